Context: an optimization exercise on an open-source flow, tuned for small area. The choices shown serve that exercise and are no tape-out recipe.
Where RTL was checked, it was by simulation tests only, not by an equivalence proof against the original.
Runs are listed by start time; runs that overlapped did not see each other's results, and the first one shown may already differ from the original design.
The series may have gaps, and a smaller design here may also do less where the tests do not look.
No functional check of the RTL was part of run 1.
No driver is modelled on the clock port, so clock power and skew are understated where the tree is cut down; a real chip needs a root buffer or a tree.
No activity file was given, so power comes from the tool's default toggle rates.

$ cat design/flow/design.v
module display(
    input [3:0] digito,  
    output reg [6:0] segmentos  
);
always @(*) begin
 case(digito)
    4'b0000: segmentos = 7'b1000000;  
    4'b0001: segmentos = 7'b1111001;  
    4'b0010: segmentos = 7'b0100100;  
    4'b0011: segmentos = 7'b0110000;  
    4'b0100: segmentos = 7'b0011001;  
    4'b0101: segmentos = 7'b0010010;  
    4'b0110: segmentos = 7'b0000010;  
    4'b0111: segmentos = 7'b1111000;  
    4'b1000: segmentos = 7'b0000000;  
    4'b1001: segmentos = 7'b0010000;  
    default: segmentos = 7'b1000000;  
endcase
end
endmodule
module cronometro (
    input clock, rst, resetI, contarI, pausarI, pararI,
    output [6:0] display_mss, display_uss, display_dss, display_css
);
    parameter delay_ms = 99;
    localparam RESET = 2'd0, CONTAR = 2'd1, PAUSAR = 2'd2, PARAR = 2'd3;
    reg       apertou;
    reg       pend;         
    reg [1:0] qual;         
    reg [1:0] prox;         
    reg [1:0] estado;       
    reg       pausado;      
    wire [3:0] btn = {pararI, pausarI, contarI, resetI};    
    wire single = (btn == 4'b1110) | (btn == 4'b1101) | (btn == 4'b1011) | (btn == 4'b0111);
    wire [1:0] idx = {~pausarI | ~pararI, ~contarI | ~pararI};
    wire fire = pend & btn[qual];
    wire set = single & apertou;
    wire [3:0] ms, us, ds, cs;
    wire roll = (ms == 4'd9) & (us == 4'd9) & (ds == 4'd9) & (cs == 4'd9);
    reg [1:0] prox_cmd;
    always @(*) begin
        case (qual)
            2'd0: prox_cmd = RESET;
            2'd1: prox_cmd = CONTAR;
            2'd2: prox_cmd = (prox == PARAR) ? PARAR : PAUSAR;
            default: prox_cmd = (prox == RESET) ? RESET : PARAR;
        endcase
    end
    always @(posedge clock) begin
        if (rst) begin
            apertou <= 1'b1;
            pend <= 1'b0;
            prox <= RESET;
        end else begin
            apertou <= apertou ? ~single : ~roll;
            if (set) pend <= 1'b1;
            else if (fire) pend <= 1'b0;
            if (fire) prox <= prox_cmd;
            else if (roll & ~set) prox <= RESET;
        end
        if (set) qual <= idx;
        estado <= prox;
        pausado <= (estado == PAUSAR);
    end
    wire zera = (estado == RESET);
    wire anda = estado[0] ^ estado[1];    
    reg [6:0] count;
    wire fim = (count == delay_ms);
    always @(posedge clock) begin
        if (zera) count <= 7'd0;
        else if (anda) count <= fim ? 7'd0 : count + 7'd1;
    end
    reg w_us, w_ds, w_cs;
    wire inc_ms = anda & fim;
    wire inc_us = anda & w_us;
    wire inc_ds = anda & w_ds;
    wire inc_cs = anda & w_cs;
    digito d_ms (.clock(clock), .zera(zera), .inc(inc_ms), .q(ms));
    digito d_us (.clock(clock), .zera(zera), .inc(inc_us), .q(us));
    digito d_ds (.clock(clock), .zera(zera), .inc(inc_ds), .q(ds));
    digito d_cs (.clock(clock), .zera(zera), .inc(inc_cs), .q(cs));
    always @(posedge clock) begin
        w_us <= (ms == 4'd9) & (zera | inc_ms);
        w_ds <= (us == 4'd9) & (zera | inc_us);
        w_cs <= (ds == 4'd9) & (zera | inc_ds);
    end
    reg [3:0] e_ms, e_us, e_ds, e_cs;
    always @(posedge clock) begin
        if (!pausado) begin
            e_ms <= ms;
            e_us <= us;
            e_ds <= ds;
            e_cs <= cs;
        end
    end
    display display0 (.digito(e_ms), .segmentos(display_mss));
    display display1 (.digito(e_us), .segmentos(display_uss));
    display display2 (.digito(e_ds), .segmentos(display_dss));
    display display3 (.digito(e_cs), .segmentos(display_css));
endmodule
module digito (
    input clock, zera, inc,
    output reg [3:0] q
);
    always @(posedge clock) begin
        if (zera) q <= 4'd0;
        else if (inc) q <= (q == 4'd9) ? 4'd0 : q + 4'd1;
    end
endmodule
$ cat design/flow/config.mk
export PLATFORM = sky130hd
export DESIGN_NAME = cronometro
export DESIGN_NICKNAME = cronometro
export VERILOG_FILES = /design/flow/design.v
export SDC_FILE = /design/flow/constraint.sdc
export NUM_CORES = 4
export LEC_CHECK = 0
export CAP_MARGIN = 20
export CORE_MARGIN = 2
export CORE_UTILIZATION = 40
export SLEW_MARGIN = 20
$ cat design/flow/constraint.sdc
create_clock -name core_clock -period 5.0 [get_ports {clock}]
set_input_delay 1.0000 -clock core_clock [delete_from_list [all_inputs] [get_ports {clock}]]
set_output_delay 1.0000 -clock core_clock [all_outputs]
set_load 0.01 [all_outputs]
$ cat design/flow/run.sh
#!/bin/bash
# synth_recipe.tcl (not shown) runs the flow's synth.tcl, then flattens the netlist and writes it again
# the make line also repeats each setting of config.mk as NAME=value (left out here)
make -C /OpenROAD-flow-scripts/flow DESIGN_CONFIG=/design/flow/config.mk WORK_HOME=/design/flow/orfs CLKGATE_MAP_FILE= SYNTH_SCRIPT=/design/flow/synth_recipe.tcl finish
==> results of run 1 <==
## worst paths after layout
| check | startpoint | end | slack, ns | depth (start not counted) |
|---|---|---|---|---|
| setup reg to reg | pausado$_DFF_P_ | display_mss[6]$_DFF_P_ | 2.65 | 6 |
| setup / recovery | pausado$_DFF_P_ | display_mss[6]$_DFF_P_ | 2.65 | 6 |
| hold reg to reg | prox[0]$_SDFFE_PP0P_ | estado[0]$_DFF_P_ | 0.39 | 0 |
| hold / removal | prox[0]$_SDFFE_PP0P_ | estado[0]$_DFF_P_ | 0.39 | 0 |
## routing by layer
metal | wire, um | part of all wire | track usage
met1 | 2710 | 0.49 | 0.151
met2 | 2560 | 0.46 | 0.203
met3 | 222 | 0.040 | 0.0477
met4 | 44 | 0.0080 | 0.0433
met5 | 0 | 0 | 0
## power breakdown
group          internal (uW)  total (uW)  switching [uW]  leakage, uW
Clock                    257         480             223     0.000105
Sequential               655         659            4.24     0.000705
Combinational           11.7        23.5            11.8     0.000733
## critical path, cell delays in order (launching register included)
cell,delay (ns)
sky130_fd_sc_hd__dfxtp_1,0.99
sky130_fd_sc_hd__mux2i_1,0.53
sky130_fd_sc_hd__inv_1,0.15
sky130_fd_sc_hd__ha_1,0.21
sky130_fd_sc_hd__nand2b_1,0.14
sky130_fd_sc_hd__a21oi_1,0.13
sky130_fd_sc_hd__a31oi_1,0.05
## flip-flops by register name (all words and copies together), names as in the netlist
signal       cells
display_uss      7
estado           2
pend             1
d_ds.q           4
d_cs.q           4
display_dss      7
display_css      7
count            7
w_ds             1
d_us.q           4
apertou          1
d_ms.q           4
e_cs             4
e_ms             4
prox             2
display_mss      7
w_us             1
qual             2
pausado          1
e_us             4
e_ds             4
w_cs             1
## cells by family after synthesis
logic type      after synthesis  share of synthesized area
flops                        79                      0.511
mux                          24                     0.0776
fa+ha+maj                    23                     0.0835
compound gates               49                     0.0802
buf+inv                      20                     0.0254
xor+xnor                     17                     0.0432
simple gates                119                      0.179
## through the flow
stage,hold WS [ns],total power [uW],std cells,util,worst slack (ns)
floorplan,0.364,688,331,-,3.09
global placement,0.379,697,462,0.466,2.46
detailed placement,0.382,698,462,0.466,2.39
CTS,0.391,1180,478,0.491,2.63
global route,0.402,1210,478,0.491,2.49
finish,0.390,1160,478,0.491,2.65
## cell type report
class	instances	area, um2	area share
sequential	79	1760	0.432
multi-input combinational	232	1600	0.392
timing repair buffer	33	330	0.0810
clock buffer	11	151	0.0371
tap	105	131	0.0322
clock inverter	5	56.3	0.0138
inverter	13	48.8	0.0120
## Yosys cell counts (all sizes together), types with 4 or more instances
library cell and n:
o32ai 4, nor3 4, nor3b 4, inv 13
nand3 5, ha 23, o21ai 12, nor4bb 4
mux2 12, nor2 39, xor2 11, nand4 6
mux2i 11, nand2 22, a21oi 26, nor2b 10
dfxtp 61, edfxtp 18, clkbuf 4, nand2b 5
and2 4, xnor2 6
## cells in the final DEF (no fill, tap or decap), drive strengths merged, types with 4 or more instances in the layout
master and instances:
nor2b 10, mux2i 11, nor3b 4, nand2b 5, a21oi 26, xnor2 6
o21ai 12, clkdlybuf4s50 33, nor3 4, ha 23, nand2 22, mux2 12
nand4 6, dfxtp 61, nand3 5, and2 4, o32ai 4, clkbuf 11
nor4bb 4, inv 13, nor2 39, xor2 11, edfxtp 18
==> results list, run 1 <==
- Clock transition at path regs: ~0.080 ns
* GRT Util Overall: 0.125
- For the pin with the worst max-slew slack, the measured transition is 1.01 ns.
* Standby leakage power: around 0.0015 uW
- Entering global routing, the biggest net connects 23 pins.
- For this design the ratio of total power to cell area is 285 mW/mm2.
- The number of global-route vias before repair came to approximately 2,200.
- RSZ-0062 raised after global routing: no
* Instance count of the mapped netlist: 331
- The floorplan step set the die height to approximately 97 um.
- After clock tree synthesis, the setup repair step added 0 buffers.
* Input/output buffers: 33
- Initial DRC count: 41
- Final antenna diode count: 0
* Synth cell types: 41
- The core region is a little over 0.008 mm2.
- In this run the deepest clock path goes through 2 buffers.
- Share of async-settable or async-resettable flops after synthesis: 0
* Global-route wire length before repair: a little under 10 mm
- Number of sinks on the clock net: 79
- The initial utilization of the core area, before any placement, comes to 0.415.
- The biggest area contributor in the post-synthesis netlist is sky130_fd_sc_hd__dfxtp_1.
* Final period demand of the worst path: around 2.4 ns
- In this run, synthesis inferred 18 flip-flops with an integrated enable.
* Top cell type's share of synthesized area: 0.354
- The initial antenna violation count was 0.
* Total Routed Length: around 5.5 mm
* Maximum level of the CTS H-tree: 3
* Start-to-end type of the worst setup path: flip-flop to flip-flop
- For the final database, setup skew stands at between 0.008 and 0.009 ns.
- Setup total negative slack on the finished layout was measured at 0 ns.
- Clock tree synthesis selected as its root buffer the cell sky130_fd_sc_hd__clkbuf_8.
* Sequential area share after synthesis: 0.511
- CTS Hold Buffers Added: 0
- The flow ran to the end and the layout has no timing, DRC or antenna violations.
* Synth Cell Area: 0.00345 mm2
- For this run, the number of Yosys warnings is 3.
- The worst hold path belongs to the class flip-flop to flip-flop.
* Number of top-level pins: 34
* Cell types with the largest area share after synthesis: sky130_fd_sc_hd__dfxtp_1, sky130_fd_sc_hd__edfxtp_1, sky130_fd_sc_hd__ha_1
* Largest driver fanout on the critical path: 20
- For this run the aggregate overflow at the end of global routing stands at 0.
- Length of the first detailed-routing pass in iterations: 6
- Clock latency on the worst-skew pair, taken at its later pin, is between 0.3 and 0.4 ns.
- A synthesized cell averages between 10 and 15 um2.
- Number of vias per cell: approximately 5.0
* Number of endpoints failing setup at the final stage: 0
- Standard cell area after detailed placement: 0.00387 mm2
- CTS tree: built
- Final routed wire length divided by cell count: between 10 and 15 um
* Count of filler cells inserted in the layout: around 800
- Required time at the worst-slack endpoint: 5.21 ns
- HPWL after detailed placement: about 3.8 mm
* Final standard cell area without fillers: 0.00408 mm2
- Die area: approximately 0.0094 mm2
* Final Net Count: approximately 400
* Number of nets in the synthesized netlist: 360
- Startpoint class of the critical path: flip-flop
- Gates resized, CTS repair: 0
- Counting flops and latches in the post-synthesis netlist gives ~80.
- Arrival time at the worst endpoint: 2.56 ns
- Derived from the worst setup path, the maximum achievable clock frequency is 0.425 GHz.
* Width of the die: a little under 100 um
- Max-slew violation count: 0
- Final critical-path share of the clock period: 0.470
- Final Hold Viols: 0
- In the routed design, unresolved DRC markers number 0.
- Among all flip-flop cells after synthesis, the most frequent one is sky130_fd_sc_hd__dfxtp_1.
* Headroom to the max-slew limit: 0.328
* Worst VDD drop: roughly 0.18 mV
* Routed Antenna Nets: 0
- Summing over every cut layer, the via total after detailed routing is around 2,400.
* Layout overhead on the synthesized area: 18.3%
- Number of maximum-capacitance constraint violations: 0
* Number of buffers created by CTS: 9
- Number of rows in the core area: 33
- RePlAce Congestion: between 0.7 and 0.8
- Fraction of final layout cells sized beyond drive strength 1: 0.0858
- The worst setup path is captured at a flip-flop.
==> run 2, diff against run 1 <==
--- a/design/flow/design.v
+++ b/design/flow/design.v
@@ -1,21 +1,13 @@
 module display(
-    input [3:0] digito,  
-    output reg [6:0] segmentos  
+    input [3:0] digito,
+    output [6:0] segmentos
 );
-always @(*) begin
- case(digito)
-    4'b0000: segmentos = 7'b1000000;  
-    4'b0001: segmentos = 7'b1111001;  
-    4'b0010: segmentos = 7'b0100100;  
-    4'b0011: segmentos = 7'b0110000;  
-    4'b0100: segmentos = 7'b0011001;  
-    4'b0101: segmentos = 7'b0010010;  
-    4'b0110: segmentos = 7'b0000010;  
-    4'b0111: segmentos = 7'b1111000;  
-    4'b1000: segmentos = 7'b0000000;  
-    4'b1001: segmentos = 7'b0010000;  
-    default: segmentos = 7'b1000000;  
-endcase
-end
+    assign segmentos[0] = (~digito[0] & ~digito[1] & digito[2]) | (digito[0] & ~digito[1] & ~digito[2] & ~digito[3]);
+    assign segmentos[1] = (digito[0] & ~digito[1] & digito[2]) | (~digito[0] & digito[1] & digito[2]);
+    assign segmentos[2] = (~digito[0] & digito[1] & ~digito[2]);
+    assign segmentos[3] = (~digito[0] & ~digito[1] & digito[2]) | (digito[0] & digito[1] & digito[2]) | (digito[0] & ~digito[1] & ~digito[2] & ~digito[3]);
+    assign segmentos[4] = digito[0] | (~digito[1] & digito[2]);
+    assign segmentos[5] = (digito[0] & digito[1]) | (digito[1] & ~digito[2]) | (digito[0] & ~digito[2] & ~digito[3]);
+    assign segmentos[6] = (digito[0] & digito[1] & digito[2]) | (~digito[1] & ~digito[2] & ~digito[3]);
 endmodule
 module cronometro (
@@ -37,5 +29,6 @@
     wire set = single & apertou;
     wire [3:0] ms, us, ds, cs;
-    wire roll = (ms == 4'd9) & (us == 4'd9) & (ds == 4'd9) & (cs == 4'd9);
+    wire ms9, us9, ds9, cs9;
+    wire roll = ms9 & us9 & ds9 & cs9;
     reg [1:0] prox_cmd;
     always @(*) begin
@@ -76,12 +69,12 @@
     wire inc_ds = anda & w_ds;
     wire inc_cs = anda & w_cs;
-    digito d_ms (.clock(clock), .zera(zera), .inc(inc_ms), .q(ms));
-    digito d_us (.clock(clock), .zera(zera), .inc(inc_us), .q(us));
-    digito d_ds (.clock(clock), .zera(zera), .inc(inc_ds), .q(ds));
-    digito d_cs (.clock(clock), .zera(zera), .inc(inc_cs), .q(cs));
+    digito d_ms (.clock(clock), .zera(zera), .inc(inc_ms), .q(ms), .is9(ms9));
+    digito d_us (.clock(clock), .zera(zera), .inc(inc_us), .q(us), .is9(us9));
+    digito d_ds (.clock(clock), .zera(zera), .inc(inc_ds), .q(ds), .is9(ds9));
+    digito d_cs (.clock(clock), .zera(zera), .inc(inc_cs), .q(cs), .is9(cs9));
     always @(posedge clock) begin
-        w_us <= (ms == 4'd9) & (zera | inc_ms);
-        w_ds <= (us == 4'd9) & (zera | inc_us);
-        w_cs <= (ds == 4'd9) & (zera | inc_ds);
+        w_us <= ms9 & (zera | inc_ms);
+        w_ds <= us9 & (zera | inc_us);
+        w_cs <= ds9 & (zera | inc_ds);
     end
     reg [3:0] e_ms, e_us, e_ds, e_cs;
@@ -101,9 +94,16 @@
 module digito (
     input clock, zera, inc,
-    output reg [3:0] q
+    output reg [3:0] q,
+    output is9
 );
+    wire [3:0] nxt;    
+    assign nxt[0] = ~q[0];
+    assign nxt[1] = (~q[0] & q[1]) | (q[0] & ~q[1] & ~q[3]);
+    assign nxt[2] = (~q[0] & q[2]) | (~q[1] & q[2]) | (q[0] & q[1] & ~q[2]);
+    assign nxt[3] = (q[0] & q[1] & q[2]) | (~q[0] & q[3]);
+    assign is9 = (q[0] & q[3]);
     always @(posedge clock) begin
         if (zera) q <= 4'd0;
-        else if (inc) q <= (q == 4'd9) ? 4'd0 : q + 4'd1;
+        else if (inc) q <= nxt;
     end
 endmodule
==> run 2 against run 1 <==
Compared with the run above: worst setup slack worse by 0.53 ns; utilization up 1.4 points; synthesized cell count down 26%; global-route usage down 0.087 points; maximum frequency down 18%; critical endpoint is now display_uss[3]; highest routed layer unchanged.
==> results list, run 2 <==
- Source-to-sink clock delay at the later pin of the worst-skew pair: 0.30 ns (-0.04 ns)
- Die area: 0.00644 mm2 (-31%)
* Fraction of final layout cells sized beyond drive strength 1: 0.0513 (-0.0345)
- The slack of the worst reg-to-reg path is 3.02 ns (+0.37 ns).
* Top cell type's share of synthesized area: 0.284 (-0.0703)
- CTS Hold Buffers Added: 0 (unchanged)
* Origin of the critical flop-to-flop path: estado[1]$_DFF_P_
* Routed Antenna Nets: 0 (unchanged)
- The maximum resistive drop on vdd was 0.199 mV (+12%).
* Area of the multi-input gates: 0.00103 mm2 (-36%)
* Via total after detailed routing: 1,718 (-28%)
- Startpoint of the lowest-slack hold path: prox[0]$_SDFFE_PP0P_
* Adder-cell area share of the yosys netlist: 0.0161 (-0.0673)
* Critical Path, Cell by Cell: nor3_1 > a21oi_1 > a21boi_0 > clkdlybuf4s50_1
* Final period demand of the worst path: 2.88 ns (+0.534 ns)
- The endpoint identified for the worst register-to-register timing path is d_ms.q[1]$_SDFFE_PN0P_.
- The worst hold path cell count was 0 (unchanged).
* Most common cell after layout, fill and taps aside: sky130_fd_sc_hd__nor2_1
- The number of global-route vias before repair came to 1,479 (-33%).
- The share of flip-flops with an asynchronous set or reset is 0 (unchanged).
* Maximum level of the CTS H-tree: 2 (-1)
- The number of storage elements in the synthesis netlist is 51 (-35%).
- Final antenna diode count: 0 (unchanged)
- GRT Util Overall: 0.124 (-0.000869)
- The share of the synthesized netlist area taken by xor and xnor gates came to 0.0715 (+0.0283).
* Number of vias per cell: 4.98 (-0.11%)
* Type of the worst min-delay path: flip-flop to flip-flop
* Cell types with the largest area share after synthesis: sky130_fd_sc_hd__dfxtp_1, sky130_fd_sc_hd__edfxtp_1, sky130_fd_sc_hd__nor2_1
- The run finished with no timing, DRC or antenna violations.
- The static power due to leakage was 0.00105 uW (-32%).
- Core box area: 0.00557 mm2 (-33%)
- Largest stage delay, worst path: 0.55 ns (-0.44 ns)
* HPWL after detailed placement: 2.65 mm (-30%)
- The CTS buffer count was 5 (-4).
- The maximum frequency from static timing analysis was 0.347 GHz (-18%).
- Utilization after layout: 0.505 (+0.0136)
- STA classifies the critical path endpoint as an output port.
- Global-route wire length before repair: 6.34 mm (-34%)
* Input/output buffers: 33 (unchanged)
* Gates resized, CTS repair: 0 (unchanged)
- The commonest cells after synthesis are sky130_fd_sc_hd__nor2_1, sky130_fd_sc_hd__dfxtp_1, sky130_fd_sc_hd__nand2_1, sky130_fd_sc_hd__edfxtp_1, sky130_fd_sc_hd__a21oi_1.
* Compound-cell area share of the yosys netlist: 0.111 (+0.0311)
* Start-to-end type of the worst setup path: flip-flop to output port
* Dominant combinational cell family by area after synthesis: simple AND/OR/NAND/NOR gates
- Number of sinks on the clock net: 51 (-35%)
- Of all cell types, the one taking the most synthesized area is sky130_fd_sc_hd__dfxtp_1.
* Most repeated cell in the gate-level netlist after synthesis: sky130_fd_sc_hd__nor2_1
* Die Height: 80.3 um (-17%)
- Post-CTS Setup Inserts: 0 (unchanged)
- Largest driver fanout on the critical path: 8 (-60%)
- Instance count of the mapped netlist: 245 (-26%)
- The mux share of post-synthesis cell area was 0.0312 (-0.0465).
- Register-to-Register Path Depth: 6 (unchanged)
- The instance count after placement with tap cells included is 337 (-27%).
- The data required time at the worst endpoint is 4.00 ns (-1.21 ns).
- Final critical-path share of the clock period: 0.577 (+0.107)
- The number of distinct standard cells referenced by the synthesized netlist came to 36 (-12%).
* Number of nets in the synthesized netlist: 254 (-29%)
* Largest net degree at the start of global routing: 21 (-8.7%)
- The setup violation total in the final timing report was 0 (unchanged).
* Width of the die: 80.3 um (-17%)
- The total standard cell area after synthesis was 0.00233 mm2 (-33%).
- Length of the first detailed-routing pass in iterations: 4 (-2)
- Max Root-Sink Buffers: 2 (unchanged)
* Sequential area share after synthesis: 0.516 (+0.00524)
- The aggregate negative setup slack was 0 ns (unchanged).
* Final Net Count: 281 (-29%)
- Number of top-level pins: 34 (unchanged)
* Fin Hold WS: 0.396 ns (+0.00601 ns)
- Ranked by flip-flop count, first place goes to count.
- Number of flops mapped to enable cells by yosys: 18 (unchanged)
* Max-slew violation count: 0 (unchanged)
- In the synthesized netlist the dominant register cell turns out to be sky130_fd_sc_hd__dfxtp_1.
- Relative to the synthesized area, the layout overhead comes to 21.0%.
- Final Hold Viols: 0 (unchanged)
- The initial antenna violation count was 0 (unchanged).
- Count of warnings emitted by yosys: 2 (-1)
* Headroom to the max-slew limit: 0.537 (+0.208)
- Arrival time at the worst endpoint: 1.88 ns (-0.68 ns)
* RePlAce Congestion: 0.802 (+6.3%)
- Register area: 0.00120 mm2 (-32%)
- The path with the worst hold slack has its endpoint at estado[0]$_DFF_P_.
- The site row count came to 27 (-18%).
* Clock transition at path regs: 0.09 ns (about the same)
- The power per cell area was 293 mW/mm2 (+2.8%).
* CTS tree: built
* Residual DRC: 0 (unchanged)
- The detailed router's first-iteration violation count is 79 (+93%).
* Buffer cell driving the clock tree root: sky130_fd_sc_hd__clkbuf_8
* RSZ-0062 raised after global routing: no
* Area fraction in and, or, nand and nor cells after synthesis: 0.211 (+0.0320)
* Standard cell with the maximum stage delay on the critical path: sky130_fd_sc_hd__clkdlybuf4s50_1
- The mean instance size in the synthesized netlist was 9.50 um2 (-8.8%).
- The wire length per cell after detailed routing was 10.9 um (-6.0%).
- The library cells used most frequently in the layout, excluding fill and tap cells, are sky130_fd_sc_hd__nor2_1, sky130_fd_sc_hd__dfxtp_1, sky130_fd_sc_hd__clkdlybuf4s50_1.
* Number of cells in the finished layout apart from fillers: 345 (-28%)
- The slew of the pin with the lowest slew margin was 0.695 ns (-0.311 ns).
* Worst clock skew: 0.00852 ns (-0.000155 ns)
* Total Routed Length: 3.75 mm (-32%)
* Flip-flop count of the largest register after layout: 7
* Number of maximum-capacitance constraint violations: 0 (unchanged)
- Count of filler cells inserted in the layout: 540 (-31%)
- The total overflow reported by the global router was 0 (unchanged).
- Startpoint class of the critical path: flip-flop
- Initial Utilization: 0.418 (+0.00201)
==> run 2: cell types whose count changed after synthesis, moves of 6 or more <==
cell	before	now
sky130_fd_sc_hd__clkbuf_1	4	10
sky130_fd_sc_hd__nor2b_1	10	0
sky130_fd_sc_hd__a21oi_1	26	17
sky130_fd_sc_hd__dfxtp_1	61	33
sky130_fd_sc_hd__mux2_2	12	0
sky130_fd_sc_hd__ha_1	23	3
sky130_fd_sc_hd__o21ai_0	12	5
sky130_fd_sc_hd__mux2i_1	11	5
==> run 2: cells by family after synthesis <==
logic type	Yosys count
xor+xnor	19
fa+ha+maj	3
compound gates	41
mux	6
buf+inv	22
flops	51
simple gates	103
==> run 2: metrics by stage <==
stage | worst slack [ns] | power (uW) | area (um2)
final | 2.12 | 825 | 2820
after global routing | 1.95 | 857 | 2820
after CTS | 2.09 | 835 | 2820
after detailed placement | 2.43 | 506 | 2680
after global placement | 2.48 | 505 | 2680
after floorplan | 2.89 | 483 | 2330
==> run 2: worst max path at each step <==
stage          depth (start not counted)              start  slack, ns        endpoint
4_1_cts                                4  e_ms[1]$_DFFE_PN_       2.09  display_mss[3]
5_1_grt                                4  e_us[1]$_DFFE_PN_       1.95  display_uss[3]
3_3_place_gp                           4  e_us[1]$_DFFE_PN_       2.48  display_uss[3]
6_report                               4  e_us[1]$_DFFE_PN_       2.12  display_uss[3]
3_5_place_dp                           4  e_ms[1]$_DFFE_PN_       2.43  display_mss[3]
2_1_floorplan                          4  e_cs[1]$_DFFE_PN_       2.89  display_css[3]
==> run 2: power breakdown <==
| group | total [uW] | internal [uW] | switching [uW] |
|---|---|---|---|
| Combinational | 55.6 | 28.6 | 27.1 |
| Sequential | 440 | 433 | 7.15 |
| Clock | 330 | 200 | 130 |
==> run 2: final cells by class <==
| cell class | count | area share |
|---|---|---|
| inverter | 9 | 0.0120 |
| multi-input combinational | 172 | 0.365 |
| clock buffer | 6 | 0.0258 |
| tap | 72 | 0.0320 |
| sequential | 51 | 0.427 |
| timing repair buffer | 33 | 0.117 |
| clock inverter | 2 | 0.0213 |
==> run 2: worst max-delay path, delay by kind of cell (launching register included) <==
family	cells	cell delay, ns
buf+inv	1	0.55
simple gates	1	0.29
compound gates	2	0.23
flops	1	0.51
==> run 2: routing by layer <==
layer | share of wire | global-route usage | vias up
met3 | 0.037 | 0.0337 | 5
met2 | 0.47 | 0.205 | 32
li1 | - | - | 898
met4 | 0.013 | 0.0407 | 0
met5 | 0 | 0 | -
met1 | 0.48 | 0.156 | 783
==> run 3, diff against run 2 <==
--- a/design/flow/config.mk
+++ b/design/flow/config.mk
@@ -9,3 +9,6 @@
 export CORE_MARGIN = 2
 export CORE_UTILIZATION = 40
+export CTS_BUF_LIST = sky130_fd_sc_hd__clkbuf_8
+export CTS_CLUSTER_DIAMETER = 500
+export CTS_CLUSTER_SIZE = 60
 export SLEW_MARGIN = 20
==> run 3 against run 2 <==
Compared with the run above: first-iteration DRC count is the same; utilization unchanged; die area unchanged; largest power group unchanged; clock power hardly changed; combinational power about the same; wire length hardly changed; count of clock-buffer cells in the layout decreased by 1; via count fell by 0.29%; critical path depth unchanged; maximum frequency unchanged.
==> results list, run 3 <==
* Flip-flop count of the largest register after layout: 7 (unchanged)
- Worst Slack Setup Final: 2.12 ns (unchanged)
- Die area: 0.00644 mm2 (unchanged)
- The power per cell area is 292 mW/mm2 (-0.27%).
- The area added between synthesis and finish was 21.0% (unchanged).
- The worst hold path belongs to the class flip-flop to flip-flop.
- The number of nets with antenna violations after detailed routing is 0 (unchanged).
- The final critical delay including setup and external delays was 2.88 ns (unchanged).
- The total overflow reported by the global router is 0 (unchanged).
- The count of antenna diodes in the layout came to 0 (unchanged).
- Vias in the first global route: 1,479 (unchanged)
- Cell types with the largest area share after synthesis: sky130_fd_sc_hd__dfxtp_1, sky130_fd_sc_hd__edfxtp_1, sky130_fd_sc_hd__nor2_1
* Required time at the worst-slack endpoint: 4.00 ns (about the same)
- Main synth FF type: sky130_fd_sc_hd__dfxtp_1
- Antenna violations before repair: 0 (unchanged)
- The flow ran to the end and the layout has no timing, DRC or antenna violations.
- Initial Utilization: 0.418 (unchanged)
- The biggest fanout along the worst timing path was 8 (unchanged).
* Startpoint class of the critical path: flip-flop
- Hold Path Sink: estado[0]$_DFF_P_
* Worst R2R Setup Slack: 3.02 ns (about the same)
- Most repeated cell in the gate-level netlist after synthesis: sky130_fd_sc_hd__nor2_1
* Total Routed Length: 3.75 mm (about the same)
- The number of synthesized flops with an enable pin is 18 (unchanged).
- Final critical-path share of the clock period: 0.577 (unchanged)
* Final routed wire length divided by cell count: 10.9 um (about the same)
* HPWL after detailed placement: 2.65 mm (unchanged)
- Post-CTS Setup Inserts: 0 (unchanged)
- The share of flip-flops with an asynchronous set or reset was 0 (unchanged).
- The number of distinct standard cells referenced by the synthesized netlist is 36 (unchanged).
- The CTS buffer count was 5 (unchanged).
- Fraction of final layout cells sized beyond drive strength 1: 0.0513 (unchanged)
- CTS Hold Buffers Added: 0 (unchanged)
- Post-synth top area cell: sky130_fd_sc_hd__dfxtp_1
- The worst hold path cell count is 0 (unchanged).
* Kind of end point of the critical path: output port
* Length of the first detailed-routing pass in iterations: 4 (unchanged)
* Arrival time at the worst endpoint: 1.88 ns (about the same)
- The worst hold margin came to 0.393 ns (-0.00365 ns).
- Number of top-level pins: 34 (unchanged)
- Largest net degree at the start of global routing: 21 (unchanged)
* Via total after detailed routing: 1,713 (-0.29%)
- Post-synthesis average cell area: 9.50 um2 (unchanged)
* Register with the highest flop count: count
- The maximum frequency from static timing analysis was 0.347 GHz (unchanged).
- Residual DRC: 0 (unchanged)
* RePlAce Congestion: 0.802 (unchanged)
- Source-to-sink clock delay at the later pin of the worst-skew pair: 0.30 ns (about the same)
* Maximum level of the CTS H-tree: 2 (unchanged)
- Reg-to-reg endpoint: d_ms.q[1]$_SDFFE_PN0P_
* Max Root-Sink Buffers: 2 (unchanged)
- The width of the die is 80.3 um (unchanged).
- The signal on the critical path passes through nor3_1 > a21oi_1 > a21boi_0 > clkdlybuf4s50_1.
- The instance count of the mapped netlist came to 245 (unchanged).
- Number of rows in the core area: 27 (unchanged)
- The static power due to leakage was 0.00106 uW (+0.39%).
- The cell sitting at the root of the clock tree is a sky130_fd_sc_hd__clkbuf_8.
- The global-route total usage across every layer came to 0.124 (unchanged).
* Worst VDD drop: 0.199 mV (unchanged)
- The number of storage elements in the synthesis netlist was 51 (unchanged).
- The aggregate negative setup slack was 0 ns (unchanged).
* Worst setup slack after placement: 2.43 ns (unchanged)
* CP top delay family: buffers and inverters
- Origin of the critical flop-to-flop path: estado[1]$_DFF_P_
- Largest stage delay, worst path: 0.55 ns (about the same)
* Worst Max-Slew Pin Slew: 0.695 ns (+0.0000833 ns)
* CTS tree: built
- The wire length of the first global-routing pass is 6.34 mm (unchanged).
* Initial DRC count: 79 (unchanged)
- The tightest slew margin relative to the limit was 0.537 (about the same).
- The register clock-pin slew on the reported worst setup and hold paths is 0.09 ns (about the same).
* Max-slew violation count: 0 (unchanged)
- Top cell type's share of synthesized area: 0.284 (unchanged)
* Number of maximum-capacitance constraint violations: 0 (unchanged)
* Die Height: 80.3 um (unchanged)
- Synth Cell Area: 0.00233 mm2 (unchanged)
* Final Hold Viols: 0 (unchanged)
- The total clock sinks is 51 (unchanged).
- Utilization after layout: 0.505 (unchanged)
- The portion of the post-synthesis area used by sequential elements is 0.516 (unchanged).
* Most used cells in the layout excluding fill and tap cells: sky130_fd_sc_hd__nor2_1, sky130_fd_sc_hd__dfxtp_1, sky130_fd_sc_hd__clkdlybuf4s50_1
- Number of vias per cell: 4.97 (-0.29%)
- The worst setup path is of the flip-flop to output port kind.
- By count the netlist is led by sky130_fd_sc_hd__nor2_1, sky130_fd_sc_hd__dfxtp_1, sky130_fd_sc_hd__nand2_1, sky130_fd_sc_hd__edfxtp_1, sky130_fd_sc_hd__a21oi_1.
- Startpoint of the lowest-slack hold path: prox[0]$_SDFFE_PP0P_
* Input/output buffers: 33 (unchanged)
- Count of warnings emitted by yosys: 2 (unchanged)
- The number of buffer and inverter instances along the worst setup path is 1 (unchanged).
- The worst-case clock skew came to 0.00792 ns (-0.000604 ns).
- Most common cell after layout, fill and taps aside: sky130_fd_sc_hd__nor2_1
- Number of endpoints failing setup at the final stage: 0 (unchanged)
- Standard cell with the maximum stage delay on the critical path: sky130_fd_sc_hd__clkdlybuf4s50_1
* Register-to-Register Path Depth: 6 (unchanged)
- Number of nets in the synthesized netlist: 254 (unchanged)
- Setup repair after global routing left no endpoint under its margin.
- Core box area: 0.00557 mm2 (unchanged)
- Gates resized, CTS repair: 0 (unchanged)
* Final Net Count: 281 (unchanged)
[run 3: cell count changes in the layout (fill, tap and decap cells not counted)]
cell	before	now
sky130_fd_sc_hd__inv_1	9	10
sky130_fd_sc_hd__clkbuf_1	1	0
[run 3: how the worst max path moves through the flow]
stage	end	cells past startpoint	slack, ns	startpoint
final	display_uss[3]	4	2.12	e_us[1]$_DFFE_PN_
after global placement	display_uss[3]	4	2.48	e_us[1]$_DFFE_PN_
after detailed placement	display_mss[3]	4	2.43	e_ms[1]$_DFFE_PN_
after CTS	display_mss[3]	4	2.09	e_ms[1]$_DFFE_PN_
after floorplan	display_css[3]	4	2.89	e_cs[1]$_DFFE_PN_
after global routing	display_uss[3]	4	1.95	e_us[1]$_DFFE_PN_
[run 3: logic make-up after synthesis]
kind of cell | after synthesis | synth area share
simple gates | 103 | 0.211
flops | 51 | 0.516
mux | 6 | 0.0312
buf+inv | 22 | 0.0425
fa+ha+maj | 3 | 0.0161
compound gates | 41 | 0.111
xor+xnor | 19 | 0.0715
[run 3: worst register-to-register path: cells and delay by family (launching register included)]
kind	cells	cell delay [ns]
fa+ha+maj	1	0.63
flops	1	0.35
buf+inv	1	0.05
simple gates	3	0.78
compound gates	1	0.12
[run 3: power by group]
part / leakage, uW / switching (uW) / total (uW) / internal [uW]
clock network: 0.0000695 / 130 / 327 / 198
registers: 0.000480 / 7.14 / 440 / 433
logic: 0.000508 / 27.1 / 55.6 / 28.6
[run 3: through the flow]
stage / instance area (um2) / instances / total power [uW]
finish: 2820 / 345 / 823
global route: 2820 / 345 / 855
CTS: 2820 / 345 / 833
detailed placement: 2680 / 337 / 506
global placement: 2680 / 337 / 505
floorplan: 2330 / 245 / 483
[run 3: area by class of cell]
| cell class | instances | area (um2) |
|---|---|---|
| multi-input cells | 172 | 1030 |
| inverters | 9 | 33.8 |
| well taps | 72 | 90.1 |
| clock inverters | 3 | 63.8 |
| flip-flops and latches | 51 | 1200 |
| repair buffers | 33 | 330 |
| fillers | 540 | 2760 |
| clock buffers | 5 | 68.8 |
[run 3: per-layer routing]
layer	share of wire	wire length, um	vias to the layer above	global-route usage
met1	0.48	1800	782	0.156
met2	0.47	1770	29	0.205
met3	0.035	131	5	0.0337
met4	0.013	49	0	0.0407
met5	0	0	-	0
li1	-	-	897	-
==> run 4, diff against run 3 <==
==> design/flow/design.v (replaced) <==
module display(
    input [3:0] digito,
    output [6:0] segmentos
);
    assign segmentos[0] = (~digito[1] & ~digito[2]);
    assign segmentos[1] = (digito[0] & ~digito[1] & digito[2]);
    assign segmentos[2] = (digito[0] & digito[1] & digito[2] & digito[3]);
    assign segmentos[3] = (~digito[0] & ~digito[1]) | (~digito[1] & ~digito[2]);
    assign segmentos[4] = (~digito[1] & ~digito[2]) | ~digito[3];
    assign segmentos[5] = (~digito[0] & ~digito[3]) | (digito[0] & digito[1] & digito[2] & digito[3]);
    assign segmentos[6] = (~digito[0] & ~digito[1]) | (~digito[0] & digito[3]);
endmodule
module cronometro (
    input clock, rst, resetI, contarI, pausarI, pararI,
    output [6:0] display_mss, display_uss, display_dss, display_css
);
    parameter delay_ms = 99;
    localparam RESET = 2'd0, CONTAR = 2'd1, PAUSAR = 2'd3, PARAR = 2'd2;
    reg       apertou;
    reg       rA, cA, pA, sA;   
    reg [1:0] prox;         
    reg [1:0] estado;       
    reg       pausado;      
    wire single = (~resetI & contarI & pausarI & pararI) | (resetI & ~contarI & pausarI & pararI) |
                  (resetI & contarI & ~pausarI & pararI) | (resetI & contarI & pausarI & ~pararI);
    wire set = single & apertou;
    wire fr = rA & resetI, fc = cA & contarI, fp = pA & pausarI, fs = sA & pararI;
    wire [3:0] ms, us, ds, cs;
    wire ms9, us9, ds9, cs9;
    wire roll = ms9 & us9 & ds9 & cs9;
    always @(posedge clock) begin
        if (rst) begin
            apertou <= 1'b1;
            rA <= 1'b0; cA <= 1'b0; pA <= 1'b0; sA <= 1'b0;
            prox <= RESET;
        end else begin
            apertou <= apertou ? ~single : ~roll;
            rA <= ~resetI & (rA | set);
            cA <= ~contarI & (cA | set);
            pA <= ~pausarI & (pA | set);
            sA <= ~pararI & (sA | set);
            if (fr) prox <= RESET;
            else if (fc) prox <= CONTAR;
            else if (fp) prox <= (prox == PARAR) ? PARAR : PAUSAR;
            else if (fs) prox <= (prox == RESET) ? RESET : PARAR;
            else if (roll & ~set) prox <= RESET;
        end
        estado <= prox;
        pausado <= (estado == PAUSAR);
    end
    wire zera = (estado == RESET);
    wire anda = (estado == CONTAR) | (estado == PAUSAR);
    reg [6:0] count;
    wire fim = ((count & delay_ms) == delay_ms);    
    always @(posedge clock) begin
        if (zera) count <= 7'd0;
        else if (anda) count <= fim ? 7'd0 : count + 7'd1;
    end
    reg w_us, w_ds, w_cs;
    wire inc_ms = anda & fim;
    wire inc_us = anda & w_us;
    wire inc_ds = anda & w_ds;
    wire inc_cs = anda & w_cs;
    digito d_ms (.clock(clock), .zera(zera), .inc(inc_ms), .q(ms), .is9(ms9));
    digito d_us (.clock(clock), .zera(zera), .inc(inc_us), .q(us), .is9(us9));
    digito d_ds (.clock(clock), .zera(zera), .inc(inc_ds), .q(ds), .is9(ds9));
    digito d_cs (.clock(clock), .zera(zera), .inc(inc_cs), .q(cs), .is9(cs9));
    always @(posedge clock) begin
        w_us <= ms9 & (zera | inc_ms);
        w_ds <= us9 & (zera | inc_us);
        w_cs <= ds9 & (zera | inc_ds);
    end
    reg [3:0] e_ms, e_us, e_ds, e_cs;
    always @(posedge clock) begin
        if (!pausado) begin
            e_ms <= ms;
            e_us <= us;
            e_ds <= ds;
            e_cs <= cs;
        end
    end
    display display0 (.digito(e_ms), .segmentos(display_mss));
    display display1 (.digito(e_us), .segmentos(display_uss));
    display display2 (.digito(e_ds), .segmentos(display_dss));
    display display3 (.digito(e_cs), .segmentos(display_css));
endmodule
module digito (
    input clock, zera, inc,
    output reg [3:0] q,
    output is9
);
    wire [3:0] nxt;    
    assign nxt[0] = ~q[2] | (~q[0] & ~q[3]) | (~q[1] & ~q[3]);
    assign nxt[1] = (~q[0] & ~q[1]) | (q[0] & q[1]);
    assign nxt[2] = q[0] | ~q[2];
    assign nxt[3] = ~q[3];
    assign is9 = (q[0] & q[1] & ~q[3]);
    always @(posedge clock) begin
        if (zera) q <= 4'd14;
        else if (inc) q <= nxt;
    end
endmodule
--- a/design/flow/config.mk
+++ b/design/flow/config.mk
@@ -9,6 +9,3 @@
 export CORE_MARGIN = 2
 export CORE_UTILIZATION = 40
-export CTS_BUF_LIST = sky130_fd_sc_hd__clkbuf_8
-export CTS_CLUSTER_DIAMETER = 500
-export CTS_CLUSTER_SIZE = 60
 export SLEW_MARGIN = 20
==> run 4 against run 3 <==
Compared with the run above: critical endpoint is now display_css[4]; global-route usage up 0.35 points; combinational power down 52%; first-iteration DRC count up 5.1%; power down 16%; sequential share of layout area up 4.4 points; highest routed layer unchanged; utilization up 0.066 points; synthesized cell count down 16%.
==> results list, run 4 <==
- Flip-flop count of the largest register after layout: 7 (unchanged)
* Number of cells on the worst hold path: 0 (unchanged)
* Source-to-sink clock delay at the later pin of the worst-skew pair: 0.30 ns (about the same)
- Combinational share of power: 0.039 (-0.029)
- Number of buffers created by CTS: 5 (unchanged)
* Switching power as a share of total power: 0.213 (+0.0138)
- Outcome: finished clean
* Length of the first detailed-routing pass in iterations: 4 (unchanged)
- From synthesis to final layout, the design area changed by 23.8%.
- Accumulated negative setup slack: 0 ns (unchanged)
- The total die area came to 0.00574 mm2 (-11%).
- Post-synthesis share of cell area spent on xor and xnor gates: 0.0298 (-0.0417)
* Standard cell with the maximum stage delay on the critical path: sky130_fd_sc_hd__clkdlybuf4s50_1
* Post-synth top area cell: sky130_fd_sc_hd__dfxtp_1
* Number of flops mapped to enable cells by yosys: 16 (-2)
- In the synthesized netlist, the cells that appear most often are sky130_fd_sc_hd__dfxtp_1, sky130_fd_sc_hd__nand2_1, sky130_fd_sc_hd__nor2_1, sky130_fd_sc_hd__a21oi_1, sky130_fd_sc_hd__edfxtp_1.
- Among all flip-flop cells after synthesis, the most frequent one is sky130_fd_sc_hd__dfxtp_1.
- The number of max-slew violations in the final report is 0 (unchanged).
* Dominant combinational cell family by area after synthesis: simple AND/OR/NAND/NOR gates
- Final period demand of the worst path: 2.50 ns (-0.382 ns)
* Final Hold Viols: 0 (unchanged)
- Compound-cell area share of the yosys netlist: 0.166 (+0.0546)
- Final Net Count: 255 (-9.3%)
- Power share of the clock group: 0.322 (-0.076)
* Fraction of synthesized area in multiplexers: 0 (-0.0312)
* Type of the worst min-delay path: flip-flop to flip-flop
* Most common cell after layout, fill and taps aside: sky130_fd_sc_hd__dfxtp_1
- The startpoint identified for the worst register-to-register timing path is estado[0]$_DFF_P_.
- The number of buffer and inverter instances along the worst setup path came to 1 (unchanged).
* Grt total ovfl: 0 (unchanged)
* Post-CTS Setup Inserts: 0 (unchanged)
- The boundary pin count came to 34 (unchanged).
- After synthesis, the cell types taking the most area are sky130_fd_sc_hd__dfxtp_1, sky130_fd_sc_hd__edfxtp_1, sky130_fd_sc_hd__nand2_1.
- Instance count of the mapped netlist: 206 (-16%)
- Top cell type's share of synthesized area: 0.350 (+0.0661)
* Worst Slack Setup Final: 2.50 ns (+0.382 ns)
- The worst setup path is launched from a flip-flop.
- Arrival time at the worst endpoint: 1.50 ns (-0.38 ns)
* Worst Max-Slew Pin Slew: 0.612 ns (-0.0835 ns)
* Most repeated cell in the gate-level netlist after synthesis: sky130_fd_sc_hd__dfxtp_1
- The largest net degree at the start of global routing came to 17 (-19%).
- Power per cell area: 270 mW/mm2 (-7.7%)
- Input/output buffers: 33 (unchanged)
- The detailed-route DRC error count is 0 (unchanged).
- Critical Path, Cell by Cell: o21ai_0 > clkdlybuf4s50_1
- CTS Hold Buffers Added: 0 (unchanged)
- The share of flip-flops with an asynchronous set or reset was 0 (unchanged).
- CTS tree: built
- The setup violation total in the final timing report was 0 (unchanged).
- The number of synthesis warnings is 2 (unchanged).
- Worst VDD drop: 0.147 mV (-26%)
- The biggest fanout along the worst timing path is 6 (-2).
* Number of storage elements in the synthesis netlist: 52 (+2.0%)
- The mean instance size in the synthesized netlist was 10.0 um2 (+5.2%).
* Number of rows in the core area: 26 (-3.7%)
* Width of the die: 75.8 um (-5.6%)
* Number of nets in the synthesized netlist: 217 (-15%)
- The number of violations of the max-capacitance limit came to 0 (unchanged).
- Final antenna diode count: 0 (unchanged)
- CP top delay family: buffers and inverters
* Initial Utilization: 0.408 (-0.00907)
* Total Routed Length: 3.41 mm (-9.1%)
- The slack of the worst reg-to-reg path is 3.35 ns (+0.33 ns).
- Worst setup slack after placement: 2.67 ns (+0.239 ns)
* Register-to-Register Path Depth: 3 (-3)
- The startpoint identified for the worst hold timing path is prox[1]$_SDFFE_PP0P_.
- The part of the total power dissipated in sequential elements is 0.639 (+0.104).
* Global-route wire length before repair: 5.46 mm (-14%)
- Internal Power: 542 uW (-18%)
- The sum of net half-perimeters after detailed placement is 2.52 mm (-5.2%).
- The root buffer cell chosen for the clock tree is sky130_fd_sc_hd__clkbuf_8.
* Gates resized, CTS repair: 0 (unchanged)
- The number of distinct standard cells referenced by the synthesized netlist was 32 (-11%).
* Fraction of final layout cells sized beyond drive strength 1: 0.0408 (-0.0105)
* RePlAce Congestion: 0.788 (-1.8%)
- The adder-cell area share of the yosys netlist came to 0.0304 (+0.0142).
- Most used cells in the layout excluding fill and tap cells: sky130_fd_sc_hd__dfxtp_1, sky130_fd_sc_hd__nand2_1, sky130_fd_sc_hd__clkdlybuf4s50_1
- The static power due to leakage came to 0.000941 uW (-11%).
- The deepest level of the CTS H-tree came to 2 (unchanged).
* Largest stage delay, worst path: 0.55 ns (about the same)
- The maximum root-to-sink buffer count is 2 (unchanged).
- GRT Util Overall: 0.127 (+0.00345)
- Final critical-path share of the clock period: 0.501 (-0.0764)
* Headroom to the max-slew limit: 0.592 (+0.0552)
- The wire length per cell after detailed routing is 10.8 um (-0.46%).
* Antenna violations before repair: 0 (unchanged)
* RSZ-0062 raised after global routing: no
- The data required time at the worst endpoint came to 4.00 ns (about the same).
* Vias in the first global route: 1,267 (-14%)
- Register with the highest flop count: count
- Via total after detailed routing: 1,556 (-9.2%)
* Worst clock skew: 0.00565 ns (-0.00227 ns)
- The portion of the post-synthesis area used by sequential elements is 0.583 (+0.0671).
- The vias per cell was 4.94 (-0.51%).
- Die Height: 75.8 um (-5.6%)
- Core box area: 0.00504 mm2 (-9.5%)
* Kind of end point of the critical path: output port
- Initial DRC count: 83 (+5.1%)
* Routed Antenna Nets: 0 (unchanged)
* Switching power of the nets: 146 uW (-11%)
- The layout filler cell count is 499 (-7.6%).
- The maximum frequency from static timing analysis is 0.400 GHz (+15%).
- Clock transition at path regs: 0.09 ns (about the same)
* Design Power: 688 uW (-16%)
- The worst setup path is of the flip-flop to output port kind.
* Area fraction in and, or, nand and nor cells after synthesis: 0.175 (-0.0363)
- The worst hold path terminates at estado[1]$_DFF_P_.
- The total clock sinks is 52 (+2.0%).
- In this run the critical register-to-register path is captured at w_us$_DFF_P_.
- Utilization after layout: 0.506 (+0.000656)
- The total standard cell area after synthesis came to 0.00206 mm2 (-12%).
run 4: final cells by class:
class	instances	area (um2)	area share
Clock buffer	5	68.8	0.0270
Clock inverter	3	13.8	0.00540
Multi-Input combinational cell	146	826	0.324
Timing Repair Buffer	33	330	0.130
Sequential cell	52	1200	0.471
Tap cell	70	87.6	0.0343
Inverter	6	22.5	0.00883
run 4: per-stage QoR:
step                      hold WS [ns]  instances  area (um2)
after CTS                        0.375        315        2550
final                            0.373        315        2550
after global placement           0.364        307        2470
after floorplan                  0.345        206        2060
after global routing             0.386        315        2550
after detailed placement         0.362        307        2470
run 4: kinds of logic after synthesis:
family,count (synthesis)
simple gates,80
buf+inv,8
xor+xnor,7
fa+ha+maj,5
compound gates,54
flops,52
run 4: worst reg2reg max path, cell delays in order, from the launching register on:
cell	delay, ns
sky130_fd_sc_hd__dfxtp_1	0.60
sky130_fd_sc_hd__or2_1	0.43
sky130_fd_sc_hd__nand2_1	0.28
sky130_fd_sc_hd__and3b_1	0.25
run 4: power groups by stage:
stage	Combinational (uW)	Clock [uW]	Sequential [uW]
after floorplan	17.9	0	448
after global placement	26.8	0	450
after detailed placement	27.2	0	450
after CTS	27.3	231	440
after global routing	30.2	247	441
final	26.7	222	440
run 4: worst max-delay path by stage:
stage	startpoint	end	slack, ns	cells past startpoint
6_report	e_cs[1]$_DFFE_PN_	display_css[4]	2.50	2
5_1_grt	e_ms[1]$_DFFE_PN_	display_mss[4]	2.37	2
4_1_cts	e_us[1]$_DFFE_PN_	display_uss[4]	2.47	2
3_5_place_dp	pararI	apertou$_SDFF_PP1_	2.67	5
3_3_place_gp	pararI	apertou$_SDFF_PP1_	2.68	5
2_1_floorplan	e_ds[1]$_DFFE_PN_	display_dss[4]	3.26	1
run 4: layer usage:
metal / routed length, um / part of all wire / track usage
met1: 1690 / 0.50 / 0.159
met2: 1540 / 0.45 / 0.204
met3: 117 / 0.034 / 0.0317
met4: 64 / 0.019 / 0.0643
met5: 0 / 0 / 0
==> run 5, diff against run 4 <==
==> design/flow/flow/run.sh (new file) <==
#!/bin/bash
# The standard layout, with the port buffers made of the smallest buffer cell.
set -euo pipefail
export BUFFER_PORTS_ARGS="-buffer_cell sky130_fd_sc_hd__buf_1"
bash standard.sh > standard.log 2>&1
==> design/flow/standard.sh (new file) <==
#!/bin/bash
# synth_recipe.tcl (not shown) runs the flow's synth.tcl, then flattens the netlist and writes it again
# the make line also repeats each setting of config.mk as NAME=value (left out here)
make -C /OpenROAD-flow-scripts/flow DESIGN_CONFIG=/design/flow/config.mk WORK_HOME=/design/flow/orfs CLKGATE_MAP_FILE= SYNTH_SCRIPT=/design/flow/synth_recipe.tcl "${@:-finish}"
removed: design/flow/run.sh
==> run 5 against run 4 <==
Compared with the run above: still clean; hold slack worse by 0.0045 ns; sequential share of layout area is 3.9 points higher; cell area is 7.7% lower; flip-flop and latch count unchanged.
==> results list, run 5 <==
- Startpoint of the lowest-slack hold path: prox[0]$_SDFFE_PP0P_
- Post-synth top cells: sky130_fd_sc_hd__dfxtp_1, sky130_fd_sc_hd__nand2_1, sky130_fd_sc_hd__nor2_1, sky130_fd_sc_hd__a21oi_1, sky130_fd_sc_hd__edfxtp_1
* CTS tree: built
- Standard cell with the maximum stage delay on the critical path: sky130_fd_sc_hd__edfxtp_1
* Final Net Count: 255 (unchanged)
- Most common cell after layout, fill and taps aside: sky130_fd_sc_hd__dfxtp_1
- The maximum root-to-sink buffer count is 2 (unchanged).
- The number of storage elements in the synthesis netlist is 52 (unchanged).
- Number of maximum-capacitance constraint violations: 0 (unchanged)
- Number of rows in the core area: 26 (unchanged)
* Layout overhead on the synthesized area: 14.3%
* Start-to-end type of the worst setup path: flip-flop to output port
- Most repeated cell in the gate-level netlist after synthesis: sky130_fd_sc_hd__dfxtp_1
* Grt total ovfl: 0 (unchanged)
* Number of flops mapped to enable cells by yosys: 16 (unchanged)
- Number of vias per cell: 4.86 (-1.5%)
- Standby leakage power: 0.000866 uW (-7.9%)
- Maximum level of the CTS H-tree: 2 (unchanged)
- Buffers plus inverters on the worst setup path: 1 (unchanged)
- Sequential area share after synthesis: 0.583 (unchanged)
- The number of buffers added for setup after CTS was 0 (unchanged).
- The total die area is 0.00574 mm2 (unchanged).
- The worst-case clock skew came to 0.00813 ns (+0.00248 ns).
- The multi-input gate area in the final layout is 826 um2 (unchanged).
- Fraction of final layout cells sized beyond drive strength 1: 0.0449 (+0.00408)
- The aggregate negative setup slack is 0 ns (unchanged).
* Startpoint class of the critical path: flip-flop
- Type of the worst min-delay path: flip-flop to flip-flop
- The worst hold path cell count is 0 (unchanged).
- Input/output buffers: 33 (unchanged)
- The clock insertion delay at the later pin of the skew report came to 0.29 ns (about the same).
* Flip-flop count of the largest register after layout: 7 (unchanged)
* Width of the die: 75.8 um (unchanged)
* Number of sinks on the clock net: 52 (unchanged)
- Critical Path, Cell by Cell: o21ai_0 > buf_1
- Number of top-level pins: 34 (unchanged)
- The power per cell area was 297 mW/mm2 (+10%).
* Required time at the worst-slack endpoint: 4.00 ns (about the same)
- Vias in the first global route: 1,183 (-6.6%)
- The count of antenna diodes in the layout came to 0 (unchanged).
- The arrival time of the worst setup path came to 1.11 ns (-0.39 ns).
- Core box area: 0.00504 mm2 (unchanged)
- Number of endpoints failing setup at the final stage: 0 (unchanged)
* Synth cell types: 32 (unchanged)
- Number of buffers created by CTS: 5 (unchanged)
* Via total after detailed routing: 1,532 (-1.5%)
* Clock transition at path regs: 0.09 ns (about the same)
* Reg-to-reg endpoint: w_us$_DFF_P_
- The final critical-path setup slack is 2.89 ns (+0.388 ns).
- Final critical-path share of the clock period: 0.423 (-0.0775)
* Final Hold Viols: 0 (unchanged)
- CP top delay family: flip-flops
- Total Routed Length: 3.30 mm (-3.2%)
- The initial antenna violation count is 0 (unchanged).
* Headroom to the max-slew limit: 0.595 (+0.00309)
- Count of filler cells inserted in the layout: 493 (-1.2%)
* Largest stage delay, worst path: 0.46 ns (-0.09 ns)
- Design Power: 700 uW (+1.7%)
* Die Height: 75.8 um (unchanged)
* Global-route wire length before repair: 5.09 mm (-6.8%)
- In the synthesized netlist the dominant register cell turns out to be sky130_fd_sc_hd__dfxtp_1.
- HPWL after detailed placement: 2.41 mm (-4.4%)
- The slew of the pin with the lowest slew margin was 0.607 ns (-0.00463 ns).
- The final critical delay including setup and external delays was 2.11 ns (-0.388 ns).
- Residual DRC: 0 (unchanged)
- Length of the first detailed-routing pass in iterations: 4 (unchanged)
- The biggest fanout along the worst timing path came to 6 (unchanged).
* Gates resized, CTS repair: 0 (unchanged)
* Count of warnings emitted by yosys: 2 (unchanged)
* Worst VDD drop: 0.136 mV (-7.6%)
- The path with the worst hold slack has its endpoint at estado[0]$_DFF_P_.
* Instance count of the mapped netlist: 206 (unchanged)
- The share of flip-flops with an asynchronous set or reset was 0 (unchanged).
- Buffer cell driving the clock tree root: sky130_fd_sc_hd__clkbuf_8
- The number of hold buffers added after CTS was 0 (unchanged).
- The top cell types in the final layout, fill and taps aside, are sky130_fd_sc_hd__dfxtp_1, sky130_fd_sc_hd__nand2_1, sky130_fd_sc_hd__buf_1.
* Standard cell area after detailed placement: 0.00226 mm2 (-8.4%)
- The run finished with no timing, DRC or antenna violations.
* Register with the highest flop count: count
* Register-to-Register Path Depth: 3 (unchanged)
* Worst setup slack after placement: 3.02 ns (+0.347 ns)
- The area share of the largest cell type after synthesis came to 0.350 (unchanged).
- Final routed wire length divided by cell count: 10.5 um (-3.2%)
* Synth Cell Area: 0.00206 mm2 (unchanged)
- In the post-synthesis netlist, the biggest area contributors are sky130_fd_sc_hd__dfxtp_1, sky130_fd_sc_hd__edfxtp_1, sky130_fd_sc_hd__nand2_1.
- Initial Utilization: 0.408 (unchanged)
- Register area: 0.00120 mm2 (unchanged)
- Initial DRC count: 56 (-33%)
* Largest net degree at the start of global routing: 17 (unchanged)
* RSZ-0062 raised after global routing: no
* Final standard cell area without fillers: 0.00235 mm2 (-7.7%)
- Routed Antenna Nets: 0 (unchanged)
- RePlAce Congestion: 0.777 (-1.4%)
- The mean instance size in the synthesized netlist is 10.0 um2 (unchanged).
* GRT Util Overall: 0.117 (-0.0103)
* FMAX: 0.473 GHz (+18%)
- Kind of end point of the critical path: output port
- In this run the critical register-to-register path is launched from estado[0]$_DFF_P_.
- Max-slew violation count: 0 (unchanged)
- Post-synth top area cell: sky130_fd_sc_hd__dfxtp_1
- Number of nets in the synthesized netlist: 217 (unchanged)
* Worst R2R Setup Slack: 3.36 ns (about the same)
-- run 5: cell counts after synthesis --
No cell type changed its count.
-- run 5: report_power, final --
part           internal (uW)  switching (uW)
clock network            111             126
registers                435            4.49
logic                   8.37            15.4
-- run 5: stage by stage --
stage / cells / hold slack [ns] / util
floorplan: 206 / 0.345 / -
CTS: 315 / 0.373 / 0.467
global placement: 307 / 0.357 / 0.448
finish: 315 / 0.369 / 0.467
global route: 315 / 0.382 / 0.467
detailed placement: 307 / 0.360 / 0.448
-- run 5: final cells by class --
type,instances,share of cell area
clock buffers,6,0.0351
clock inverters,2,0.00425
inverters,6,0.00957
multi-input cells,146,0.351
flip-flops and latches,52,0.510
well taps,70,0.0372
repair buffers,33,0.0526
-- run 5: metal layers --
| metal | wire, um | global-route usage | vias to the layer above |
|---|---|---|---|
| met4 | 23 | 0.0468 | 0 |
| met3 | 115 | 0.0397 | 2 |
| li1 | - | - | 813 |
| met1 | 1730 | 0.153 | 692 |
| met5 | 0 | 0 | - |
| met2 | 1430 | 0.178 | 25 |
-- run 5: worst reg2reg max path, stage by stage (launching register included) --
cell                      delay, ns
sky130_fd_sc_hd__dfxtp_1       0.59
sky130_fd_sc_hd__or2_1         0.44
sky130_fd_sc_hd__nand2_1       0.27
sky130_fd_sc_hd__and3b_1       0.25
-- run 5: cells by family (layout without fill, tap and decap cells) --
| group | Yosys count | count (layout) | synth area share |
|---|---|---|---|
| XOR/XNOR | 7 | 7 | 0.0298 |
| flip-flops | 52 | 52 | 0.583 |
| AO/OA/AOI/OAI | 54 | 54 | 0.166 |
| buffers and inverters | 8 | 47 | 0.0158 |
| adder cells (fa/ha/maj) | 5 | 5 | 0.0304 |
| AND/OR/NAND/NOR | 80 | 80 | 0.175 |
-- run 5: worst max-delay path by stage --
stage	from	slack (ns)	cells past startpoint	end
2_1_floorplan	e_ds[1]$_DFFE_PN_	3.26	1	display_dss[4]
3_3_place_gp	pararI	3.06	5	apertou$_SDFF_PP1_
3_5_place_dp	pararI	3.02	5	cA$_SDFF_PP0_
4_1_cts	e_cs[1]$_DFFE_PN_	2.87	2	display_css[4]
5_1_grt	e_ds[1]$_DFFE_PN_	2.75	2	display_dss[4]
6_report	e_cs[1]$_DFFE_PN_	2.89	2	display_css[4]
==> run 6, diff against run 5 <==
==> design/flow/flow/run.sh (replaced) <==
#!/bin/bash
# The standard layout, with the port buffers made of the smallest buffer
# cell and a clock tree without dummy loads.
set -euo pipefail
export BUFFER_PORTS_ARGS="-buffer_cell sky130_fd_sc_hd__buf_1"
export CTS_ARGS="-sink_clustering_enable -repair_clock_nets -dont_use_dummy_load -sink_clustering_size 30 -buf_list sky130_fd_sc_hd__clkbuf_8"
bash standard.sh > standard.log 2>&1
==> run 6 against run 5 <==
Compared with the run above: hold slack got worse by 0.00094 ns; largest cell class unchanged; maximum frequency increased by 0.46%; flip-flop and latch count unchanged; utilization decreased by 0.47 points; global-route usage increased by 0.11 points; sequential power about the same; synthesized cell count unchanged.
==> results list, run 6 <==
- The mean instance size in the synthesized netlist is 10.0 um2 (unchanged).
- The first-pass iteration count of the detailed router is 4 (unchanged).
- sky130_fd_sc_hd__dfxtp_1 takes more of the synthesized area than any other cell.
- In the post-synthesis netlist, the biggest area contributors are sky130_fd_sc_hd__dfxtp_1, sky130_fd_sc_hd__edfxtp_1, sky130_fd_sc_hd__nand2_1.
* Main synth FF type: sky130_fd_sc_hd__dfxtp_1
- Number of flops mapped to enable cells by yosys: 16 (unchanged)
- The number of synthesis warnings came to 2 (unchanged).
* Number of sinks on the clock net: 52 (unchanged)
- Source-to-sink clock delay at the later pin of the worst-skew pair: 0.30 ns (about the same)
* Number of rows in the core area: 26 (unchanged)
- The width of the die is 75.8 um (unchanged).
* Utilization after layout: 0.462 (-0.00471)
- The area share of the largest cell type after synthesis is 0.350 (unchanged).
- The worst hold path terminates at estado[0]$_DFF_P_.
* Max-slew violation count: 0 (unchanged)
* Gates resized, CTS repair: 0 (unchanged)
- The worst slack after detailed placement came to 3.02 ns (unchanged).
- The vias per cell came to 4.89 (+0.63%).
* Standard cell area after detailed placement: 0.00226 mm2 (unchanged)
- The tightest slew margin relative to the limit was 0.590 (-0.00443).
- The number of buffers inserted by port buffering was 33 (unchanged).
* Post-synth top cells: sky130_fd_sc_hd__dfxtp_1, sky130_fd_sc_hd__nand2_1, sky130_fd_sc_hd__nor2_1, sky130_fd_sc_hd__a21oi_1, sky130_fd_sc_hd__edfxtp_1
- The portion of the post-synthesis area used by sequential elements came to 0.583 (unchanged).
- Final standard cell area without fillers: 0.00233 mm2 (-1.0%)
- The slack of the worst reg-to-reg path was 3.35 ns (about the same).
* Fraction of final layout cells sized beyond drive strength 1: 0.0331 (-0.0118)
* Start-to-end type of the worst setup path: flip-flop to output port
- The maximum root-to-sink buffer count came to 2 (unchanged).
- Area of the multi-input gates: 826 um2 (unchanged)
* Power per cell area: 287 mW/mm2 (-3.4%)
* Count of filler cells inserted in the layout: 492 (-0.20%)
* Routed length on met3: 115 um (unchanged)
- HPWL after detailed placement: 2.41 mm (unchanged)
- Residual DRC: 0 (unchanged)
* CP top delay family: flip-flops
- The area of the core region came to 0.00504 mm2 (unchanged).
- Number of endpoints failing setup at the final stage: 0 (unchanged)
- Via total after detailed routing: 1,527 (-0.33%)
- The number of cell instances on the worst register-to-register path was 5 (+2).
- The post-layout net count is 255 (unchanged).
- The data required time at the worst endpoint was 4.00 ns (about the same).
- Most common cell after layout, fill and taps aside: sky130_fd_sc_hd__dfxtp_1
- The run finished with no timing, DRC or antenna violations.
- The final critical-path share of the clock period was 0.421 (-0.00194).
* Instance count of the mapped netlist: 206 (unchanged)
- The final cell count without fillers was 312 (-0.95%).
* Vias in the first global route: 1,183 (unchanged)
* Number of buffers created by CTS: 5 (unchanged)
- Maximum level of the CTS H-tree: 2 (unchanged)
- Count of placed standard cells including taps: 307 (unchanged)
* Largest driver fanout on the critical path: 6 (unchanged)
- Final routed wire length divided by cell count: 10.7 um (+2.6%)
* Kind of end point of the critical path: output port
- The detailed router used layers up to and including met4.
- Startpoint of the lowest-slack hold path: prox[0]$_SDFFE_PP0P_
- The post-synthesis net count came to 217 (unchanged).
* Clock transition at path regs: 0.08 ns (about the same)
- The tree is rooted in a sky130_fd_sc_hd__clkbuf_8.
* CTS tree: built
- Global-route wire length before repair: 5.10 mm (+0.14%)
- Largest stage delay, worst path: 0.46 ns (about the same)
- Largest net degree at the start of global routing: 17 (unchanged)
- The post-route met1 wirelength came to 1.69 mm (-2.1%).
* Total Routed Length: 3.35 mm (+1.7%)
- Most repeated cell in the gate-level netlist after synthesis: sky130_fd_sc_hd__dfxtp_1
- The endpoint identified for the worst register-to-register timing path is apertou$_SDFF_PP1_.
- Worst VDD drop: 0.206 mV (+52%)
- The starting density of the core is 0.408 (unchanged).
* Worst Max-Slew Pin Slew: 0.614 ns (+0.00664 ns)
- Flip-flop count of the largest register after layout: 7 (unchanged)
- The final critical-path setup slack is 2.89 ns (+0.00968 ns).
* Startpoint class of the critical path: flip-flop
- Number of maximum-capacitance constraint violations: 0 (unchanged)
- The total standard cell area after synthesis came to 0.00206 mm2 (unchanged).
- The count of antenna diodes in the layout was 0 (unchanged).
- Accumulated negative setup slack: 0 ns (unchanged)
* Final period demand of the worst path: 2.11 ns (-0.00968 ns)
* Post-CTS Setup Inserts: 0 (unchanged)
- Share of async-settable or async-resettable flops after synthesis: 0 (unchanged)
- RePlAce Congestion: 0.777 (unchanged)
* Initial DRC count: 33 (-41%)
- The arrival time of the worst setup path was 1.11 ns (about the same).
- For this design, the slowest cell found on the critical path is sky130_fd_sc_hd__edfxtp_1.
- FMAX: 0.475 GHz (+0.46%)
- The number of hold buffers added after CTS came to 0 (unchanged).
- The total die area came to 0.00574 mm2 (unchanged).
* Most used cells in the layout excluding fill and tap cells: sky130_fd_sc_hd__dfxtp_1, sky130_fd_sc_hd__nand2_1, sky130_fd_sc_hd__buf_1
- Grt total ovfl: 0 (unchanged)
- Traced cell by cell, the critical path runs through o21ai_0 > buf_1.
* Layout overhead on the synthesized area: 13.1%
* Origin of the critical flop-to-flop path: d_ds.q[0]$_SDFFE_PN0P_
* Register with the highest flop count: count
* Detailed route wirelength on metal2: 1.53 mm (+6.6%)
- Register area: 0.00120 mm2 (unchanged)
* Routed Antenna Nets: 0 (unchanged)
- Standby leakage power: 0.000851 uW (-1.7%)
* Die Height: 75.8 um (unchanged)
- The tightest min-delay check is of the flip-flop to flip-flop type.
- CP Depth: 2 (unchanged)
* Number of top-level pins: 34 (unchanged)
- Number of cells on the worst hold path: 0 (unchanged)
- Antenna violations before repair: 0 (unchanged)
* Final Hold Viols: 0 (unchanged)
- The number of distinct standard cells referenced by the synthesized netlist is 32 (unchanged).
- Number of storage elements in the synthesis netlist: 52 (unchanged)
* RSZ-0062 raised after global routing: no
- The worst-case clock skew was 0.0132 ns (+0.00504 ns).
* GRT Util Overall: 0.118 (+0.00110)
- Buffers plus inverters on the worst setup path: 1 (unchanged)
## run 6: cell counts after synthesis
No cell type changed its count.
## run 6: worst max path at each step
| stage | from | to | slack [ns] |
|---|---|---|---|
| finish | e_cs[1]$_DFFE_PN_ | display_css[4] | 2.89 |
| global route | e_ds[1]$_DFFE_PN_ | display_dss[4] | 2.74 |
| CTS | e_cs[1]$_DFFE_PN_ | display_css[4] | 2.88 |
| detailed placement | pararI | cA$_SDFF_PP0_ | 3.02 |
| global placement | pararI | apertou$_SDFF_PP1_ | 3.06 |
| floorplan | e_ds[1]$_DFFE_PN_ | display_dss[4] | 3.26 |
## run 6: area by class of cell
cell class                      instances  area share
Inverter                                6     0.00967
Clock buffer                            5      0.0295
Sequential cell                        52       0.516
Multi-Input combinational cell        146       0.354
Tap cell                               70      0.0376
Timing Repair Buffer                   33      0.0532
## run 6: kinds of logic after synthesis
logic type	synth area share
AOI/OAI and AO/OA	0.166
DFF	0.583
xor gates and xnor gates	0.0298
buffers and inverters	0.0158
and+or+nand+nor	0.175
adders and majority gates	0.0304
## run 6: routing by layer
layer  vias up  track usage
met3         2       0.0397
met4         0       0.0526
met2        27        0.184
met1       691        0.149
met5         -            0
li1        807            -
## run 6: worst register-to-register path, stage by stage (launching register included)
cell and delay [ns]:
sky130_fd_sc_hd__dfxtp_1 0.41, sky130_fd_sc_hd__ha_1 0.20, sky130_fd_sc_hd__nor4bb_1 0.36, sky130_fd_sc_hd__nand2_1 0.16, sky130_fd_sc_hd__or2_1 0.24, sky130_fd_sc_hd__a21o_1 0.17
## run 6: through the flow
step,total power [uW],hold WS (ns)
3_5_place_dp,474,0.360
4_1_cts,679,0.372
5_1_grt,700,0.381
6_report,669,0.368
2_1_floorplan,465,0.345
3_3_place_gp,473,0.357
## run 6: power breakdown
part	switching (uW)	internal, uW	leakage (uW)
logic	15.3	8.37	0.000380
clock network	115	90.4	0.0000359
registers	4.46	435	0.000436
==> run 7, diff against run 6 <==
==> design/flow/flow/run.sh (replaced) <==
#!/bin/bash
# The standard layout (standard.sh) with three changes:
#  - synthesis maps the logic with an area-oriented ABC script (flow/synth.tcl,
#    flow/area.abc); every other synthesis step is the standard flow's own;
#  - the port buffers are the smallest buffer cell (buf_1);
#  - the clock tree is built without dummy loads.
set -euo pipefail
here=$(pwd)
export AREA_ABC_SCRIPT=$here/flow/area.abc
export BUFFER_PORTS_ARGS="-buffer_cell sky130_fd_sc_hd__buf_1"
export CTS_ARGS="-sink_clustering_enable -repair_clock_nets -dont_use_dummy_load -sink_clustering_size 30 -buf_list sky130_fd_sc_hd__clkbuf_8"
sed "s#SYNTH_SCRIPT=[^ ]*#SYNTH_SCRIPT=$here/flow/synth.tcl#" standard.sh > own_standard.sh
grep -q "SYNTH_SCRIPT=$here/flow/synth.tcl" own_standard.sh
bash own_standard.sh > standard.log 2>&1
==> design/flow/flow/area.abc (new file) <==
&get -n
&st
&dch
&nf -R 1000
&st
&syn2
&dch -f
&nf -R 1000 -p
&st
&syn2
&dch -f
&nf -R 1000 -p
&put
==> design/flow/flow/synth.tcl (new file) <==
# The standard flow's synthesis script (synth_recipe.tcl), with the final ABC mapping run
# with an area-oriented script (flow/area.abc) in place of ORFS's speed script.
proc synth {args} { yosys synth -nofsm -noshare {*}$args }
proc abc {args} {
  set i [lsearch -exact $args -script]
  if {$i >= 0} { set args [lreplace $args [expr {$i+1}] [expr {$i+1}] $::env(AREA_ABC_SCRIPT)] }
  yosys abc {*}$args
}
source $::env(SCRIPTS_DIR)/synth.tcl
# left out here: clear keep_hierarchy, flatten, clean up, hide names made inside functions, write 1_2_yosys.v
==> run 7 against run 6 <==
Compared with the run above: highest routed layer unchanged; critical endpoint is now display_mss[4]; synthesized area is 3.0% lower; sequential power barely moved; flip-flop and latch count did not move; clock skew decreased by 0.00065 ns; critical path depth did not move.
==> results list, run 7 <==
* Internal Power: 535 uW (about the same)
- Leaving out fill and tap cells, the most frequent cell in the layout is sky130_fd_sc_hd__dfxtp_1.
- Standby leakage power: 0.000780 uW (-8.4%)
- Buffer cell driving the clock tree root: sky130_fd_sc_hd__clkbuf_8
* Number of buffers created by CTS: 5 (unchanged)
* Detailed route wirelength on metal2: 1.50 mm (-1.9%)
- Final Hold Viols: 0 (unchanged)
- The largest stage delay on the critical path is 0.48 ns (+0.02 ns).
- The first-pass iteration count of the detailed router came to 4 (unchanged).
* Post-synthesis average cell area: 10.1 um2 (+1.4%)
- Number of nets in the synthesized netlist: 208 (-4.1%)
* Global-route wire length before repair: 5.35 mm (+4.9%)
- Instance count of the mapped netlist: 197 (-4.4%)
- Worst setup slack after placement: 2.59 ns (-0.421 ns)
* Register area: 0.00120 mm2 (unchanged)
- GRT Util Overall: 0.126 (+0.00760)
* Standard cell with the maximum stage delay on the critical path: sky130_fd_sc_hd__edfxtp_1
- Initial DRC count: 91 (+180%)
- Design Power: 672 uW (+0.36%)
* Arrival time at the worst endpoint: 1.14 ns (+0.03 ns)
- Area of the multi-input gates: 777 um2 (-5.9%)
- Number of cells in the finished layout apart from fillers: 302 (-3.2%)
- The switching power of the nets is 137 uW (+1.4%).
- The site row count came to 25 (-3.8%).
* FMAX: 0.468 GHz (-1.5%)
- The number of max-slew violations in the final report is 0 (unchanged).
- CTS tree: built
- Start-to-end type of the worst setup path: flip-flop to output port
* Outcome: finished clean
- Initial Utilization: 0.420 (+0.0116)
- The layout filler cell count is 468 (-4.9%).
- Grt total ovfl: 0 (unchanged)
* Startpoint class of the critical path: flip-flop
* Cell types with the largest area share after synthesis: sky130_fd_sc_hd__dfxtp_1, sky130_fd_sc_hd__edfxtp_1, sky130_fd_sc_hd__nor2_1
- The share of total power consumed by net switching was 0.204 (+0.00209).
- The instance count after placement with tap cells included is 297 (-3.3%).
- The aggregate negative setup slack was 0 ns (unchanged).
- Final antenna diode count: 0 (unchanged)
- Final critical-path share of the clock period: 0.427 (+0.00636)
- The register clock-pin slew on the reported worst setup and hold paths came to 0.09 ns (about the same).
- Synth cell types: 33 (+3.1%)
- The total standard cell area after synthesis came to 0.00200 mm2 (-3.0%).
* Number of endpoints failing setup at the final stage: 0 (unchanged)
- The total clock sinks was 52 (unchanged).
- Largest driver fanout on the critical path: 6 (unchanged)
* Die area: 0.00557 mm2 (-2.9%)
- The number of global-route vias before repair came to 1,283 (+8.5%).
- Highest layer used for signal routing: met4
- The largest net degree at the start of global routing came to 20 (+3).
* Top cell type's share of synthesized area: 0.361 (+0.0110)
- Leaving out fill and tap cells, the most frequent cells in the layout are sky130_fd_sc_hd__dfxtp_1, sky130_fd_sc_hd__buf_1, sky130_fd_sc_hd__nor2_1.
* Power share of the clock group: 0.307 (about the same)
- RSZ-0062 raised after global routing: no
- HPWL after detailed placement: 2.37 mm (-1.6%)
* Power per cell area: 295 mW/mm2 (+2.8%)
- The boundary pin count was 34 (unchanged).
- The share of flip-flops with an asynchronous set or reset is 0 (unchanged).
- The width of the die was 74.7 um (-1.5%).
- Final routed wire length divided by cell count: 11.2 um (+3.8%)
- The total via count after detailed routing came to 1,481 (-3.0%).
- Relative to the synthesized area, the layout overhead comes to 13.8%.
* CTS Hold Buffers Added: 0 (unchanged)
* Sequential area share after synthesis: 0.602 (+0.0183)
- Headroom to the max-slew limit: 0.575 (-0.0155)
- Total Routed Length: 3.37 mm (+0.48%)
- Number of flops mapped to enable cells by yosys: 16 (unchanged)
- The final critical-path setup slack was 2.86 ns (-0.0318 ns).
- Post-CTS Setup Inserts: 0 (unchanged)
- Type of the worst min-delay path: flip-flop to flip-flop
- Traced cell by cell, the critical path runs through o21ai_0 > buf_1.
- Post-synth top area cell: sky130_fd_sc_hd__dfxtp_1
- The maximum root-to-sink buffer count is 2 (unchanged).
* Power share of the sequential group: 0.658 (about the same)
- The routed length on met3 was 118 um (+2.6%).
- The count of instances resized after the clock tree is built came to 0 (unchanged).
- The post-layout net count came to 248 (-2.7%).
- Main synth FF type: sky130_fd_sc_hd__dfxtp_1
- The maximum resistive drop on vdd is 0.183 mV (-11%).
- Source-to-sink clock delay at the later pin of the worst-skew pair: 0.29 ns (about the same)
- Count of warnings emitted by yosys: 2 (unchanged)
- The area of the core region is 0.00475 mm2 (-5.7%).
- The worst setup path is captured at an output port.
* Die Height: 74.7 um (-1.5%)
* Final period demand of the worst path: 2.14 ns (+0.0318 ns)
- The number of flip-flops in the largest register was 7 (unchanged).
- The detailed-route DRC error count came to 0 (unchanged).
- The commonest cells after synthesis are sky130_fd_sc_hd__dfxtp_1, sky130_fd_sc_hd__nor2_1, sky130_fd_sc_hd__nand2_1, sky130_fd_sc_hd__a21oi_1, sky130_fd_sc_hd__edfxtp_1.
- Register with the highest flop count: count
- The most common cell in the synthesized netlist is sky130_fd_sc_hd__dfxtp_1.
* Number of maximum-capacitance constraint violations: 0 (unchanged)
* Input/output buffers: 33 (unchanged)
- Number of vias per cell: 4.90 (+0.20%)
- Fraction of final layout cells sized beyond drive strength 1: 0.0213 (-0.0118)
- The combinational cell fraction of total power came to 0.035 (about the same).
- The worst-case clock skew came to 0.0125 ns (-0.000655 ns).
* Worst Max-Slew Pin Slew: 0.637 ns (+0.0230 ns)
- The number of nets with antenna violations after detailed routing was 0 (unchanged).
- The post-route met1 wirelength is 1.70 mm (+0.53%).
- RePlAce Congestion: 0.744 (-4.2%)
- The number of storage elements in the synthesis netlist was 52 (unchanged).
* Antenna violations before repair: 0 (unchanged)
- Maximum level of the CTS H-tree: 2 (unchanged)
* Required time at the worst-slack endpoint: 4.00 ns (about the same)
- Utilization after layout: 0.478 (+0.0161)
-- run 7: layout make-up --
| type | count | area share |
|---|---|---|
| flip-flops and latches | 52 | 0.528 |
| multi-input cells | 140 | 0.342 |
| repair buffers | 33 | 0.0545 |
| well taps | 67 | 0.0369 |
| clock buffers | 5 | 0.0303 |
| inverters | 5 | 0.00826 |
-- run 7: path summary, 6_finish.rpt --
| kind | startpoint | to | slack, ns | cells after the start |
|---|---|---|---|---|
| setup / recovery | e_ms[1]$_DFFE_PN_ | display_mss[4] | 2.86 | 2 |
| hold / removal | prox[0]$_SDFFE_PP0P_ | estado[0]$_DFF_P_ | 0.38 | 0 |
| setup reg to reg | estado[0]$_DFF_P_ | w_us$_DFF_P_ | 3.04 | 3 |
| hold reg to reg | prox[0]$_SDFFE_PP0P_ | estado[0]$_DFF_P_ | 0.38 | 0 |
-- run 7: power by group through the flow --
stage | Combinational [uW] | Clock, uW | Sequential [uW]
after floorplan | 15.7 | 0 | 450
after global placement | 23.6 | 0 | 452
after detailed placement | 23.8 | 0 | 452
after CTS | 23.9 | 216 | 442
after global routing | 27.4 | 230 | 443
final | 23.6 | 206 | 442
-- run 7: per-layer routing --
| layer | global-route usage | up-vias |
|---|---|---|
| met5 | 0 | - |
| met4 | 0.0595 | 0 |
| met3 | 0.0321 | 5 |
| met2 | 0.205 | 29 |
| met1 | 0.157 | 655 |
| li1 | - | 792 |
-- run 7: critical path, delay by kind of cell, from the launching register on --
kind	cells	cell delay, ns
buf+inv	1	0.17
compound gates	1	0.20
flops	1	0.48
-- run 7: logic make-up after synthesis --
family | Yosys count | share of synthesized area
AND/OR/NAND/NOR | 81 | 0.180
buffers and inverters | 5 | 0.00940
AO/OA/AOI/OAI | 48 | 0.151
XOR/XNOR | 6 | 0.0263
adder cells (fa/ha/maj) | 5 | 0.0313
flip-flops | 52 | 0.602
-- run 7: metrics by stage --
| stage | area (um2) | hold slack [ns] |
|---|---|---|
| 4_1_cts | 2270 | 0.385 |
| 3_5_place_dp | 2200 | 0.372 |
| 6_report | 2270 | 0.381 |
| 3_3_place_gp | 2200 | 0.374 |
| 5_1_grt | 2270 | 0.389 |
| 2_1_floorplan | 2000 | 0.359 |
==> run 8, diff against run 7 <==
--- a/design/flow/flow/run.sh
+++ b/design/flow/flow/run.sh
@@ -9,5 +9,5 @@
 export AREA_ABC_SCRIPT=$here/flow/area.abc
 export BUFFER_PORTS_ARGS="-buffer_cell sky130_fd_sc_hd__buf_1"
-export CTS_ARGS="-sink_clustering_enable -repair_clock_nets -dont_use_dummy_load -sink_clustering_size 30 -buf_list sky130_fd_sc_hd__clkbuf_8"
+export CTS_ARGS="-sink_clustering_enable -repair_clock_nets -dont_use_dummy_load -buf_list sky130_fd_sc_hd__clkbuf_4"
 sed "s#SYNTH_SCRIPT=[^ ]*#SYNTH_SCRIPT=$here/flow/synth.tcl#" standard.sh > own_standard.sh
 grep -q "SYNTH_SCRIPT=$here/flow/synth.tcl" own_standard.sh
--- a/design/flow/config.mk
+++ b/design/flow/config.mk
@@ -8,4 +8,5 @@
 export CAP_MARGIN = 20
 export CORE_MARGIN = 2
-export CORE_UTILIZATION = 40
+export CORE_UTILIZATION = 65
+export PLACE_DENSITY = 0.85
 export SLEW_MARGIN = 20
==> run 8 against run 7 <==
Compared with the run above: power fell by 8.0%; maximum frequency is 4.5% lower; count of clock-buffer cells in the layout is the same; critical path depth increased by 1; non-clock buffer count did not move; wire length up 6.8%; final cell count shrank 11%; sequential share of layout area increased by 1.8 points; still clean; cell area is 3.2% lower.
==> results list, run 8 <==
- Outcome: finished clean
- The detailed-route DRC error count was 0 (unchanged).
* Largest net degree at the start of global routing: 20 (unchanged)
- Synth cell types: 33 (unchanged)
- Initial Utilization: 0.671 (+0.251)
- Final critical-path share of the clock period: 0.448 (+0.0202)
* Most common cell after layout, fill and taps aside: sky130_fd_sc_hd__dfxtp_1
- The static power due to leakage is 0.000767 uW (-1.7%).
- The register with the most flip-flops in the final layout is count.
- The CTS buffer count came to 5 (unchanged).
* Number of rows in the core area: 20 (-20%)
- Number of cells on the worst hold path: 0 (unchanged)
* Layout overhead on the synthesized area: 10.2%
- The total die area came to 0.00353 mm2 (-37%).
- The largest stage delay on the critical path came to 0.46 ns (-0.02 ns).
* Accumulated negative setup slack: 0 ns (unchanged)
- The wire length of the first global-routing pass is 5.93 mm (+11%).
- The synthesized design spends more area on one cell type than any other, namely sky130_fd_sc_hd__dfxtp_1.
- Input/output buffers: 33 (unchanged)
* Vias in the first global route: 1,485 (+16%)
* Number of endpoints failing setup at the final stage: 0 (unchanged)
- Worst setup slack after placement: 2.56 ns (-0.0325 ns)
- The register clock-pin slew on the reported worst setup and hold paths is 0.12 ns (+0.03 ns).
- Largest driver fanout on the critical path: 6 (unchanged)
- The initial antenna violation count is 0 (unchanged).
- The worst hold margin is 0.402 ns (+0.0206 ns).
- Headroom to the max-slew limit: 0.604 (+0.0287)
* Worst Slack Setup Final: 2.76 ns (-0.101 ns)
* Register-to-Register Path Depth: 3 (unchanged)
- The post-layout net count is 248 (unchanged).
- The maximum frequency from static timing analysis was 0.447 GHz (-4.5%).
- Grt total ovfl: 0 (unchanged)
- The number of synthesized flops with an enable pin was 16 (unchanged).
- The total clock sinks is 52 (unchanged).
- Kind of end point of the critical path: output port
* Buffers plus inverters on the worst setup path: 1 (unchanged)
- The detailed router's first-iteration violation count is 45 (-51%).
- Worst clock skew: 0.00854 ns (-0.00397 ns)
- Most used cells in the layout excluding fill and tap cells: sky130_fd_sc_hd__dfxtp_1, sky130_fd_sc_hd__buf_1, sky130_fd_sc_hd__nor2_1
- Number of nets in the synthesized netlist: 208 (unchanged)
- The deepest level of the CTS H-tree is 2 (unchanged).
- The slack of the worst reg-to-reg path is 3.10 ns (+0.06 ns).
* Number of maximum-capacitance constraint violations: 0 (unchanged)
* Final period demand of the worst path: 2.24 ns (+0.101 ns)
- CTS Hold Buffers Added: 0 (unchanged)
- Synth Cell Area: 0.00200 mm2 (unchanged)
- Source-to-sink clock delay at the later pin of the worst-skew pair: 0.35 ns (+0.06 ns)
- CP top delay family: flip-flops
- Most repeated cell in the gate-level netlist after synthesis: sky130_fd_sc_hd__dfxtp_1
* RSZ-0062 raised after global routing: no
- The instance count after placement with tap cells included is 263 (-11%).
- Final antenna diode count: 0 (unchanged)
- The global-route total usage across every layer came to 0.226 (+0.101).
- The share of post-route cells with drive strength above 1 came to 0.0213 (unchanged).
* Power per cell area: 281 mW/mm2 (-4.9%)
- Type of the worst min-delay path: flip-flop to flip-flop
- Standard cell with the maximum stage delay on the critical path: sky130_fd_sc_hd__edfxtp_1
- The arrival time of the worst setup path came to 1.24 ns (+0.10 ns).
- Hold Path Sink: estado[0]$_DFF_P_
- CTS tree: built
- Worst Max-Slew Pin Slew: 0.594 ns (-0.0430 ns)
- Number of cells in the finished layout apart from fillers: 268 (-11%)
* Core box area: 0.00298 mm2 (-37%)
- Area of the multi-input gates: 777 um2 (unchanged)
- The boundary pin count is 34 (unchanged).
- Post-synth top cells: sky130_fd_sc_hd__dfxtp_1, sky130_fd_sc_hd__nor2_1, sky130_fd_sc_hd__nand2_1, sky130_fd_sc_hd__a21oi_1, sky130_fd_sc_hd__edfxtp_1
- Required time at the worst-slack endpoint: 4.00 ns (about the same)
- Share of async-settable or async-resettable flops after synthesis: 0 (unchanged)
- The worst setup path is launched from a flip-flop.
- Routed Antenna Nets: 0 (unchanged)
- The vias per cell came to 5.97 (+22%).
- The number of hold-slack violations in the final timing report is 0 (unchanged).
* Sequential area share after synthesis: 0.602 (unchanged)
- The total wirelength of the detailed-routed design is 3.60 mm (+6.8%).
- RePlAce Congestion: 0.854 (+15%)
- The number of flip-flops in the largest register is 7 (unchanged).
- Width of the die: 59.4 um (-20%)
- The maximum resistive drop on vdd was 0.167 mV (-9.0%).
- HPWL after detailed placement: 2.70 mm (+14%)
* Register area: 0.00120 mm2 (unchanged)
- The mean instance size in the synthesized netlist was 10.1 um2 (unchanged).
- The chip height is 59.4 um (-20%).
- Instance count of the mapped netlist: 197 (unchanged)
- Via total after detailed routing: 1,599 (+8.0%)
* Count of filler cells inserted in the layout: 216 (-54%)
* Gates resized, CTS repair: 0 (unchanged)
- Traced cell by cell, the critical path runs through nand2_1 > nor2_1 > buf_1.
- Start-to-end type of the worst setup path: flip-flop to output port
* Number of storage elements in the synthesis netlist: 52 (unchanged)
* Buffer cell driving the clock tree root: sky130_fd_sc_hd__clkbuf_4
- Post-CTS Setup Inserts: 0 (unchanged)
- The wire length per cell after detailed routing is 13.4 um (+20%).
* Count of warnings emitted by yosys: 2 (unchanged)
- Origin of the critical flop-to-flop path: estado[0]$_DFF_P_
* Top cell type's share of synthesized area: 0.361 (unchanged)
- Main synth FF type: sky130_fd_sc_hd__dfxtp_1
* Max-slew violation count: 0 (unchanged)
- Length of the first detailed-routing pass in iterations: 4 (unchanged)
* Startpoint of the lowest-slack hold path: prox[0]$_SDFFE_PP0P_
- The maximum root-to-sink buffer count was 2 (unchanged).
- After synthesis, the cell types taking the most area are sky130_fd_sc_hd__dfxtp_1, sky130_fd_sc_hd__edfxtp_1, sky130_fd_sc_hd__nor2_1.
* Reg-to-reg endpoint: d_ms.q[2]$_SDFFE_PN1P_
==> run 8: cell count changes in the layout (fill, tap and decap cells not counted) <==
cell and change:
sky130_fd_sc_hd__clkbuf_8 -5, sky130_fd_sc_hd__clkbuf_4 +5
==> run 8: area by class of cell <==
class / count / share of cell area
repair buffers: 33 / 0.0563
multi-input cells: 140 / 0.353
inverters: 5 / 0.00853
clock buffers: 5 / 0.0171
flip-flops and latches: 52 / 0.546
well taps: 33 / 0.0188
==> run 8: kinds of logic after synthesis <==
group	Yosys count	share of synthesized area
AO/OA/AOI/OAI	48	0.151
XOR/XNOR	6	0.0263
adder cells (fa/ha/maj)	5	0.0313
buffers and inverters	5	0.00940
flip-flops	52	0.602
AND/OR/NAND/NOR	81	0.180
==> run 8: worst max-delay path by stage <==
stage | to | depth (start not counted) | startpoint | slack [ns]
2_1_floorplan | prox[1]$_SDFFE_PP0P_ | 6 | pararI | 2.94
3_3_place_gp | prox[0]$_SDFFE_PP0P_ | 7 | resetI | 2.76
3_5_place_dp | prox[0]$_SDFFE_PP0P_ | 7 | resetI | 2.56
4_1_cts | display_dss[5] | 3 | e_ds[1]$_DFFE_PN_ | 2.77
5_1_grt | display_dss[2] | 3 | e_ds[1]$_DFFE_PN_ | 2.65
6_report | display_dss[2] | 3 | e_ds[1]$_DFFE_PN_ | 2.76
==> run 8: metal layers <==
layer | part of all wire | global-route usage | vias to the layer above | wire [um]
met4 | 0.016 | 0.133 | 0 | 56
met3 | 0.040 | 0.0546 | 5 | 143
met1 | 0.42 | 0.242 | 760 | 1510
met5 | 0 | 0 | - | 0
met2 | 0.52 | 0.400 | 36 | 1880
li1 | - | - | 798 | -
==> run 8: power by group <==
group | total [uW] | leakage, uW | internal (uW) | switching [uW]
registers | 442 | 0.000436 | 436 | 5.88
clock network | 152 | 0.0000230 | 47.2 | 105
logic | 23.6 | 0.000308 | 8.07 | 15.6
==> run 8: per-stage QoR <==
| step | total power [uW] | area, um2 | utilization |
|---|---|---|---|
| final | 618 | 2200 | 0.739 |
| after detailed placement | 475 | 2160 | 0.726 |
| after floorplan | 466 | 2000 | - |
| after global placement | 473 | 2160 | 0.726 |
| after CTS | 625 | 2200 | 0.739 |
| after global routing | 643 | 2200 | 0.739 |
==> run 9, diff against run 8 <==
--- a/design/flow/flow/run.sh
+++ b/design/flow/flow/run.sh
@@ -9,5 +9,5 @@
 export AREA_ABC_SCRIPT=$here/flow/area.abc
 export BUFFER_PORTS_ARGS="-buffer_cell sky130_fd_sc_hd__buf_1"
-export CTS_ARGS="-sink_clustering_enable -repair_clock_nets -dont_use_dummy_load -buf_list sky130_fd_sc_hd__clkbuf_4"
+export CTS_ARGS="-sink_clustering_enable -repair_clock_nets -dont_use_dummy_load -buf_list sky130_fd_sc_hd__clkbuf_4 -root_buf sky130_fd_sc_hd__clkbuf_8"
 sed "s#SYNTH_SCRIPT=[^ ]*#SYNTH_SCRIPT=$here/flow/synth.tcl#" standard.sh > own_standard.sh
 grep -q "SYNTH_SCRIPT=$here/flow/synth.tcl" own_standard.sh
==> run 9 against run 8 <==
Compared with the run above: still clean on timing, DRC and antenna; count of clock-buffer cells in the layout unchanged; critical path depth unchanged; non-clock buffer count unchanged.
==> results list, run 9 <==
- Global-route wire length before repair: 6.04 mm (+1.9%)
- The final critical-path setup slack was 2.82 ns (+0.0609 ns).
- The count of antenna diodes in the layout is 0 (unchanged).
- Setup repair after global routing left no endpoint under its margin.
* Die Height: 59.4 um (unchanged)
* Detailed route wirelength on metal2: 1.90 mm (+0.90%)
- Final Hold Viols: 0 (unchanged)
- The post-route met1 wirelength was 1.52 mm (+0.73%).
- Sorting the synthesized cells by how often they occur yields sky130_fd_sc_hd__dfxtp_1, sky130_fd_sc_hd__nor2_1, sky130_fd_sc_hd__nand2_1, sky130_fd_sc_hd__a21oi_1, sky130_fd_sc_hd__edfxtp_1.
- Final routed wire length divided by cell count: 13.6 um (+1.1%)
- Synth Cell Area: 0.00200 mm2 (unchanged)
* Sequential area share after synthesis: 0.602 (unchanged)
- Core box area: 0.00298 mm2 (unchanged)
- Post-synth top area cell: sky130_fd_sc_hd__dfxtp_1
- Highest layer used for signal routing: met4
- The post-layout net count is 248 (unchanged).
* Number of top-level pins: 34 (unchanged)
- Clock transition at path regs: 0.08 ns (-0.04 ns)
- Standard cell with the maximum stage delay on the critical path: sky130_fd_sc_hd__edfxtp_1
- Number of flops mapped to enable cells by yosys: 16 (unchanged)
* Most repeated cell in the gate-level netlist after synthesis: sky130_fd_sc_hd__dfxtp_1
- The final critical-path share of the clock period was 0.435 (-0.0122).
* GRT Util Overall: 0.230 (+0.00370)
* Antenna violations before repair: 0 (unchanged)
* Start-to-end type of the worst setup path: flip-flop to output port
- The mean instance size in the synthesized netlist was 10.1 um2 (unchanged).
- The data required time at the worst endpoint came to 4.00 ns (about the same).
- The number of global-route vias before repair came to 1,495 (+0.67%).
- The instance count of the mapped netlist was 197 (unchanged).
- Worst setup slack after placement: 2.56 ns (unchanged)
* Most common cell after layout, fill and taps aside: sky130_fd_sc_hd__dfxtp_1
- Share of async-settable or async-resettable flops after synthesis: 0 (unchanged)
* Power per cell area: 299 mW/mm2 (+6.4%)
- STA classifies the critical path endpoint as an output port.
* Number of buffers created by CTS: 5 (unchanged)
* Total Routed Length: 3.64 mm (+1.1%)
- Hold Path Sink: estado[0]$_DFF_P_
- The largest net degree at the start of global routing came to 20 (unchanged).
- Count of filler cells inserted in the layout: 202 (-6.5%)
- In the layout the commonest cells are sky130_fd_sc_hd__dfxtp_1, sky130_fd_sc_hd__buf_1, sky130_fd_sc_hd__nor2_1.
- Power share of the clock group: 0.301 (+0.055)
- The worst register-to-register path begins at estado[0]$_DFF_P_.
- The worst hold path cell count is 0 (unchanged).
- Initial Utilization: 0.671 (unchanged)
- The maximum root-to-sink buffer count was 2 (unchanged).
- The worst hold margin is 0.396 ns (-0.00515 ns).
* Number of endpoints failing setup at the final stage: 0 (unchanged)
* Number of sinks on the clock net: 52 (unchanged)
* Switching power of the nets: 132 uW (+4.8%)
- The static power due to leakage is 0.000780 uW (+1.7%).
- Residual DRC: 0 (unchanged)
* Layout overhead on the synthesized area: 11.7%
- Via total after detailed routing: 1,586 (-0.81%)
- Count of warnings emitted by yosys: 2 (unchanged)
- Arrival time at the worst endpoint: 1.18 ns (-0.06 ns)
* Max-slew violation count: 0 (unchanged)
- In this run the clock root is driven by a sky130_fd_sc_hd__clkbuf_8.
* Number of rows in the core area: 20 (unchanged)
- Combinational share of power: 0.036 (-0.002)
- Critical Path, Cell by Cell: nand2_1 > nor2_1 > buf_1
- The worst-case clock skew is 0.00398 ns (-0.00457 ns).
- RePlAce Congestion: 0.854 (unchanged)
- The run finished with no timing, DRC or antenna violations.
- Post-CTS Setup Inserts: 0 (unchanged)
* Worst VDD drop: 0.200 mV (+20%)
* Initial DRC count: 52 (+16%)
- FMAX: 0.459 GHz (+2.8%)
- Switching power as a share of total power: 0.198 (-0.00583)
- Utilization after layout: 0.749 (+0.0105)
* Register-to-Register Path Depth: 3 (unchanged)
- Routed Antenna Nets: 0 (unchanged)
- Internal Power: 534 uW (+8.7%)
- Worst Max-Slew Pin Slew: 0.608 ns (+0.0139 ns)
- The share of post-route cells with drive strength above 1 came to 0.0213 (unchanged).
- Largest stage delay, worst path: 0.44 ns (-0.02 ns)
* Gates resized, CTS repair: 0 (unchanged)
- Number of nets in the synthesized netlist: 208 (unchanged)
- Startpoint of the lowest-slack hold path: prox[0]$_SDFFE_PP0P_
- The deepest level of the CTS H-tree was 2 (unchanged).
- Input/output buffers: 33 (unchanged)
- The routed length on met3 came to 165 um (+15%).
- Grouping stages by cell kind, the critical path spends the most delay in flip-flops.
- Type of the worst min-delay path: flip-flop to flip-flop
* CTS Hold Buffers Added: 0 (unchanged)
- Startpoint class of the critical path: flip-flop
- Accumulated negative setup slack: 0 ns (unchanged)
* Reg-to-reg endpoint: d_ms.q[2]$_SDFFE_PN1P_
- Cell types with the largest area share after synthesis: sky130_fd_sc_hd__dfxtp_1, sky130_fd_sc_hd__edfxtp_1, sky130_fd_sc_hd__nor2_1
* Length of the first detailed-routing pass in iterations: 4 (unchanged)
* Worst R2R Setup Slack: 3.09 ns (about the same)
* Buffers plus inverters on the worst setup path: 1 (unchanged)
- Source-to-sink clock delay at the later pin of the worst-skew pair: 0.29 ns (-0.06 ns)
- The part of the total power dissipated in sequential elements came to 0.663 (-0.053).
* Top cell type's share of synthesized area: 0.361 (unchanged)
* CTS tree: built
* Final period demand of the worst path: 2.18 ns (-0.0609 ns)
- For this run, the leading register cell type out of synthesis is sky130_fd_sc_hd__dfxtp_1.
- The total die area is 0.00353 mm2 (unchanged).
* Width of the die: 59.4 um (unchanged)
* Largest driver fanout on the critical path: 6 (unchanged)
* HPWL after detailed placement: 2.70 mm (unchanged)
- Number of maximum-capacitance constraint violations: 0 (unchanged)
* Register with the highest flop count: count
- The number of distinct standard cells referenced by the synthesized netlist is 33 (unchanged).
* Flip-flop count of the largest register after layout: 7 (unchanged)
* Headroom to the max-slew limit: 0.594 (-0.00928)
- Number of vias per cell: 5.92 (-0.81%)
* Number of storage elements in the synthesis netlist: 52 (unchanged)
* Grt total ovfl: 0 (unchanged)
==> run 9: cell counts after synthesis <==
No cell type changed its count.
==> run 9: power by group through the flow <==
stage | logic [uW] | clock network, uW | registers [uW]
2_1_floorplan | 15.7 | 0 | 450
3_3_place_gp | 22.0 | 0 | 451
3_5_place_dp | 23.7 | 0 | 452
4_1_cts | 23.9 | 207 | 442
5_1_grt | 27.3 | 221 | 443
6_report | 23.8 | 201 | 442
==> run 9: cell families after synthesis <==
family	share of synthesized area
and+or+nand+nor	0.180
adders and majority gates	0.0313
AOI/OAI and AO/OA	0.151
DFF	0.602
buffers and inverters	0.00940
xor gates and xnor gates	0.0263
==> run 9: worst max path at each step <==
stage / from / end / cells after the start
after floorplan: pararI / prox[1]$_SDFFE_PP0P_ / 6
after detailed placement: resetI / prox[0]$_SDFFE_PP0P_ / 7
after global routing: resetI / prox[0]$_SDFFE_PP0P_ / 7
after global placement: resetI / prox[0]$_SDFFE_PP0P_ / 7
after CTS: e_ds[1]$_DFFE_PN_ / display_dss[2] / 3
final: e_ds[1]$_DFFE_PN_ / display_dss[2] / 3
==> run 9: layout make-up <==
| type | instances | area (um2) | area share |
|---|---|---|---|
| Clock buffer | 5 | 68.8 | 0.0308 |
| Inverter | 5 | 18.8 | 0.00841 |
| Multi-Input combinational cell | 140 | 777 | 0.348 |
| Sequential cell | 52 | 1200 | 0.538 |
| Tap cell | 33 | 41.3 | 0.0185 |
| Timing Repair Buffer | 33 | 124 | 0.0555 |
==> run 9: metrics by stage <==
step | instances | area (um2) | total power, uW
floorplan | 197 | 2000 | 466
global placement | 263 | 2160 | 473
detailed placement | 263 | 2160 | 475
CTS | 268 | 2230 | 672
global route | 268 | 2230 | 691
finish | 268 | 2230 | 667
==> run 9: layer usage <==
| layer | up-vias | GRT usage |
|---|---|---|
| li1 | 795 | - |
| met1 | 742 | 0.251 |
| met2 | 44 | 0.408 |
| met3 | 5 | 0.0546 |
| met4 | 0 | 0.123 |
| met5 | - | 0 |
==> run 10, diff against run 9 <==
==> design/flow/flow/run.sh (replaced) <==
#!/bin/bash
set -euo pipefail
here=$(pwd)
export AREA_ABC_SCRIPT=$here/flow/area.abc
export BUFFER_PORTS_ARGS="-buffer_cell sky130_fd_sc_hd__buf_1"
export POST_CTS_TCL=$here/flow/post_cts.tcl
export CTS_ARGS="-sink_clustering_enable -repair_clock_nets -dont_use_dummy_load -buf_list sky130_fd_sc_hd__clkbuf_4"
sed "s#SYNTH_SCRIPT=[^ ]*#SYNTH_SCRIPT=$here/flow/synth.tcl#" standard.sh > own_standard.sh
grep -q "SYNTH_SCRIPT=$here/flow/synth.tcl" own_standard.sh
bash own_standard.sh > standard.log 2>&1
==> design/flow/flow/post_cts.tcl (new file) <==
set roots [get_cells -quiet clkbuf_0_clock]
if {[llength $roots] == 1} {
  set drv [get_pins -of_objects [get_nets clock] -filter "direction == input"]
  if {[llength $drv] <= 1} {
    set loads [get_pins -of_objects [get_nets -of_objects [get_pins clkbuf_0_clock/X]] -filter "direction == input"]
    if {[llength $loads] <= 4} {
      puts "post_cts: removing root clock buffer, the clock port now drives [llength $loads] buffers"
      remove_buffers $roots
    }
  }
}
==> run 10 against run 9 <==
Compared with the run above: still clean; combinational power about the same; flip-flop and latch count stayed put; final cell count shrank 0.37%; critical path type is now primary input to flip-flop; largest cell class unchanged.
==> results list, run 10 <==
- The run finished with no timing, DRC or antenna violations.
* Arrival time at the worst endpoint: 2.34 ns (+1.16 ns)
- The portion of the post-synthesis area used by sequential elements was 0.602 (unchanged).
- The part of the total power dissipated in sequential elements came to 0.744 (+0.081).
- The instance count of the mapped netlist was 197 (unchanged).
* Number of maximum-capacitance constraint violations: 0 (unchanged)
* Final period demand of the worst path: 2.26 ns (+0.0845 ns)
* RSZ-0062 raised after global routing: no
- The share of flip-flops with an asynchronous set or reset was 0 (unchanged).
- FMAX: 0.442 GHz (-3.7%)
* Core box area: 0.00298 mm2 (unchanged)
* Register-to-Register Path Depth: 3 (unchanged)
- The largest net degree at the start of global routing came to 20 (unchanged).
* Fraction of final layout cells sized beyond drive strength 1: 0.0171 (-0.00418)
- The site row count came to 20 (unchanged).
- Final antenna diode count: 0 (unchanged)
* Origin of the critical flop-to-flop path: estado[0]$_DFF_P_
- Layout overhead on the synthesized area: 9.77%
- The total clock sinks is 52 (unchanged).
* Post-synthesis average cell area: 10.1 um2 (unchanged)
* Start-to-end type of the worst setup path: primary input to flip-flop
- The combinational cell fraction of total power came to 0.040 (+0.004).
- Ranked by flip-flop count, first place goes to count.
* Switching power as a share of total power: 0.188 (-0.0107)
- Power share of the clock group: 0.216 (-0.085)
- Cell types with the largest area share after synthesis: sky130_fd_sc_hd__dfxtp_1, sky130_fd_sc_hd__edfxtp_1, sky130_fd_sc_hd__nor2_1
- The most used flip-flop cell after synthesis is sky130_fd_sc_hd__dfxtp_1.
* Worst VDD drop: 0.166 mV (-17%)
- The post-layout net count came to 247 (-0.40%).
- The static power due to leakage was 0.000763 uW (-2.2%).
- The path with the worst hold slack has its endpoint at estado[0]$_DFF_P_.
* Total Routed Length: 3.55 mm (-2.3%)
* Worst Max-Slew Pin Slew: 0.596 ns (-0.0118 ns)
* Worst R2R Setup Slack: 3.10 ns (about the same)
* Vias in the first global route: 1,469 (-1.7%)
* RePlAce Congestion: 0.854 (unchanged)
* Flip-flop count of the largest register after layout: 7 (unchanged)
- The biggest fanout along the worst timing path came to 6 (unchanged).
- Detailed route wirelength on metal2: 1.86 mm (-1.9%)
- The boundary pin count came to 34 (unchanged).
- Most used cells in the layout excluding fill and tap cells: sky130_fd_sc_hd__dfxtp_1, sky130_fd_sc_hd__buf_1, sky130_fd_sc_hd__nor2_1
- In this run the critical register-to-register path is captured at d_ms.q[2]$_SDFFE_PN1P_.
* Accumulated negative setup slack: 0 ns (unchanged)
* Worst clock skew: 0.00718 ns (+0.00321 ns)
* Post-synth top cells: sky130_fd_sc_hd__dfxtp_1, sky130_fd_sc_hd__nor2_1, sky130_fd_sc_hd__nand2_1, sky130_fd_sc_hd__a21oi_1, sky130_fd_sc_hd__edfxtp_1
* Count of warnings emitted by yosys: 2 (unchanged)
- Headroom to the max-slew limit: 0.602 (+0.00787)
- Type of the worst min-delay path: flip-flop to flip-flop
* Highest layer used for signal routing: met4
* Final routed wire length divided by cell count: 13.3 um (-1.9%)
- The final critical-path share of the clock period was 0.452 (+0.0169).
- The total via count after detailed routing is 1,581 (-0.32%).
* Number of storage elements in the synthesis netlist: 52 (unchanged)
* Required time at the worst-slack endpoint: 5.08 ns (+1.08 ns)
- Width of the die: 59.4 um (unchanged)
* Power per cell area: 271 mW/mm2 (-9.2%)
* Initial DRC count: 54 (+3.8%)
- The area share of the largest cell type after synthesis is 0.361 (unchanged).
- The number of synthesized flops with an enable pin is 16 (unchanged).
- Die area: 0.00353 mm2 (unchanged)
* Switching power of the nets: 111 uW (-16%)
- The setup violation total in the final timing report came to 0 (unchanged).
- HPWL after detailed placement: 2.70 mm (unchanged)
- The worst hold margin is 0.401 ns (+0.00484 ns).
* Number of nets in the synthesized netlist: 208 (unchanged)
- Global-route wire length before repair: 5.89 mm (-2.5%)
* Source-to-sink clock delay at the later pin of the worst-skew pair: 0.17 ns (-0.12 ns)
- The total internal power came to 483 uW (-9.6%).
- The first-pass iteration count of the detailed router is 4 (unchanged).
- Grt total ovfl: 0 (unchanged)
- Most common cell after layout, fill and taps aside: sky130_fd_sc_hd__dfxtp_1
* Synth Cell Area: 0.00200 mm2 (unchanged)
- Kind of end point of the critical path: flip-flop
- Number of vias per cell: 5.92 (about the same)
- The initial antenna violation count was 0 (unchanged).
- Number of cells on the worst hold path: 0 (unchanged)
* GRT Util Overall: 0.221 (-0.00924)
- Initial Utilization: 0.671 (unchanged)
- The chip height was 59.4 um (unchanged).
- The number of hold-slack violations in the final timing report is 0 (unchanged).
- The number of buffers inserted by port buffering is 33 (unchanged).
- The post-route met1 wirelength came to 1.51 mm (-0.92%).
- Most repeated cell in the gate-level netlist after synthesis: sky130_fd_sc_hd__dfxtp_1
* Post-synth top area cell: sky130_fd_sc_hd__dfxtp_1
* Synth cell types: 33 (unchanged)
* Utilization after layout: 0.736 (-0.0130)
* Clock transition at path regs: 0.11 ns (+0.03 ns)
- Startpoint class of the critical path: primary input
- The number of max-slew violations in the final report was 0 (unchanged).
- The detailed-route DRC error count was 0 (unchanged).
- Routed length on met3: 144 um (-13%)
- Routed Antenna Nets: 0 (unchanged)
- Startpoint of the lowest-slack hold path: prox[0]$_SDFFE_PP0P_
==> run 10: worst max path at each step <==
stage,startpoint,cells after the start,endpoint,slack [ns]
detailed placement,resetI,7,prox[0]$_SDFFE_PP0P_,2.56
finish,resetI,7,prox[0]$_SDFFE_PP0P_,2.74
global placement,resetI,7,prox[0]$_SDFFE_PP0P_,2.76
floorplan,pararI,6,prox[1]$_SDFFE_PP0P_,2.94
global route,resetI,7,prox[0]$_SDFFE_PP0P_,2.57
==> run 10: metrics by stage <==
stage	total power, uW	cell area, um2	setup WS [ns]	std cells
floorplan	466	2000	2.94	197
global placement	473	2160	2.76	263
detailed placement	475	2160	2.56	263
global route	618	2190	2.57	267
finish	594	2190	2.74	267
==> run 10: cell families after synthesis <==
group                      after synthesis  synth area share
buffers and inverters                    5           0.00940
xor gates and xnor gates                 6            0.0263
and+or+nand+nor                         81             0.180
adders and majority gates                5            0.0313
AOI/OAI and AO/OA                       48             0.151
DFF                                     52             0.602
==> run 10: area by class of cell <==
type                    instances  area, um2
inverters                       5       18.8
repair buffers                 33        124
flip-flops and latches         52       1200
clock buffers                   4       30.0
multi-input cells             140        777
fillers                       216        786
well taps                      33       41.3
==> run 10: routing by layer <==
| layer | up-vias | track usage |
|---|---|---|
| met2 | 36 | 0.400 |
| met1 | 744 | 0.242 |
| met4 | 0 | 0.104 |
| li1 | 798 | - |
| met3 | 3 | 0.0480 |
| met5 | - | 0 |
==> run 10: power by group through the flow <==
stage / clock (uW) / combinational [uW] / sequential, uW
after floorplan: 0 / 15.7 / 450
after global placement: 0 / 22.0 / 451
after detailed placement: 0 / 23.7 / 452
after global routing: 148 / 27.1 / 443
final: 129 / 23.7 / 442
==> run 10: critical path: stages <==
cell                       delay [ns]
sky130_fd_sc_hd__buf_1           0.21
sky130_fd_sc_hd__a22o_1          0.19
sky130_fd_sc_hd__nand2_1         0.05
sky130_fd_sc_hd__a21oi_1         0.35
sky130_fd_sc_hd__or3_1           0.21
sky130_fd_sc_hd__nand3_1         0.08
sky130_fd_sc_hd__a221oi_1        0.25
==> run 11, diff against run 10 <==
==> design/flow/flow/run.sh (replaced) <==
#!/bin/bash
# The standard layout (standard.sh) with these changes:
#  - synthesis maps the logic with an area-oriented ABC script (flow/synth.tcl,
#    flow/area.abc) and leaves adders to ABC (no half/full-adder cells,
#    ADDER_MAP_FILE empty); every other synthesis step is the standard flow's own;
#  - the port buffers are the smallest buffer cell (buf_1);
set -euo pipefail
here=$(pwd)
export AREA_ABC_SCRIPT=$here/flow/area.abc
export BUFFER_PORTS_ARGS="-buffer_cell sky130_fd_sc_hd__buf_1"
export POST_CTS_TCL=$here/flow/post_cts.tcl
export CTS_ARGS="-sink_clustering_enable -repair_clock_nets -dont_use_dummy_load -buf_list sky130_fd_sc_hd__clkbuf_4"
sed "s#SYNTH_SCRIPT=[^ ]*#SYNTH_SCRIPT=$here/flow/synth.tcl ADDER_MAP_FILE=#" standard.sh > own_standard.sh
grep -q "SYNTH_SCRIPT=$here/flow/synth.tcl" own_standard.sh
bash own_standard.sh > standard.log 2>&1
==> design/flow/flow/post_cts.tcl (replaced) <==
# After clock tree synthesis:
set roots [get_cells -quiet clkbuf_0_clock]
if {[llength $roots] == 1} {
  set loads [get_pins -of_objects [get_nets -of_objects [get_pins clkbuf_0_clock/X]] -filter "direction == input"]
  if {[llength $loads] <= 4} {
    puts "post_cts: removing root clock buffer, the clock port now drives [llength $loads] buffers"
    remove_buffers $roots
  }
}
set_propagated_clock [all_clocks]
estimate_parasitics -placement
foreach buf [get_cells -quiet clkbuf_*] {
  set worst 0
  foreach pin [get_pins -of_objects [get_nets -of_objects [get_pins [get_full_name $buf]/X]] -filter "direction == input"] {
    set s [get_property $pin slew_max]
    if {$s > $worst} { set worst $s }
  }
  puts "post_cts: [get_full_name $buf] [get_property $buf ref_name] worst load slew $worst"
  if {$worst > 0.110 && [get_property $buf ref_name] eq "sky130_fd_sc_hd__clkbuf_4"} {
    puts "post_cts: upsizing [get_full_name $buf] to clkbuf_8"
    replace_cell $buf sky130_fd_sc_hd__clkbuf_8
  }
}
estimate_parasitics -placement
foreach buf [get_cells -quiet clkbuf_*] {
  set worst 0
  foreach pin [get_pins -of_objects [get_nets -of_objects [get_pins [get_full_name $buf]/X]] -filter "direction == input"] {
    set s [get_property $pin slew_max]
    if {$s > $worst} { set worst $s }
  }
  puts "post_cts: after: [get_full_name $buf] [get_property $buf ref_name] worst load slew $worst"
}
# upsized cells are wider: legalize the placement again
detailed_placement
check_placement -verbose
--- a/design/flow/config.mk
+++ b/design/flow/config.mk
@@ -8,5 +8,5 @@
 export CAP_MARGIN = 20
 export CORE_MARGIN = 2
-export CORE_UTILIZATION = 65
+export CORE_UTILIZATION = 45
 export PLACE_DENSITY = 0.85
 export SLEW_MARGIN = 20
==> run 11 against run 10 <==
Compared with the run above: still clean; count of clock-buffer cells in the layout did not move; combinational power increased by 5%; utilization is 20 points lower; register-to-register slack better by 0.28 ns; die area rose by 38%; clock power rose by 26%; synthesized cell count up 0.51%; critical endpoint is now prox[1]$_SDFFE_PP0P_; largest power group unchanged.
==> results list, run 11 <==
- The flow ran to the end and the layout has no timing, DRC or antenna violations.
* Start-to-end type of the worst setup path: primary input to flip-flop
* Fraction of final layout cells sized beyond drive strength 1: 0.0170 (-0.0000727)
- For this run, the leading register cell type out of synthesis is sky130_fd_sc_hd__dfxtp_1.
* Dominant combinational cell family by area after synthesis: simple AND/OR/NAND/NOR gates
- The total overflow reported by the global router is 0 (unchanged).
* Post-synthesis average cell area: 9.84 um2 (-2.9%)
* Antenna violations before repair: 0 (unchanged)
- The total standard cell area after synthesis came to 0.00195 mm2 (-2.4%).
- Most repeated cell in the gate-level netlist after synthesis: sky130_fd_sc_hd__dfxtp_1
- Power per cell area: 288 mW/mm2 (+6.1%)
- Number of cells in the finished layout apart from fillers: 285 (+6.7%)
* Power share of the sequential group: 0.701 (-0.043)
- Synth cell types: 30 (-9.1%)
- Sequential area share after synthesis: 0.617 (+0.0151)
- The total die area is 0.00487 mm2 (+38%).
- Final Hold Viols: 0 (unchanged)
- The area of the core region was 0.00409 mm2 (+37%).
* Count of placed standard cells including taps: 281 (+6.8%)
- Yosys attributes the largest share of cell area to sky130_fd_sc_hd__dfxtp_1, sky130_fd_sc_hd__edfxtp_1, sky130_fd_sc_hd__a21oi_1.
* Critical Path, Cell by Cell: buf_1 > xnor2_1 > a21oi_1 > or4_1 > a22oi_1 > a21oi_1
- RePlAce Congestion: 0.773 (-9.5%)
- The chip height came to 69.8 um (+17%).
- Standard cell with the maximum stage delay on the critical path: sky130_fd_sc_hd__or4_1
- The largest net degree at the start of global routing is 17 (-15%).
- Total Routed Length: 3.40 mm (-4.3%)
- Count of warnings emitted by yosys: 2 (unchanged)
- Final Net Count: 243 (-1.6%)
* Most used cells in the layout excluding fill and tap cells: sky130_fd_sc_hd__dfxtp_1, sky130_fd_sc_hd__buf_1, sky130_fd_sc_hd__nand2_1, sky130_fd_sc_hd__a21oi_1
* Number of vias per cell: 5.32 (-10%)
* Initial DRC count: 44 (-19%)
- The largest stage delay on the critical path came to 0.52 ns (+0.17 ns).
* Number of top-level pins: 34 (unchanged)
- Input/output buffers: 33 (unchanged)
- Standby leakage power: 0.000753 uW (-1.3%)
* Fraction of synthesized area in multiplexers: 0 (unchanged)
* RSZ-0062 raised after global routing: no
- Max-slew violation count: 0 (unchanged)
* Clock transition at path regs: 0.07 ns (-0.04 ns)
- STA classifies the critical path endpoint as a flip-flop.
* Area fraction in and, or, nand and nor cells after synthesis: 0.182 (+0.00131)
- Required time at the worst-slack endpoint: 5.03 ns (-0.05 ns)
- Post-synthesis share of cell area spent on xor and xnor gates: 0.0135 (-0.0128)
* GRT Util Overall: 0.142 (-0.0789)
- Switching power as a share of total power: 0.189 (+0.00151)
- The maximum resistive drop on vdd was 0.195 mV (+17%).
* Final antenna diode count: 0 (unchanged)
- Combinational share of power: 0.039 (about the same)
- The site row count is 23 (+15%).
- The area share of the largest cell type after synthesis was 0.370 (+0.00904).
* Most common cell after layout, fill and taps aside: sky130_fd_sc_hd__dfxtp_1
* Number of sinks on the clock net: 52 (unchanged)
* CP top delay family: simple AND/OR/NAND/NOR gates
- Instance count of the mapped netlist: 198 (+0.51%)
- Vias in the first global route: 1,374 (-6.5%)
* Layout overhead on the synthesized area: 12.1%
- The largest total area in the synthesized netlist belongs to sky130_fd_sc_hd__dfxtp_1.
* FMAX: 0.431 GHz (-2.4%)
* Post-synth top cells: sky130_fd_sc_hd__dfxtp_1, sky130_fd_sc_hd__a21oi_1, sky130_fd_sc_hd__nand2_1, sky130_fd_sc_hd__nor2_1, sky130_fd_sc_hd__o21ai_0
- Share of async-settable or async-resettable flops after synthesis: 0 (unchanged)
* Width of the die: 69.8 um (+17%)
- The aggregate negative setup slack was 0 ns (unchanged).
- Arrival time at the worst endpoint: 2.35 ns (about the same)
* Via total after detailed routing: 1,517 (-4.0%)
* Routed Antenna Nets: 0 (unchanged)
* Final routed wire length divided by cell count: 11.9 um (-10%)
* Headroom to the max-slew limit: 0.600 (-0.00192)
* Final period demand of the worst path: 2.32 ns (+0.0567 ns)
* Largest driver fanout on the critical path: 6 (unchanged)
* Count of filler cells inserted in the layout: 371 (+72%)
* HPWL after detailed placement: 2.46 mm (-8.8%)
* Startpoint class of the critical path: primary input
- Global-route wire length before repair: 5.73 mm (-2.7%)
* Number of nets in the synthesized netlist: 204 (-1.9%)
- Internal Power: 509 uW (+5.5%)
- The switching power of the nets came to 119 uW (+6.5%).
- The detailed-route DRC error count is 0 (unchanged).
- The clock insertion delay at the later pin of the skew report was 0.17 ns (about the same).
- Number of endpoints failing setup at the final stage: 0 (unchanged)
- Initial Utilization: 0.477 (-0.194)
- The number of violations of the max-capacitance limit came to 0 (unchanged).
- Worst Max-Slew Pin Slew: 0.599 ns (+0.00369 ns)
* Library cell appearing most often on the critical path: sky130_fd_sc_hd__a21oi_1
- Compound-cell area share of the yosys netlist: 0.179 (+0.0275)
- Register with the highest flop count: count
- The adder-cell area share of the yosys netlist is 0 (-0.0313).
* Length of the first detailed-routing pass in iterations: 4 (unchanged)
- The clock share of power is 0.259 (+0.043).
* Number of storage elements in the synthesis netlist: 52 (unchanged)
* Worst clock skew: 0.0309 ns (+0.0237 ns)
* Type of the worst min-delay path: flip-flop to flip-flop
- Number of flops mapped to enable cells by yosys: 16 (unchanged)
- Utilization after layout: 0.534 (-0.202)
- Final critical-path share of the clock period: 0.464 (+0.0113)
* Flip-flop count of the largest register after layout: 7 (unchanged)
- The number of buffer and inverter instances along the worst setup path is 1 (unchanged).
## run 11: cells by family (layout without fill, tap and decap cells)
family                 Yosys count  in the layout
buffers and inverters            5             42
AND/OR/NAND/NOR                 77             77
flip-flops                      52             52
AO/OA/AOI/OAI                   61             61
XOR/XNOR                         3              3
## run 11: layout make-up
class	instances	area (um2)	share of cell area
Sequential cell	52	1200	0.550
Clock buffer	4	48.8	0.0223
Timing Repair Buffer	33	124	0.0567
Inverter	5	18.8	0.00860
Multi-Input combinational cell	141	728	0.334
Tap cell	50	62.6	0.0287
## run 11: routing by layer
metal | GRT usage | part of all wire | routed length (um)
met1 | 0.165 | 0.46 | 1550
met2 | 0.261 | 0.50 | 1700
met3 | 0.0349 | 0.033 | 113
met4 | 0.0321 | 0.010 | 34
met5 | 0 | 0 | 0
## run 11: through the flow
step	setup slack, ns	cell area, um2	hold WS [ns]	power, uW
5_1_grt	2.54	2180	0.409	648
6_report	2.68	2180	0.399	628
3_5_place_dp	2.55	2130	0.377	475
2_1_floorplan	2.84	1950	0.359	465
3_3_place_gp	2.64	2130	0.381	473
## run 11: final timing paths
kind                                             start                   end  slack [ns]  depth (start not counted)
worst max-delay path                            resetI  prox[1]$_SDFFE_PP0P_        2.68                          6
worst min-delay path              prox[1]$_SDFFE_PP0P_     estado[1]$_DFF_P_        0.40                          0
worst max register to register  d_ds.q[0]$_SDFFE_PN0P_  prox[1]$_SDFFE_PP0P_        3.38                          6
worst min register to register    prox[1]$_SDFFE_PP0P_     estado[1]$_DFF_P_        0.40                          0
## run 11: power groups by stage
stage | combinational, uW | sequential [uW] | clock [uW]
3_3_place_gp | 23.3 | 450 | 0
2_1_floorplan | 16.1 | 449 | 0
5_1_grt | 27.7 | 441 | 179
6_report | 24.8 | 441 | 163
3_5_place_dp | 24.7 | 450 | 0
## run 11: worst register-to-register path, stage by stage (launching register included)
cell                      delay, ns
sky130_fd_sc_hd__dfxtp_1       0.40
sky130_fd_sc_hd__nand2_1       0.11
sky130_fd_sc_hd__nor2_1        0.09
sky130_fd_sc_hd__nand4_1       0.17
sky130_fd_sc_hd__or4_1         0.47
sky130_fd_sc_hd__a22oi_1       0.18
sky130_fd_sc_hd__a21oi_1       0.09
==> run 12, diff against run 11 <==
--- a/design/flow/design.v
+++ b/design/flow/design.v
@@ -16,5 +16,5 @@
 );
     parameter delay_ms = 99;
-    localparam RESET = 2'd0, CONTAR = 2'd1, PAUSAR = 2'd3, PARAR = 2'd2;
+    localparam RESET = 2'd3, CONTAR = 2'd1, PAUSAR = 2'd0, PARAR = 2'd2;
     reg       apertou;
     reg       rA, cA, pA, sA;   
==> run 12 against run 11 <==
Compared with the run above: still clean; die area fell by 0.36%; count of clock-buffer cells in the layout did not move; flip-flop and latch count did not move; cell area fell by 0.34%; hold slack got worse by 0.0029 ns; clock skew fell by 0.013 ns; highest routed layer unchanged.
==> results list, run 12 <==
- The flow ran to the end and the layout has no timing, DRC or antenna violations.
- The data required time at the worst endpoint came to 5.03 ns (about the same).
* Worst Max-Slew Pin Slew: 0.545 ns (-0.0544 ns)
* Most common cell after layout, fill and taps aside: sky130_fd_sc_hd__dfxtp_1
- The final critical delay including setup and external delays is 2.16 ns (-0.157 ns).
* Accumulated negative setup slack: 0 ns (unchanged)
- The boundary pin count was 34 (unchanged).
* RePlAce Congestion: 0.775 (+0.25%)
* Dominant combinational cell family by area after synthesis: compound AO/OA/AOI/OAI gates
* Number of maximum-capacitance constraint violations: 0 (unchanged)
- Cell types with the largest area share after synthesis: sky130_fd_sc_hd__dfxtp_1, sky130_fd_sc_hd__edfxtp_1, sky130_fd_sc_hd__a21oi_1
- Start-to-end type of the worst setup path: primary input to flip-flop
- Max-slew violation count: 0 (unchanged)
- The worst hold margin came to 0.396 ns (-0.00293 ns).
* Number of rows in the core area: 23 (unchanged)
- Number of sinks on the clock net: 52 (unchanged)
- Via total after detailed routing: 1,493 (-1.6%)
* Worst VDD drop: 0.162 mV (-17%)
- The number of buffers inserted by port buffering came to 33 (unchanged).
* Number of cells in the finished layout apart from fillers: 286 (+0.35%)
- The synthesized-area fraction occupied by ao, oa, aoi and oai cells is 0.186 (+0.00714).
- Instance count of the mapped netlist: 199 (+0.51%)
- The worst-case clock skew came to 0.0176 ns (-0.0133 ns).
- Top cell type's share of synthesized area: 0.371 (+0.00143)
- The total overflow reported by the global router was 0 (unchanged).
* Post-synth top cells: sky130_fd_sc_hd__dfxtp_1, sky130_fd_sc_hd__a21oi_1, sky130_fd_sc_hd__nand2_1, sky130_fd_sc_hd__o21ai_0, sky130_fd_sc_hd__nor2_1
* Routed Antenna Nets: 0 (unchanged)
- The setup violation total in the final timing report came to 0 (unchanged).
* Sequential area share after synthesis: 0.619 (+0.00239)
- Largest net degree at the start of global routing: 17 (unchanged)
* Power per cell area: 287 mW/mm2 (-0.17%)
- The final critical-path share of the clock period is 0.432 (-0.0314).
- Number of storage elements in the synthesis netlist: 52 (unchanged)
- The wire length per cell after detailed routing came to 11.3 um (-5.4%).
- Residual DRC: 0 (unchanged)
- Most used cells in the layout excluding fill and tap cells: sky130_fd_sc_hd__dfxtp_1, sky130_fd_sc_hd__buf_1, sky130_fd_sc_hd__a21oi_1
- Type of the worst min-delay path: flip-flop to flip-flop
- The total wirelength of the detailed-routed design is 3.23 mm (-5.1%).
- Setup repair after global routing left no endpoint under its margin.
* Count of filler cells inserted in the layout: 384 (+3.5%)
* Flip-flop count of the largest register after layout: 7 (unchanged)
* Area fraction in and, or, nand and nor cells after synthesis: 0.173 (-0.00897)
* Count of warnings emitted by yosys: 2 (unchanged)
- The width of the die came to 69.7 um (-0.18%).
- The arrival time of the worst setup path is 2.19 ns (-0.16 ns).
- Source-to-sink clock delay at the later pin of the worst-skew pair: 0.16 ns (about the same)
- sky130_fd_sc_hd__dfxtp_1 takes more of the synthesized area than any other cell.
- Initial Utilization: 0.475 (-0.00184)
* HPWL after detailed placement: 2.36 mm (-4.1%)
- Register with the highest flop count: count
- The share of flip-flops with an asynchronous set or reset was 0 (unchanged).
- Final antenna diode count: 0 (unchanged)
- The chip height is 69.7 um (-0.18%).
- The register clock-pin slew on the reported worst setup and hold paths came to 0.08 ns (about the same).
- Synth cell types: 25 (-17%)
- Largest driver fanout on the critical path: 6 (unchanged)
- The number of synthesized flops with an enable pin came to 16 (unchanged).
- Number of vias per cell: 5.22 (-1.9%)
- Synth Cell Area: 0.00194 mm2 (-0.39%)
- The share of post-route cells with drive strength above 1 was 0.0169 (-0.0000721).
- The global-route total usage across every layer is 0.142 (-0.000352).
- Vias in the first global route: 1,402 (+2.0%)
- Initial DRC count: 94 (+110%)
- The instance count after placement with tap cells included came to 282 (+0.36%).
- Startpoint class of the critical path: primary input
- Post-synthesis share of cell area spent on xor and xnor gates: 0.00903 (-0.00446)
* Die area: 0.00485 mm2 (-0.36%)
- The wire length of the first global-routing pass came to 5.63 mm (-1.7%).
* Final Hold Viols: 0 (unchanged)
* Post-synthesis average cell area: 9.75 um2 (-0.89%)
- The initial antenna violation count is 0 (unchanged).
- Core box area: 0.00409 mm2 (unchanged)
- Headroom to the max-slew limit: 0.634 (+0.0340)
- FMAX: 0.463 GHz (+7.3%)
* Final Net Count: 244 (+0.41%)
* Layout overhead on the synthesized area: 12.1% (about the same)
* Main synth FF type: sky130_fd_sc_hd__dfxtp_1
* Fraction of synthesized area in multiplexers: 0 (unchanged)
- Number of nets in the synthesized netlist: 205 (+0.49%)
- The total power draw was 625 uW (-0.51%).
- The static power due to leakage was 0.000777 uW (+3.2%).
* Adder-cell area share of the yosys netlist: 0 (unchanged)
* Length of the first detailed-routing pass in iterations: 4 (unchanged)
- Kind of end point of the critical path: flip-flop
* Most repeated cell in the gate-level netlist after synthesis: sky130_fd_sc_hd__dfxtp_1
## run 12: critical path: stages
cell and delay (ns):
sky130_fd_sc_hd__buf_1 0.20, sky130_fd_sc_hd__a22o_1 0.17, sky130_fd_sc_hd__nand2_1 0.05, sky130_fd_sc_hd__a21oi_1 0.33, sky130_fd_sc_hd__o21ai_0 0.19, sky130_fd_sc_hd__o21ai_0 0.17
sky130_fd_sc_hd__nand3_1 0.08
## run 12: final timing paths
check	start	endpoint	slack (ns)	cells past startpoint
setup / recovery	pausarI	prox[0]$_SDFFE_PP1P_	2.84	7
hold / removal	prox[1]$_SDFFE_PP1P_	estado[1]$_DFF_P_	0.40	0
setup reg to reg	d_ds.q[3]$_SDFFE_PN1P_	prox[1]$_SDFFE_PP1P_	3.05	5
hold reg to reg	prox[1]$_SDFFE_PP1P_	estado[1]$_DFF_P_	0.40	0
## run 12: cell families (layout without fill, tap and decap cells)
family          Yosys count  after routing
compound gates           65             65
xor+xnor                  2              2
buf+inv                   7             44
flops                    52             52
simple gates             73             73
## run 12: per-stage QoR
| step | cell area (um2) | setup slack [ns] | utilization |
|---|---|---|---|
| floorplan | 1940 | 3.08 | - |
| global placement | 2130 | 2.79 | 0.521 |
| detailed placement | 2130 | 2.71 | 0.521 |
| global route | 2180 | 2.68 | 0.532 |
| finish | 2180 | 2.84 | 0.532 |
## run 12: metal layers
layer	routed length [um]	up-vias	part of all wire	track usage
met4	40	0	0.012	0.0491
li1	-	796	-	-
met1	1450	664	0.45	0.155
met3	114	3	0.035	0.0363
met5	0	-	0	0
met2	1620	30	0.50	0.263
## run 12: report_power, final
| part | total, uW | internal, uW | switching, uW |
|---|---|---|---|
| Sequential | 440 | 437 | 3.77 |
| Combinational | 24.1 | 7.74 | 16.3 |
| Clock | 161 | 64.7 | 95.9 |
| Total | 625 | 509 | 116 |
## run 12: final cells by class
class	count	area (um2)	share of cell area
multi-input cells	140	713	0.328
flip-flops and latches	52	1200	0.552
clock buffers	4	48.8	0.0224
repair buffers	33	124	0.0569
well taps	50	62.6	0.0288
inverters	7	26.3	0.0121
==> run 13, diff against run 12 <==
--- a/design/flow/config.mk
+++ b/design/flow/config.mk
@@ -8,5 +8,5 @@
 export CAP_MARGIN = 20
 export CORE_MARGIN = 2
-export CORE_UTILIZATION = 45
-export PLACE_DENSITY = 0.85
+export CORE_UTILIZATION = 55
+export PLACE_DENSITY = 0.9
 export SLEW_MARGIN = 20
==> run 13 against run 12 <==
Compared with the run above: still clean on timing, DRC and antenna; maximum frequency down 0.87%; power fell by 0.14%; utilization is 11 points higher; sequential power barely moved; clock power hardly changed; register-to-register slack got worse by 0.05 ns; non-clock buffer count is the same; synthesized cell count unchanged; synthesized area is the same; die area is 17% lower; via count increased by 4.3%; clock skew increased by 0.012 ns; critical path type unchanged; largest power group unchanged.
==> results list, run 13 <==
- The run finished with no timing, DRC or antenna violations.
- The area share of the largest cell type after synthesis came to 0.371 (unchanged).
- In this design, the largest share of critical-path delay is due to compound AO/OA/AOI/OAI gates.
- The final critical-path setup slack came to 2.82 ns (-0.0190 ns).
- In this run the worst hold path is classified as flip-flop to flip-flop.
- The number of nets with antenna violations after detailed routing is 0 (unchanged).
* Grt total ovfl: 0 (unchanged)
* Accumulated negative setup slack: 0 ns (unchanged)
* HPWL after detailed placement: 2.44 mm (+3.5%)
- The tightest slew margin relative to the limit came to 0.639 (+0.00486).
* Total Routed Length: 3.40 mm (+5.4%)
* Number of nets in the synthesized netlist: 205 (unchanged)
- The number of storage elements in the synthesis netlist came to 52 (unchanged).
- The instance count after placement with tap cells included came to 278 (-1.4%).
* Worst setup slack after placement: 2.66 ns (-0.0462 ns)
- Synth cell types: 25 (unchanged)
* Die area: 0.00402 mm2 (-17%)
- The maximum resistive drop on vdd was 0.195 mV (+21%).
- The number of global-route vias before repair was 1,390 (-0.86%).
- The data required time at the worst endpoint came to 5.06 ns (+0.03 ns).
- The commonest cells after synthesis are sky130_fd_sc_hd__dfxtp_1, sky130_fd_sc_hd__a21oi_1, sky130_fd_sc_hd__nand2_1, sky130_fd_sc_hd__o21ai_0, sky130_fd_sc_hd__nor2_1.
- The chip height is 63.4 um (-9.0%).
- From synthesis to final layout, the design area changed by 11.9%.
- Flip-flop count of the largest register after layout: 7 (unchanged)
* FMAX: 0.459 GHz (-0.87%)
- The post-layout net count was 244 (unchanged).
- Startpoint class of the critical path: primary input
- The boundary pin count was 34 (unchanged).
- The number of buffers inserted by port buffering is 33 (unchanged).
* Kind of end point of the critical path: flip-flop
- Residual DRC: 0 (unchanged)
- Number of endpoints failing setup at the final stage: 0 (unchanged)
- In the layout the commonest cells are sky130_fd_sc_hd__dfxtp_1, sky130_fd_sc_hd__buf_1, sky130_fd_sc_hd__a21oi_1.
- The critical path goes through buf_1 > a22o_1 > nand2_1 > a21oi_1 > o21ai_0 > o21ai_0 > nand3_1.
- Largest stage delay, worst path: 0.33 ns (about the same)
- Standby leakage power: 0.000777 uW (unchanged)
* Antenna violations before repair: 0 (unchanged)
- The instance count of the mapped netlist is 199 (unchanged).
* Design Power: 624 uW (-0.14%)
- Final antenna diode count: 0 (unchanged)
- The most used flip-flop cell after synthesis is sky130_fd_sc_hd__dfxtp_1.
* Fraction of final layout cells sized beyond drive strength 1: 0.0169 (unchanged)
- By instance count, the cell type seen most on the critical path is sky130_fd_sc_hd__o21ai_0.
* Most common cell after layout, fill and taps aside: sky130_fd_sc_hd__dfxtp_1
- Width of the die: 63.4 um (-9.0%)
- Source-to-sink clock delay at the later pin of the worst-skew pair: 0.17 ns (about the same)
* Final period demand of the worst path: 2.18 ns (+0.0190 ns)
* Worst R2R Setup Slack: 3.00 ns (-0.05 ns)
* Max-slew violation count: 0 (unchanged)
* Initial DRC count: 57 (-39%)
* RePlAce Congestion: 0.751 (-3.1%)
* Number of rows in the core area: 21 (-8.7%)
* Standard cell with the maximum stage delay on the critical path: sky130_fd_sc_hd__a21oi_1
- Start-to-end type of the worst setup path: primary input to flip-flop
* Global-route wire length before repair: 5.80 mm (+3.1%)
- The final critical-path share of the clock period is 0.436 (+0.00381).
- The number of synthesized flops with an enable pin was 16 (unchanged).
* Length of the first detailed-routing pass in iterations: 4 (unchanged)
- Register with the highest flop count: count
- Post-synthesis average cell area: 9.75 um2 (unchanged)
* Via total after detailed routing: 1,557 (+4.3%)
* Number of vias per cell: 5.52 (+5.8%)
* Share of async-settable or async-resettable flops after synthesis: 0 (unchanged)
- The number of violations of the max-capacitance limit came to 0 (unchanged).
- Worst clock skew: 0.0292 ns (+0.0117 ns)
* Number of cells in the finished layout apart from fillers: 282 (-1.4%)
- The largest total area in the synthesized netlist belongs to sky130_fd_sc_hd__dfxtp_1.
* GRT Util Overall: 0.179 (+0.0373)
* Largest net degree at the start of global routing: 17 (unchanged)
* Final Hold Viols: 0 (unchanged)
- The portion of the post-synthesis area used by sequential elements is 0.619 (unchanged).
* Arrival time at the worst endpoint: 2.24 ns (+0.05 ns)
* Count of warnings emitted by yosys: 2 (unchanged)
* Worst Max-Slew Pin Slew: 0.538 ns (-0.00724 ns)
- Clock transition at path regs: 0.11 ns (+0.03 ns)
- Core box area: 0.00336 mm2 (-18%)
* Power per cell area: 288 mW/mm2 (about the same)
* Largest driver fanout on the critical path: 6 (unchanged)
- Most repeated cell in the gate-level netlist after synthesis: sky130_fd_sc_hd__dfxtp_1
* Initial Utilization: 0.577 (+0.102)
* Cell types with the largest area share after synthesis: sky130_fd_sc_hd__dfxtp_1, sky130_fd_sc_hd__edfxtp_1, sky130_fd_sc_hd__a21oi_1
- Setup repair after global routing left no endpoint under its margin.
- Final routed wire length divided by cell count: 12.1 um (+6.9%)
* Buffers plus inverters on the worst setup path: 1 (unchanged)
- The total standard cell area after synthesis was 0.00194 mm2 (unchanged).
- Number of sinks on the clock net: 52 (unchanged)
run 13: layout make-up:
cell class              count  area [um2]
multi-input cells         140         713
flip-flops and latches     52        1200
repair buffers             33         124
well taps                  46        57.6
clock buffers               4        48.8
fillers                   288        1190
inverters                   7        26.3
run 13: where the power goes:
part / internal, uW / switching [uW]
Combinational: 7.73 / 16.5
Clock: 64.6 / 95.1
Sequential: 437 / 3.67
run 13: worst paths after layout:
check	endpoint	cells after the start	startpoint
max reg2reg	prox[1]$_SDFFE_PP1P_	5	d_cs.q[3]$_SDFFE_PN1P_
min reg2reg	estado[1]$_DFF_P_	0	prox[1]$_SDFFE_PP1P_
max	prox[0]$_SDFFE_PP1P_	7	pausarI
min	estado[1]$_DFF_P_	0	prox[1]$_SDFFE_PP1P_
run 13: cells by family after synthesis:
family	after synthesis	synth area share
xor+xnor	2	0.00903
simple gates	73	0.173
flops	52	0.619
compound gates	65	0.186
buf+inv	7	0.0135
run 13: worst reg2reg max path, delay by kind of cell (launching register included):
kind,cells,cell delay (ns)
AO/OA/AOI/OAI,3,0.51
flip-flops,1,0.36
AND/OR/NAND/NOR,2,1.09
run 13: metal layers:
metal	part of all wire	global-route usage
met3	0.041	0.0286
met1	0.42	0.199
met2	0.52	0.342
met4	0.015	0.0598
met5	0	0
run 13: through the flow:
| step | cell area (um2) | hold slack, ns | util |
|---|---|---|---|
| finish | 2170 | 0.400 | 0.645 |
| global route | 2170 | 0.414 | 0.645 |
| detailed placement | 2120 | 0.371 | 0.631 |
| global placement | 2120 | 0.378 | 0.631 |
| floorplan | 1940 | 0.361 | - |

static timing again, ports no longer ideal:
Ports are ideal in the flow. The routed layouts listed here were re-timed in OpenROAD.
Step 1 sets driving cells, clkbuf_16 on the clock port and buf_2 on the other inputs (assumed; they add their load-dependent delay and slew).
Step 2 times the ports against the registers' clock, not the clock port: input delays grow and output delays shrink by t, the midpoint of the rising clock arrivals with the driver on.
a / b / c = no drivers / after step 1 / after step 2; a / b = the first two.
| run | t (ns) | slack for setup (ns) | worst setup path at the end | latest minus earliest clock arrival (ns) |
|---|---|---|---|---|
| run 1 | 0.371 | 2.649 / 2.649 / 2.383 | input to register | 0.009 / 0.008 |
| run 2 | 0.323 | 2.115 / 2.090 / 2.412 | register to output | 0.009 / 0.009 |
| run 3 | 0.322 | 2.115 / 2.090 / 2.412 | register to output | 0.008 / 0.008 |
| run 4 | 0.322 | 2.497 / 2.470 / 2.663 | input to register | 0.006 / 0.006 |
| run 5 | 0.318 | 2.885 / 2.858 / 3.004 | input to register | 0.008 / 0.008 |
| run 6 | 0.316 | 2.895 / 2.867 / 3.012 | input to register | 0.013 / 0.013 |
| run 7 | 0.315 | 2.863 / 2.836 / 2.592 | input to register | 0.013 / 0.013 |
| run 8 | 0.366 | 2.762 / 2.739 / 2.552 | input to register | 0.008 / 0.009 |
| run 9 | 0.312 | 2.823 / 2.799 / 2.534 | input to register | 0.004 / 0.004 |
| run 10 | 0.212 | 2.738 / 2.758 / 2.546 | input to register | 0.008 / 0.007 |
| run 11 | 0.202 | 2.682 / 2.711 / 2.509 | input to register | 0.031 / 0.031 |
| run 12 | 0.197 | 2.839 / 2.869 / 2.672 | input to register | 0.018 / 0.018 |
| run 13 | 0.201 | 2.820 / 2.848 / 2.647 | input to register | 0.029 / 0.030 |
After both steps every run listed still meets setup and hold. For run 9, which loses most, drivers alone change the setup slack by -0.024 ns; drivers and shift together by -0.289 ns.
